From an optimization exercise on the open Yosys and OpenROAD flow, aimed at a short achievable clock period and few clock cycles; shortcuts taken in it are not production practice.
RTL that was checked went through simulation tests only; none was proved equivalent to the original.
The runs stand in the order in which they began. Some may have run side by side, so a run need not build on the results above it, and the first need not be the original design.
Some runs may be left out. An edit can pass the tests and still lose a function that they never use.
Function not checked in run 3: the RTL went through the layout flow alone.
Power is estimated from default activity; no workload was simulated.

==> flow/design.v <==
module SumModule(input [31:0] num1, num2, output signed [31:0] result);
    assign result = num1 + num2;
endmodule
module Mux2to1(input sel, input [31:0] a, b, output[31:0] out);
	assign out = (sel == 0) ? a : b;
endmodule
module Mux3to1(input [1:0] sel, input[31:0] a, b, c, output [31:0] out);
	assign out= (sel == 2'b00) ? a:
		    (sel == 2'b01) ? b:
		    (sel == 2'b10) ? c:
			{32{1'b0}};
endmodule
module Mux4to1(input [1:0] sel, input[31:0] a, b, c, d, output [31:0] out);
	assign out= (sel == 2'b00) ? a:
		    (sel == 2'b01) ? b:
		    (sel == 2'b10) ? c:
		    (sel == 2'b11) ? d:
			{32{1'b0}};
endmodule
module DFlipFlop(input clk, en, sclr, d, output reg q);
    always @(posedge clk) begin
        if (sclr)
            q <= 1'b0;
        else if (en)
            q <= d;
    end
endmodule
module Register #(parameter N = 32) (
    input clk, en, sclr,
    input [N-1:0] d,
    output reg [N-1:0] q
);
    always @(posedge clk) begin
        if (sclr)
            q <= {N{1'b0}};
        else if (en)
            q <= d;
    end
endmodule
module RegisterFile(input clk, we, input [4:0] A1, A2, A3, input[31:0] WD3, output[31:0] RD1, RD2);
	reg[31:0] regFile [1:31];
	assign RD1 = (A1 == 5'd0) ? 32'b0 : (we && A3 == A1) ? WD3 : regFile[A1];
	assign RD2 = (A2 == 5'd0) ? 32'b0 : (we && A3 == A2) ? WD3 : regFile[A2];
	always@(posedge clk)begin 
		if(we == 1 && A3 != 5'b0)
			regFile[A3] <= WD3;
	end
endmodule
module ArithmeticLogicUnit (input signed [31:0] operandA, operandB, input [2:0] controlSignal, output reg [31:0] result, output zeroFlag);
    always @(operandA, operandB, controlSignal) begin
        case (controlSignal)
            3'b000:  result = operandA + operandB;
            3'b001:  result = operandA - operandB;
            3'b010:  result = operandA & operandB;
            3'b011:  result = operandA | operandB;
            3'b100:  result = operandA ^ operandB;
            3'b101:  result = operandA < operandB ? 1'b1 : 1'b0;
            3'b110:  result = $unsigned(operandA) < $unsigned(operandB) ? 1'b1 : 1'b0;
            default: result = {32{1'b0}};
        endcase
    end
    assign zeroFlag = ~|result;
endmodule
module ImmediateExtend(input [2:0] immSelect, input [31:7] instructionPart, output reg [31:0] extendedImmediate);
    always @(immSelect, instructionPart) begin 
        case(immSelect)
            3'b000: extendedImmediate = {{20{instructionPart[31]}}, instructionPart[31:20]};
            3'b001: extendedImmediate = {{20{instructionPart[31]}}, instructionPart[31:25], instructionPart[11:7]};
            3'b010: extendedImmediate = {{12{instructionPart[31]}}, instructionPart[31], instructionPart[19:12], instructionPart[20], instructionPart[30:21], 1'b0};
            3'b011: extendedImmediate = {{19{instructionPart[31]}}, instructionPart[31], instructionPart[7], instructionPart[30:25], instructionPart[11:8], 1'b0};
            3'b100: extendedImmediate = {instructionPart[31:12], {12{1'b0}}};
            default: extendedImmediate = {32{1'b0}};
        endcase
    end
endmodule
module ControlUnit(input [2:0] function3, input [6:0] function7, opcode, output reg memWrite, aluSrc, regWrite, jump, branch, jalr, output reg [1:0] resultSrc, output reg [2:0] aluControl, immSrc);
    wire [9:0] functionn;
    assign functionn = {function7, function3};
    always @(function3, function7, opcode) begin
        {memWrite, aluSrc, regWrite, jump, branch, jalr, resultSrc, aluControl, immSrc} = 14'b00000000000000;
        case (opcode)
            7'b0110011: begin
                regWrite = 1'b1;
                case (functionn)
                    10'b0000000000: aluControl = 3'b000;
                    10'b0100000000: aluControl = 3'b001;
                    10'b0000000111: aluControl = 3'b010;
                    10'b0000000110: aluControl = 3'b011;
                    10'b0000000010: aluControl = 3'b101;
                    10'b0000000011: aluControl = 3'b110;
                endcase
            end
            7'b0000011: {regWrite, resultSrc, aluSrc} = 4'b1011;
            7'b0010011: begin
                {aluSrc, regWrite} = 2'b11;
                case (function3)
                    3'b100: aluControl = 3'b100;
                    3'b110: aluControl = 3'b011;
                    3'b010: aluControl = 3'b101;
                    3'b011: aluControl = 3'b110;
                endcase
            end
            7'b1100111: {jalr, aluSrc, resultSrc, regWrite} = 5'b11101;
            7'b0100011: {immSrc, aluSrc, memWrite} = 5'b00111;
            7'b1101111: {resultSrc, immSrc, regWrite, jump} = 7'b1001011;
            7'b1100011: begin
                {branch, immSrc} = 4'b1011;
                case (function3)
                    3'b000: aluControl = 3'b001;
                    3'b001: aluControl = 3'b001;
                    3'b100: aluControl = 3'b101;
                    3'b101: aluControl = 3'b101;
                endcase
            end
            7'b0110111: {resultSrc, immSrc, regWrite} = 6'b111001;
        endcase
    end
endmodule
module ControlDecoder(input jalrFlag, jumpFlag, branchFlag, zeroFlag, aluResultFlag, input [2:0] funcCode, output [1:0] pcSource);
    assign pcSource = (jalrFlag) ? 2'b10 :
        ((jumpFlag) ||
        (branchFlag && funcCode == 3'b000 && zeroFlag) ||  
        (branchFlag && funcCode == 3'b001 && ~zeroFlag) ||  
        (branchFlag && funcCode == 3'b100 && aluResultFlag) ||  
        (branchFlag && funcCode == 3'b101 && ~aluResultFlag)) ? 2'b01 :  
        2'b00;
endmodule
module HazardUnit(
    input RegWriteM, RegWriteW,
    input [1:0] ResultSrcE, PCSrcE, ResultSrcM, ResultSrcW,
    input [4:0] Rs1D, Rs2D, Rs1E, Rs2E, RdE, RdM, RdW,
    output StallF, StallD, FlushD, FlushE,
    output [1:0] ForwardAE, ForwardBE
);
    wire loadStall;
    assign ForwardAE = ((Rs1E == RdM && RegWriteM) && Rs1E != 0) ? 2'b10 :
                      (((Rs1E == RdW && RegWriteW) && Rs1E != 0) || (Rs1E == RdW && ResultSrcW == 2'b11 && Rs1E != 0)) ? 2'b01 :
                      (Rs1E == RdM && ResultSrcM == 2'b11 && Rs1E != 0) ? 2'b11 :
                      2'b00;
    assign ForwardBE = ((Rs2E == RdM && RegWriteM) && Rs2E != 0) ? 2'b10 :
                      (((Rs2E == RdW && RegWriteW) && Rs2E != 0) || (Rs2E == RdW && ResultSrcW == 2'b11 && Rs2E != 0)) ? 2'b01 :
                      (Rs2E == RdM && ResultSrcM == 2'b11 && Rs2E != 0) ? 2'b11 :
                      2'b00;
    assign loadStall = ((Rs1D == RdE) || (Rs2D == RdE)) && ResultSrcE == 2'b01;
    assign StallF = loadStall;
    assign StallD = loadStall;
    assign FlushE = loadStall || (PCSrcE == 2'b01) || (PCSrcE == 2'b10);
    assign FlushD = (PCSrcE == 2'b01) || (PCSrcE == 2'b10);
endmodule
module IF_ID_Regs(
    input clk, sclr, en, 
    input [31:0] InstrF, PCF, PCPlus4F, 
    output [31:0] InstrD, PCD, PCPlus4D
);
    Register R1(clk, en, sclr, InstrF, InstrD);
    Register R2(clk, en, sclr, PCF, PCD);
    Register R3(clk, en, sclr, PCPlus4F, PCPlus4D);
endmodule
module ID_EX_Regs(
    input clk, sclr, RegWriteD, MemWriteD, ALUSrcD, JumpD, BranchD, JalrD, 
    input [1:0] ResultSrcD, 
    input [2:0] ALUControlD, func3D, 
    input [4:0] Rs1D, Rs2D, RdD, 
    input [31:0] PCD, ExtImmD, PCPlus4D, RD1D, RD2D, 
    output RegWriteE, MemWriteE, ALUSrcE, JumpE, BranchE, JalrE, 
    output [1:0] ResultSrcE, 
    output [2:0] ALUControlE, func3E, 
    output [4:0] Rs1E, Rs2E, RdE, 
    output [31:0] PCE, ExtImmE, PCPlus4E, RD1E, RD2E
);
    DFlipFlop D1(clk, 1'b1, sclr, RegWriteD, RegWriteE);
    DFlipFlop D2(clk, 1'b1, sclr, MemWriteD, MemWriteE);
    DFlipFlop D3(clk, 1'b1, sclr, JumpD, JumpE);
    DFlipFlop D4(clk, 1'b1, sclr, ALUSrcD, ALUSrcE);
    DFlipFlop D5(clk, 1'b1, sclr, BranchD, BranchE);
    DFlipFlop D6(clk, 1'b1, sclr, JalrD, JalrE);
    Register #(2) R4 (clk, 1'b1, sclr, ResultSrcD, ResultSrcE);
    Register #(3) R5 (clk, 1'b1, sclr, ALUControlD, ALUControlE);
    Register #(3) R6 (clk, 1'b1, sclr, func3D, func3E);
    Register #(5) R7 (clk, 1'b1, sclr, Rs1D, Rs1E);
    Register #(5) R8 (clk, 1'b1, sclr, Rs2D, Rs2E);
    Register #(5) R9 (clk, 1'b1, sclr, RdD, RdE);
    Register R10 (clk, 1'b1, sclr, PCD, PCE);
    Register R11(clk, 1'b1, sclr, ExtImmD, ExtImmE);
    Register R12(clk, 1'b1, sclr, PCPlus4D, PCPlus4E);
    Register R13(clk, 1'b1, sclr, RD1D, RD1E);
    Register R14(clk, 1'b1, sclr, RD2D, RD2E);
endmodule
module EX_Mem_Regs(
    input clk, rst, RegWriteE, MemWriteE, 
    input [1:0] ResultSrcE, 
    input [4:0] RdE, 
    input [31:0] ALUResultE, WriteDataE, ExtImmE, PCPlus4E, 
    output RegWriteM, MemWriteM, 
    output [1:0] ResultSrcM, 
    output [4:0] RdM, 
    output [31:0] ALUResultM, WriteDataM, ExtImmM, PCPlus4M
);
    DFlipFlop D7(clk, 1'b1, rst, RegWriteE, RegWriteM);
    DFlipFlop D8(clk, 1'b1, rst, MemWriteE, MemWriteM);
    Register #(2) R15 (clk, 1'b1, rst, ResultSrcE, ResultSrcM);
    Register #(5) R16 (clk, 1'b1, rst, RdE, RdM);
    Register R17 (clk, 1'b1, 1'b0, ALUResultE, ALUResultM);
    Register R18 (clk, 1'b1, 1'b0, WriteDataE, WriteDataM);
    Register R19 (clk, 1'b1, 1'b0, ExtImmE, ExtImmM);
    Register R20 (clk, 1'b1, 1'b0, PCPlus4E, PCPlus4M);
endmodule
module Mem_WB_Regs(
    input clk, rst, RegWriteM, 
    input [1:0] ResultSrcM, 
    input [4:0] RdM, 
    input [31:0] ALUResultM, ReadDataM, ExtImmM, PCPlus4M, 
    output RegWriteW, 
    output [1:0] ResultSrcW, 
    output [4:0] RdW, 
    output [31:0] ALUResultW, ReadDataW, ExtImmW, PCPlus4W
);
    DFlipFlop D9(clk, 1'b1, rst, RegWriteM, RegWriteW);
    Register #(2) R21 (clk, 1'b1, rst, ResultSrcM, ResultSrcW);
    Register #(5) R22 (clk, 1'b1, rst, RdM, RdW);
    Register R23 (clk, 1'b1, 1'b0, ALUResultM, ALUResultW);
    Register R24 (clk, 1'b1, 1'b0, ReadDataM, ReadDataW);
    Register R25 (clk, 1'b1, 1'b0, ExtImmM, ExtImmW);
    Register R26 (clk, 1'b1, 1'b0, PCPlus4M, PCPlus4W);
endmodule
module DataPath (
    input clk, rst, MemWriteD, ALUSrcD, RegWriteD, JumpD, BranchD, JalrD, StallF, StallD, FlushD, FlushE, 
    input [1:0] ResultSrcD, ForwardAE, ForwardBE, PCSrcE, 
    input [2:0] ALUControlD, ImmSrcD, 
    output BranchE, JumpE, JalrE, ZeroE, ALUResult0, RegWriteM, RegWriteW, 
    output [1:0] ResultSrcE,  
    output [2:0] func3D, func3E, 
    output [6:0] func7, op, 
    output [4:0] Rs1D, Rs2D, Rs1E, Rs2E, RdE, RdM, RdW, 
    output [1:0] ResultSrcM, ResultSrcW,
    output [31:0] imem_addr, input [31:0] imem_rdata,
    output [31:0] dmem_addr, output [31:0] dmem_wdata, output dmem_we, input [31:0] dmem_rdata
);
    wire [31:0] PCPlus4F, PCTargetE, ALUResultE, PCF_, PCF, InstrF, InstrD, ResultW, RD1D, RD2D, ExtImmD, SrcAE, ALUResultM, RD1E, RD2E,
        WriteDataE, ExtImmE, SrcBE, PCE, WriteDataM, ReadDataM, ALUResultW, ReadDataW, PCPlus4W, ExtImmW, PCD, PCPlus4D, PCPlus4E, ExtImmM, PCPlus4M;
    wire [4:0] RdD;
    wire [2:0] ALUControlE;
    wire [31:0] ResultM;
    wire MemWriteM, RegWriteE, MemWriteE, ALUSrcE;
    assign ALUResult0 = ALUResultE[0];
    assign Rs1D = InstrD[19:15];
    assign Rs2D = InstrD[24:20];
    assign RdD = InstrD[11:7];
    assign func3D = InstrD[14:12];
    assign func7 = InstrD[31:25];
    assign op = InstrD[6:0];
    Mux3to1 PCMux(PCSrcE, PCPlus4F, PCTargetE, ALUResultE, PCF_);
    Register PCReg(clk, ~StallF, rst, PCF_, PCF);
    assign imem_addr = PCF;
    assign InstrF = imem_rdata;
    SumModule PCAdd4(PCF, 4, PCPlus4F);
    IF_ID_Regs IF_ID_Reg(clk, FlushD | rst, ~StallD, InstrF, PCF, PCPlus4F, InstrD, PCD, PCPlus4D);
    RegisterFile RegFile(clk, RegWriteW, InstrD[19:15], InstrD[24:20], RdW, ResultW, RD1D, RD2D);
    ImmediateExtend Extend(ImmSrcD, InstrD[31:7], ExtImmD);
    ID_EX_Regs ID_EX_Reg(clk, FlushE | rst, RegWriteD, MemWriteD, ALUSrcD, JumpD, BranchD, JalrD, ResultSrcD, ALUControlD, 
        func3D, Rs1D, Rs2D, RdD, PCD, ExtImmD, PCPlus4D, RD1D, RD2D, RegWriteE, MemWriteE, ALUSrcE, JumpE, BranchE, JalrE, 
        ResultSrcE, ALUControlE, func3E, Rs1E, Rs2E, RdE, PCE, ExtImmE, PCPlus4E, RD1E, RD2E);
    Mux4to1 ForwardAMux(ForwardAE, RD1E, ResultW, ResultM, ExtImmE, SrcAE);
    Mux4to1 ForwardBMux(ForwardBE, RD2E, ResultW, ResultM, ExtImmE, WriteDataE);
    Mux2to1 ALUSrcBMux(ALUSrcE, WriteDataE, ExtImmE, SrcBE);
    SumModule PCImmAdd(PCE, ExtImmE, PCTargetE);
    ArithmeticLogicUnit ALU(SrcAE, SrcBE, ALUControlE, ALUResultE, ZeroE);
    EX_Mem_Regs EX_Mem_Reg(clk, rst, RegWriteE, MemWriteE, ResultSrcE, RdE, ALUResultE, WriteDataE, ExtImmE, 
        PCPlus4E, RegWriteM, MemWriteM, ResultSrcM, RdM, ALUResultM, WriteDataM, ExtImmM, PCPlus4M);
    assign dmem_addr = ALUResultM;
    assign dmem_wdata = WriteDataM;
    assign dmem_we = MemWriteM;
    assign ReadDataM = dmem_rdata;
    assign ResultM = ResultSrcM[1] ? (ResultSrcM[0] ? ExtImmM : PCPlus4M) : ALUResultM;
    Mem_WB_Regs Mem_WB_Reg(clk, rst, RegWriteM, ResultSrcM, RdM, ALUResultM, ReadDataM, ExtImmM, PCPlus4M, 
        RegWriteW, ResultSrcW, RdW, ALUResultW, ReadDataW, ExtImmW, PCPlus4W);
    Mux4to1 ResultSrcMux(ResultSrcW, ALUResultW, ReadDataW, PCPlus4W, ExtImmW, ResultW);
endmodule
module TopLevelPipe(input clk, rst,
	output [31:0] imem_addr, input [31:0] imem_rdata,
	output [31:0] dmem_addr, output [31:0] dmem_wdata, output dmem_we, input [31:0] dmem_rdata);
	wire MemWriteD, ALUSrcD, RegWriteD, JumpD, BranchD, JalrD, RegWriteM, RegWriteW, JalrE, JumpE, BranchE, ZeroE, ALUResult0, StallF, StallD, FlushD, FlushE;
	wire[1:0] ResultSrcD, ResultSrcE, PCSrcE, ForwardAE, ForwardBE, ResultSrcM, ResultSrcW;
	wire[2:0] func3D, func3E, ALUControlD, ImmSrcD;
	wire[4:0] Rs1D, Rs2D, Rs1E, Rs2E, RdE, RdM, RdW;
	wire[6:0] func7, op;
	ControlUnit	CTRL(func3D, func7, op, MemWriteD, ALUSrcD, RegWriteD, JumpD, BranchD, JalrD, ResultSrcD, ALUControlD, ImmSrcD);
	HazardUnit	HU(RegWriteM, RegWriteW, ResultSrcE, PCSrcE, ResultSrcM, ResultSrcW, Rs1D, Rs2D, Rs1E, Rs2E, RdE, RdM, RdW, StallF, StallD, FlushD, FlushE, ForwardAE, ForwardBE);
	ControlDecoder		DC(JalrE, JumpE, BranchE, ZeroE, ALUResult0, func3E, PCSrcE);
	DataPath	DP(clk, rst, MemWriteD, ALUSrcD, RegWriteD, JumpD, BranchD, JalrD, StallF, StallD, FlushD, FlushE, 
		ResultSrcD, ForwardAE, ForwardBE, PCSrcE, ALUControlD, ImmSrcD, BranchE, JumpE, JalrE, ZeroE, ALUResult0, RegWriteM, RegWriteW, 
		ResultSrcE, func3D, func3E, func7, op, Rs1D, Rs2D, Rs1E, Rs2E, RdE, RdM, RdW, ResultSrcM, ResultSrcW,
		imem_addr, imem_rdata, dmem_addr, dmem_wdata, dmem_we, dmem_rdata);
endmodule
==> flow/run.sh <==
#!/bin/bash
# synth_recipe.tcl (not shown) runs the flow's synth.tcl, then flattens the netlist and writes it again
# the make line also repeats each setting of config.mk as NAME=value (left out here)
make -C /OpenROAD-flow-scripts/flow DESIGN_CONFIG=/design/flow/config.mk WORK_HOME=/design/flow/orfs CLKGATE_MAP_FILE= SYNTH_SCRIPT=/design/flow/synth_recipe.tcl finish
==> flow/config.mk <==
export PLATFORM = sky130hd
export DESIGN_NAME = TopLevelPipe
export DESIGN_NICKNAME = TopLevelPipe
export VERILOG_FILES = /design/flow/design.v
export SDC_FILE = /design/flow/constraint.sdc
export NUM_CORES = 4
export LEC_CHECK = 0
export CAP_MARGIN = 20
export CORE_MARGIN = 2
export CORE_UTILIZATION = 40
export SLEW_MARGIN = 20
==> flow/constraint.sdc <==
create_clock -name core_clock -period 10.0 [get_ports {clk}]
set_input_delay 2.0000 -clock core_clock [delete_from_list [all_inputs] [get_ports {clk}]]
set_output_delay 2.0000 -clock core_clock [all_outputs]
set_load 0.01 [all_outputs]
==> parameters.txt, run 1 <==
Parameter                              Value

Outcome
  Result of the run ... finished clean

Pwr
  Worst IR Drop VDD ... 0.000170 V
  Power Dens Cells ... 187 nW/um^2
  Total power of the final layout ... 15.6 mW
  Leakage power ... 28.1 nW

Synthesis
  Average size of a mapped cell ... 14.1 sq um
  Number of instances in the synthesized netlist ... 5216
  Fraction of registers with async set or reset after synthesis ... 0%
  Post-synthesis sequential element count ... 1578
  Distinct cell type count of the synthesized netlist ... 89
  Main area contributors after synthesis ... sky130_fd_sc_hd__edfxtp_1 (40%), sky130_fd_sc_hd__mux4_2 (19%), sky130_fd_sc_hd__dfxtp_1 (16%), sky130_fd_sc_hd__mux2i_1 (2.8%), sky130_fd_sc_hd__ha_1 (2.5%)
  Dominant cell type by area after synthesis ... sky130_fd_sc_hd__edfxtp_1
  Share of synthesized area occupied by flip-flops and latches ... 56.4%
  YS warnings ... 9
  Count of flip-flops with a built-in enable after synthesis ... 992
  Post-synth design cell area ... 73600 sq um
  Top cell type's share of synthesized area ... 40.5%
  Most common flop cell mapped by yosys ... sky130_fd_sc_hd__edfxtp_1
  Syn_nets ... 5430

Route
  Final wirelength ... 241 mm
  First-pass iteration count of the detailed router ... 8
  Post-detailed-route wirelength per cell ... 30.5 um
  Initial DRC count ... 5089
  Vias per cell ... 6.07
  Antenna-violating nets left ... 0
  Number of remaining DRC errors ... 0
  Vias after detailed routing ... 48.0k

Worst setup path
  Data required time at the worst endpoint ... 10.66 ns
  Maximum fanout count along the critical path ... 32
  CP Launch Type ... flip-flop
  Arr. time, crit path ... 9.45 ns
  Critical path endpoint category ... flip-flop
  Worst setup path category ... reg2reg

STA
  Final number of max-transition violations ... 0
  Share of the clock period used by the worst path ... 87.8%
  Min cycle time layout ... 8.78 ns
  Normalized max-slew margin ... 21.9%
  Measured slew at the worst slew-check pin ... 1.17 ns
  Setup TNS ... 0 ns
  Final setup violation count ... 0
  Maximum operating frequency ... 114 MHz
  Worst clock skew on the final layout ... 0.0393 ns
  RSZ-0062 raised after global routing ... no
  Endpoints failing hold ... 0

Job
  Reported max-cap violation count ... 0

Finish
  Most frequent cells in the layout ... sky130_fd_sc_hd__edfxtp_1 (992), sky130_fd_sc_hd__mux4_2 (608), sky130_fd_sc_hd__dfxtp_1 (568)
  P&R area growth vs syn ... 13.4%
  Count of non-filler cells in the finished layout ... 7902
  Share of cells above drive strength 1 ... 20.7%
  Final net count ... 5512
  Most frequent standard cell in the layout excluding fill and tap cells ... sky130_fd_sc_hd__edfxtp_1
  Summed area of non-filler cells in the final layout ... 83500 sq um

Placed design
  Placed instance area ... 78100 sq um
  GP Congestion ... 0.969
  Detailed Place HPWL ... 156 mm
  Number of placed cells counting well taps ... 7597
  Number of input and output port buffers inserted ... 162

CTS
  Number of hold buffers added after CTS ... 0
  Maximum root-to-sink buffer count ... 3
  Total setup buffers inserted after CTS ... 0
  Clock tree from TritonCTS ... done
  Reg clk slew, reported paths ... 0.07 ns
  Cell at the root of the clock tree ... sky130_fd_sc_hd__clkbuf_16
  Source-to-sink clock delay at the later pin of the worst-skew pair ... 0.84 ns
  Sinks on the clock net ... 1578
  Cts repair resizes ... 0
  Num CTS Buffers ... 163
  H-Tree Depth ... 4

Die
  Floorplan die width ... 433 um
  Total Die Area ... 188000 sq um
  Number of rows created at floorplan ... 157
  Core region area ... 183000 sq um
  Top-Level Pins ... 163
  Die H ... 433 um
  Starting utilization of the core area ... 40.3%

Global routing
  Via count of the first global-routing pass ... 47.3k
  Total track usage ... 25.5%
  Number of antenna violations at the first check in global routing ... 8
  Wire length of the first global-routing pass ... 344 mm
  Overflow after GRT ... 0
  Pin count of the biggest net entering global routing ... 96

Hold path
  Tightest Hold Check Type ... reg2reg
-- logic make-up (layout without fill, tap and decap cells) --
| family | count (synthesis) | in the layout | synth area share [%] |
|---|---|---|---|
| xor+xnor | 104 | 104 | 1.24 |
| simple gates | 1116 | 1116 | 7.06 |
| buf+inv | 501 | 721 | 2.71 |
| other cells | 0 | 2 | 0 |
| flops | 1578 | 1578 | 56.4 |
| compound gates | 936 | 936 | 8.36 |
| mux | 833 | 833 | 21.7 |
| fa+ha+maj | 148 | 148 | 2.55 |
-- worst max-delay path: stages (launching register included) --
cell and delay, ns:
sky130_fd_sc_hd__dfxtp_1 0.63, sky130_fd_sc_hd__nand2_1 0.09, sky130_fd_sc_hd__a2111oi_0 0.67, sky130_fd_sc_hd__nand2_1 0.24, sky130_fd_sc_hd__nand2b_1 0.65, sky130_fd_sc_hd__o21ai_0 0.55
sky130_fd_sc_hd__mux2_2 0.45, sky130_fd_sc_hd__ha_1 0.58, sky130_fd_sc_hd__nand2_1 0.15, sky130_fd_sc_hd__nor4_1 0.51, sky130_fd_sc_hd__nor2b_1 0.13, sky130_fd_sc_hd__or4_1 0.42
sky130_fd_sc_hd__o21ba_2 0.27, sky130_fd_sc_hd__o31a_1 0.31, sky130_fd_sc_hd__a211oi_1 0.24, sky130_fd_sc_hd__buf_4 0.19, sky130_fd_sc_hd__nand4b_1 0.10, sky130_fd_sc_hd__nor4_1 0.26
sky130_fd_sc_hd__nand4b_1 0.27, sky130_fd_sc_hd__or4b_4 0.59, sky130_fd_sc_hd__and2_1 0.20, sky130_fd_sc_hd__nand4_1 0.32, sky130_fd_sc_hd__a21o_2 0.62, sky130_fd_sc_hd__a211oi_1 0.11
-- worst paths after layout --
kind / slack (ns) / start / cells after the start / endpoint
hold / removal: 0.33 / DP.ID_EX_Reg.R12.q[30] / 0 / DP.EX_Mem_Reg.R20.q[30]
hold reg to reg: 0.33 / DP.ID_EX_Reg.R12.q[30] / 0 / DP.EX_Mem_Reg.R20.q[30]
setup / recovery: 1.22 / DP.Mem_WB_Reg.R22.q[4] / 23 / DP.ID_EX_Reg.R14.q[16]
setup reg to reg: 1.22 / DP.Mem_WB_Reg.R22.q[4] / 23 / DP.ID_EX_Reg.R14.q[16]
-- layer usage --
layer	wire (um)	global-route usage (%)	up-vias
li1	-	-	20527
met5	36	0	-
met4	12500	12.2	6
met2	111000	40.0	2144
met3	17300	3.93	485
met1	99800	34.9	24838
-- power breakdown --
group / internal (mW) / total [mW] / switching [mW]
Sequential: 7.33 / 7.50 / 0.177
Clock: 3.43 / 6.10 / 2.68
Combinational: 0.689 / 2.01 / 1.32
-- layout make-up --
| class | count | area [sq um] |
|---|---|---|
| Fill cell | 16011 | 99400 |
| Sequential cell | 1578 | 41600 |
| Multi-Input combinational cell | 3137 | 30400 |
| Clock buffer | 203 | 4340 |
| Tap cell | 2464 | 3080 |
| Timing Repair Buffer | 288 | 2610 |
| Clock inverter | 100 | 982 |
| Inverter | 130 | 488 |
| Antenna cell | 2 | 5.00 |
-- through the flow --
stage	hold slack (ns)	utilization, %	worst slack [ns]
5_1_grt	0.332	45.6	0.628
3_3_place_gp	0.314	42.7	1.17
3_5_place_dp	0.314	42.7	1.42
2_1_floorplan	0.310	-	3.43
4_1_cts	0.327	45.6	1.41
6_report	0.327	45.6	1.22
-- synth_stat cells (all sizes together) (130+ instances only) --
cell type	number
a211oi	133
a21oi	332
clkbuf	276
dfxtp	586
edfxtp	992
ha	145
inv	130
mux2i	204
mux4	608
nand2	266
nor2	426
o21ai	140
-- sequential cells by signal (all words and copies together) (netlist names), 30 cells and up --
register             count
DP.EX_Mem_Reg.R19.q     32
DP.ID_EX_Reg.R11.q      32
DP.Mem_WB_Reg.R24.q     32
DP.RegFile.regFile     992
DP.IF_ID_Reg.R2.q       30
DP.ID_EX_Reg.R10.q      32
DP.Mem_WB_Reg.R26.q     32
DP.ID_EX_Reg.R14.q      32
DP.Mem_WB_Reg.R25.q     32
DP.IF_ID_Reg.R3.q       32
DP.ID_EX_Reg.R13.q      32
DP.Mem_WB_Reg.R23.q     32
DP.EX_Mem_Reg.R17.q     32
DP.EX_Mem_Reg.R20.q     32
DP.EX_Mem_Reg.R18.q     32
DP.ID_EX_Reg.R12.q      30
DP.IF_ID_Reg.R1.q       32
DP.PCReg.q              32
Testbench counts, summed over its fixed seeds: cycles 36,752.
==> run 2, diff against run 1 <==
==> flow/design.v (replaced) <==
module TopLevelPipe(input clk, rst,
	output [31:0] imem_addr, input [31:0] imem_rdata,
	output [31:0] dmem_addr, output [31:0] dmem_wdata, output dmem_we, input [31:0] dmem_rdata);
	reg  [31:0] pcF;
	assign imem_addr = pcF;
	wire [31:0] ins = imem_rdata;
	wire [6:0] op  = ins[6:0];
	wire [2:0] f3  = ins[14:12];
	wire [4:0] rs1 = ins[19:15];
	wire [4:0] rs2 = ins[24:20];
	wire [4:0] rd  = ins[11:7];
	wire isR    = op == 7'b0110011;
	wire isI    = op == 7'b0010011;
	wire isLW   = op == 7'b0000011;
	wire isSW   = op == 7'b0100011;
	wire isB    = op == 7'b1100011;
	wire isJAL  = op == 7'b1101111;
	wire isJALR = op == 7'b1100111;
	wire isLUI  = op == 7'b0110111;
	wire [31:0] immI = {{20{ins[31]}}, ins[31:20]};
	wire [31:0] immS = {{20{ins[31]}}, ins[31:25], ins[11:7]};
	wire [31:0] immB = {{19{ins[31]}}, ins[31], ins[7], ins[30:25], ins[11:8], 1'b0};
	wire [31:0] immJ = {{11{ins[31]}}, ins[31], ins[19:12], ins[20], ins[30:21], 1'b0};
	wire [31:0] immU = {ins[31:12], 12'b0};
	wire usesRs1 = isR | isI | isLW | isSW | isB | isJALR;
	wire usesRs2 = isR | isSW | isB;
	wire regWr   = (isR | isI | isLW | isJAL | isJALR | isLUI) & (rd != 5'd0);
	wire predT = isJAL | (isB & ins[31]);
	wire [31:0] pc4F = pcF + 32'd4;
	wire [31:0] tgtF = pcF + (isJAL ? immJ : immB);
	reg         vE, rwE, ldE, swE, brE, jalrE, predTE, passSelE;
	reg         fwdA, fwdB, fwdS;
	reg  [2:0]  f3E;
	reg  [4:0]  rdE;
	reg  [7:0]  aluE;        
	reg  [31:0] aE, bE, sE, passE, altE;
	reg         rwM, mwM, ldM;
	reg  [4:0]  rdM;
	reg  [31:0] resM, sdM;
	reg  [31:0] rf [1:31];
	wire [31:0] wbM = ldM ? dmem_rdata : resM;
	wire [31:0] rf1 = (rs1 == 5'd0) ? 32'd0 : (rwM && rdM == rs1) ? wbM : rf[rs1];
	wire [31:0] rf2 = (rs2 == 5'd0) ? 32'd0 : (rwM && rdM == rs2) ? wbM : rf[rs2];
	wire stall = ldE & ((usesRs1 & rs1 == rdE) | (usesRs2 & rs2 == rdE));
	wire [31:0] a  = fwdA ? resM : aE;
	wire [31:0] b  = fwdB ? resM : bE;
	wire [31:0] sd = fwdS ? resM : sE;
	wire [31:0] sum  = a + b;
	wire [31:0] diff = a - b;
	wire        lt   = {~a[31], a[30:0]} < {~b[31], b[30:0]};
	wire        ltu  = a < b;
	wire        eq   = a == b;
	wire [31:0] res = ({32{aluE[0]}} & sum) | ({32{aluE[1]}} & diff) | ({32{aluE[2]}} & (a & b)) |
	                  ({32{aluE[3]}} & (a | b)) | ({32{aluE[4]}} & (a ^ b)) |
	                  {31'd0, (aluE[5] & lt) | (aluE[6] & ltu)} | ({32{aluE[7]}} & passE);
	wire cond  = (f3E == 3'b000) ? eq : (f3E == 3'b001) ? ~eq : (f3E == 3'b100) ? lt : (f3E == 3'b101) ? ~lt : 1'b0;
	wire redirE = vE & ((brE & (cond ^ predTE)) | jalrE);
	wire [31:0] fixPC = jalrE ? sum : altE;
	wire [7:0] aluD;
	assign aluD[0] = ((isR | isI) & f3 == 3'b000 & ~(isR & ins[30])) | isLW | isSW;
	assign aluD[1] = isR & f3 == 3'b000 & ins[30];
	assign aluD[2] = (isR | isI) & f3 == 3'b111;
	assign aluD[3] = (isR | isI) & f3 == 3'b110;
	assign aluD[4] = (isR | isI) & f3 == 3'b100;
	assign aluD[5] = (isR | isI) & f3 == 3'b010;
	assign aluD[6] = (isR | isI) & f3 == 3'b011;
	assign aluD[7] = isJAL | isJALR | isLUI;
	wire go = ~rst & ~redirE & ~stall;    
	always @(posedge clk) begin
		if (rst)         pcF <= 32'd0;
		else if (redirE) pcF <= fixPC;
		else if (!stall) pcF <= predT ? tgtF : pc4F;
		vE    <= go;
		rwE   <= go & regWr;
		ldE   <= go & isLW & (rd != 5'd0);
		swE   <= go & isSW;
		brE   <= go & isB;
		jalrE <= go & isJALR;
		predTE <= predT;
		f3E   <= f3;
		rdE   <= rd;
		aluE  <= aluD;
		aE    <= rf1;
		bE    <= (isI | isLW | isJALR) ? immI : isSW ? immS : rf2;
		sE    <= rf2;
		passE <= isLUI ? immU : pc4F;
		altE  <= predT ? pc4F : tgtF;
		fwdA  <= rwE & vE & ~ldE & (rdE == rs1);
		fwdB  <= rwE & vE & ~ldE & (rdE == rs2) & ~(isI | isLW | isJALR | isSW);
		fwdS  <= rwE & vE & ~ldE & (rdE == rs2);
		rwM  <= ~rst & vE & rwE;
		mwM  <= ~rst & vE & swE;
		ldM  <= ldE;
		rdM  <= rdE;
		resM <= res;
		sdM  <= sd;
		if (rwM) rf[rdM] <= wbM;
	end
	assign dmem_addr  = resM;
	assign dmem_wdata = sdM;
	assign dmem_we    = mwM;
endmodule
==> run 2 against run 1 <==
Still clean on timing, DRC and antenna. Utilization up 0.16 points. Clock power is 13% lower. Synthesized cell count down 15%. Wire length shrank 10%. Critical path depth down 6. Sequential power fell by 19%. Sequential cell count fell by 296. Hold slack better by 0.053 ns. Register-to-register slack better by 2.8 ns. Largest cell class unchanged. Largest power group unchanged.
==> parameters.txt, run 2 <==
Parameter                              Value

Outcome
  Result of the run ... finished clean

STA
  Maximum operating frequency ... 157 MHz (+38%)
  Min cycle time layout ... 6.36 ns (-2.43 ns)
  Endpoints failing hold ... 0 (unchanged)
  Final setup violation count ... 0 (unchanged)
  Setup TNS ... 0 ns (unchanged)
  Measured slew at the worst slew-check pin ... 1.13 ns (-0.0372 ns)
  Share of the clock period used by the worst path ... 63.6% (-24 points)
  Worst clock skew on the final layout ... 0.0347 ns (-0.00464 ns)
  Normalized max-slew margin ... 24.4% (+2.5 points)
  Final number of max-transition violations ... 0 (unchanged)
  RSZ-0062 raised after global routing ... no
  Setup slack of the critical path after layout ... 3.64 ns (+2.43 ns)
  Worst slack on hold paths ... 0.379 ns (+0.0525 ns)

Route
  Number of remaining DRC errors ... 0 (unchanged)
  Vias after detailed routing ... 42.3k (-12%)
  Initial DRC count ... 5403 (+6.2%)
  Post-detailed-route wirelength per cell ... 32.3 um (+6.0%)
  Final wirelength ... 216 mm (-10%)
  Antenna-violating nets left ... 0 (unchanged)
  First-pass iteration count of the detailed router ... 6 (-2)
  Vias per cell ... 6.34 (+4.4%)

Global routing
  Pin count of the biggest net entering global routing ... 121 (+26%)
  Total track usage ... 26.3% (+0.80 points)
  Overflow after GRT ... 0 (unchanged)
  Via count of the first global-routing pass ... 41.5k (-12%)
  Wire length of the first global-routing pass ... 306 mm (-11%)
  Number of antenna violations at the first check in global routing ... 5 (-3)

Worst setup path
  Logic depth of the worst register-to-register path ... 14 (-39%)
  RR Startpoint ... fwdB
  Number of cells on the critical path ... 17 (-26%)
  Data required time at the worst endpoint ... 10.61 ns (-0.05 ns)
  CP Launch Type ... input pin
  End point of the critical path ... pcF[30]
  Reg-to-reg slack, setup ... 4.05 ns (+2.83 ns)
  CP Buf/Inv Count ... 1 (unchanged)
  Endpoint of the worst register-to-register path ... pcF[13]
  Critical path cell sequence ... clkdlybuf4s50_1 > nand4b_1 > nor2_1 > and2_1 > nor2_1 > a21o_1 > ha_1 > o21ai_0 > o21ai_0 > a221oi_1 > o21ai_0 > a31oi_1 > o21a_1 > o21ai_0 > xor2_1 > a2111oi_0 > a211oi_1
  Max stage delay cell, worst path ... sky130_fd_sc_hd__clkdlybuf4s50_1
  Worst setup path startpoint ... imem_rdata[2]
  Maximum fanout count along the critical path ... 15 (-53%)
  Worst setup path category ... in2reg
  Kind of cell with the highest combined delay on the critical path ... compound AO/OA/AOI/OAI gates
  Arr. time, crit path ... 6.97 ns (-2.48 ns)
  Critical path endpoint category ... flip-flop
  Top cell by count, worst path ... sky130_fd_sc_hd__o21ai_0
  Largest stage delay on the critical path ... 0.66 ns (about the same)

CTS
  Total setup buffers inserted after CTS ... 0 (unchanged)
  Maximum root-to-sink buffer count ... 3 (unchanged)
  Sinks on the clock net ... 1282 (-19%)
  Reg clk slew, reported paths ... 0.06 ns (about the same)
  H-Tree Depth ... 4 (unchanged)
  Cts repair resizes ... 0 (unchanged)
  Clock tree from TritonCTS ... done
  Source-to-sink clock delay at the later pin of the worst-skew pair ... 0.80 ns (-0.04 ns)
  Num CTS Buffers ... 136 (-17%)
  Number of hold buffers added after CTS ... 0 (unchanged)
  Cell at the root of the clock tree ... sky130_fd_sc_hd__clkbuf_16

Synthesis
  Main area contributors after synthesis ... sky130_fd_sc_hd__edfxtp_1 (47%), sky130_fd_sc_hd__mux4_2 (17%), sky130_fd_sc_hd__dfxtp_1 (9.1%), sky130_fd_sc_hd__mux2i_1 (4.4%), sky130_fd_sc_hd__ha_1 (2.5%)
  Fraction of registers with async set or reset after synthesis ... 0% (unchanged)
  Top cells by count, synth ... sky130_fd_sc_hd__edfxtp_1 (992), sky130_fd_sc_hd__mux4_2 (494), sky130_fd_sc_hd__nor2_1 (363), sky130_fd_sc_hd__dfxtp_1 (290), sky130_fd_sc_hd__mux2i_1 (281)
  Distinct cell type count of the synthesized netlist ... 75 (-16%)
  YS warnings ... 1 (-8)
  Average size of a mapped cell ... 14.4 sq um (+2.0%)
  Top-count cell post-synth ... sky130_fd_sc_hd__edfxtp_1
  Syn_nets ... 4622 (-15%)
  Number of instances in the synthesized netlist ... 4425 (-15%)
  Top cell type's share of synthesized area ... 46.8% (+6.3 points)
  Dominant cell type by area after synthesis ... sky130_fd_sc_hd__edfxtp_1
  Post-synth design cell area ... 63700 sq um (-14%)
  Count of flip-flops with a built-in enable after synthesis ... 992 (unchanged)
  Share of synthesized area occupied by flip-flops and latches ... 55.9% (-0.50 points)
  Post-synthesis sequential element count ... 1282 (-19%)
  Most common flop cell mapped by yosys ... sky130_fd_sc_hd__edfxtp_1

Finish
  Most frequent standard cell in the layout excluding fill and tap cells ... sky130_fd_sc_hd__edfxtp_1
  Final net count ... 4689 (-15%)
  Most flops, register ... rf
  Flip-flop count of the largest register, all copies and words added ... 992 (unchanged)
  Final-layout fill cell count ... 13.8k (-14%)
  Finished Core Util ... 45.8% (+0.16 points)
  Share of cells above drive strength 1 ... 20.9% (+0.15 points)
  Summed area of non-filler cells in the final layout ... 72500 sq um (-13%)
  Most frequent cells in the layout ... sky130_fd_sc_hd__edfxtp_1 (992), sky130_fd_sc_hd__mux4_2 (494), sky130_fd_sc_hd__nor2_1 (329)
  P&R area growth vs syn ... 13.8%
  Count of non-filler cells in the finished layout ... 6678 (-15%)

Die
  Total Die Area ... 162000 sq um (-13%)
  Die H ... 403 um (-6.9%)
  Floorplan die width ... 403 um (-6.9%)
  Starting utilization of the core area ... 40.3% (about the same)
  Core region area ... 158000 sq um (-13%)
  Number of rows created at floorplan ... 146 (-7.0%)
  Top-Level Pins ... 163 (unchanged)

Placed design
  GP Congestion ... 0.920 (-5.0%)
  Number of input and output port buffers inserted ... 162 (unchanged)
  Placed instance area ... 67800 sq um (-13%)
  Worst slack at placement ... 2.95 ns (+1.53 ns)
  Number of placed cells counting well taps ... 6425 (-15%)
  Detailed Place HPWL ... 133 mm (-15%)

Hold path
  Tightest Hold Check Type ... reg2reg
  Critical hold path startpoint ... ldE

Job
  Reported max-cap violation count ... 0 (unchanged)

Pwr
  Worst IR Drop VDD ... 0.000188 V (+10%)
  Leakage power ... 25.1 nW (-11%)
  Total power of the final layout ... 13.3 mW (-15%)
  Power Dens Cells ... 184 nW/um^2 (-1.9%)
run 2: layer usage:
layer,routed length (um),part of all wire (%),global-route usage [%],vias to the layer above
li1,-,-,-,17739
met1,84500,39,35.5,21857
met2,98800,46,40.6,2315
met3,21800,10,5.63,424
met4,11000,5.1,12.6,0
met5,0,0,0,-
run 2: cell type report:
class                           count  area [sq um]  share of cell area, %
Sequential cell                  1282         35600                   49.1
Multi-Input combinational cell   2701         26700                   36.9
Clock buffer                      186          3860                   5.32
Tap cell                         2072          2590                   3.58
Timing Repair Buffer              258          2430                   3.35
Clock inverter                     62           810                   1.12
Inverter                          113           424                  0.585
Antenna cell                        4          10.0                 0.0138
run 2: report_power, final:
part / total [mW] / switching (mW) / leakage [nW] / internal (mW)
logic: 1.90 / 1.22 / 11.0 / 0.685
clock network: 5.29 / 2.22 / 2.27 / 3.07
registers: 6.10 / 0.114 / 11.8 / 5.99
total: 13.3 / 3.55 / 25.1 / 9.74
run 2: cell families after synthesis:
| kind of cell | after synthesis | share of synthesized area, % |
|---|---|---|
| xor+xnor | 107 | 1.47 |
| flops | 1282 | 55.9 |
| mux | 849 | 23.2 |
| fa+ha+maj | 131 | 2.61 |
| simple gates | 764 | 5.40 |
| buf+inv | 442 | 2.64 |
| compound gates | 850 | 8.78 |
run 2: worst min-delay path by stage:
stage          end  cells past startpoint  slack [ns]
2_1_floorplan  ldM                      0        0.36
5_1_grt        ldM                      0        0.39
3_5_place_dp   ldM                      0        0.38
6_report       ldM                      0        0.38
4_1_cts        ldM                      0        0.38
3_3_place_gp   ldM                      0        0.38
Testbench counts for the RTL of run 2, summed over its fixed seeds: cycles 31,335.
==> run 3, diff against run 2 <==
--- a/flow/design.v
+++ b/flow/design.v
@@ -25,15 +25,31 @@
 	wire usesRs1 = isR | isI | isLW | isSW | isB | isJALR;
 	wire usesRs2 = isR | isSW | isB;
 	wire regWr   = (isR | isI | isLW | isJAL | isJALR | isLUI) & (rd != 5'd0);
-	wire predT = isJAL | (isB & ins[31]);
+	localparam BHB = 6, JTB = 4;
+	reg  [1:0]  bht [0:(1<<BHB)-1];      
+	reg  [(1<<JTB)-1:0] jtv;
+	reg  [29:0] jtt [0:(1<<JTB)-1];
+	wire [BHB-1:0] bhiF = pcF[BHB+1:2];
+	wire [JTB-1:0] jtiF = pcF[JTB+1:2];
+	wire bdis  = bht[bhiF][1];
+	wire predT = isJAL | (isB & (ins[31] ^ bdis));
 	wire [31:0] pc4F = pcF + 32'd4;
 	wire [31:0] tgtF = pcF + (isJAL ? immJ : immB);
+	wire jhit = jtv[jtiF];
+	wire [31:0] jpred = jhit ? {jtt[jtiF], 2'b00} : pc4F;
 	reg         vE, rwE, ldE, swE, brE, jalrE, predTE, passSelE;
 	reg         fwdA, fwdB, fwdS;
 	reg  [2:0]  f3E;
 	reg  [4:0]  rdE;
 	reg  [7:0]  aluE;        
-	reg  [31:0] aE, bE, sE, passE, altE;
+	reg  [31:0] aE, bE, sE, passE, altE, jpredE;
+	reg  [BHB-1:0] bhiE;
+	reg  [JTB-1:0] jtiE;
+	reg         statE;
+	reg         bupM, boutM, jupM;
+	reg  [BHB-1:0] bhiM;
+	reg  [JTB-1:0] jtiM;
+	reg  [29:0] jtgtM;
 	reg         rwM, mwM, ldM;
 	reg  [4:0]  rdM;
 	reg  [31:0] resM, sdM;
@@ -54,7 +70,10 @@
 	                  ({32{aluE[3]}} & (a | b)) | ({32{aluE[4]}} & (a ^ b)) |
 	                  {31'd0, (aluE[5] & lt) | (aluE[6] & ltu)} | ({32{aluE[7]}} & passE);
 	wire cond  = (f3E == 3'b000) ? eq : (f3E == 3'b001) ? ~eq : (f3E == 3'b100) ? lt : (f3E == 3'b101) ? ~lt : 1'b0;
-	wire redirE = vE & ((brE & (cond ^ predTE)) | jalrE);
+	wire [31:0] jx = a ^ bE ^ jpredE;
+	wire [31:0] jg = (a & bE) | ((a ^ bE) & ~jpredE);
+	wire jok = (jx == {jg[30:0], 1'b0});
+	wire redirE = vE & ((brE & (cond ^ predTE)) | (jalrE & ~jok));
 	wire [31:0] fixPC = jalrE ? sum : altE;
 	wire [7:0] aluD;
 	assign aluD[0] = ((isR | isI) & f3 == 3'b000 & ~(isR & ins[30])) | isLW | isSW;
@@ -69,7 +88,7 @@
 	always @(posedge clk) begin
 		if (rst)         pcF <= 32'd0;
 		else if (redirE) pcF <= fixPC;
-		else if (!stall) pcF <= predT ? tgtF : pc4F;
+		else if (!stall) pcF <= predT ? tgtF : isJALR ? jpred : pc4F;
 		vE    <= go;
 		rwE   <= go & regWr;
 		ldE   <= go & isLW & (rd != 5'd0);
@@ -85,6 +104,10 @@
 		sE    <= rf2;
 		passE <= isLUI ? immU : pc4F;
 		altE  <= predT ? pc4F : tgtF;
+		jpredE <= jpred;
+		bhiE  <= bhiF;
+		jtiE  <= jtiF;
+		statE <= ins[31];
 		fwdA  <= rwE & vE & ~ldE & (rdE == rs1);
 		fwdB  <= rwE & vE & ~ldE & (rdE == rs2) & ~(isI | isLW | isJALR | isSW);
 		fwdS  <= rwE & vE & ~ldE & (rdE == rs2);
@@ -94,6 +117,21 @@
 		rdM  <= rdE;
 		resM <= res;
 		sdM  <= sd;
+		bupM  <= ~rst & vE & brE;
+		boutM <= cond ^ statE;           
+		bhiM  <= bhiE;
+		jupM  <= ~rst & vE & jalrE;
+		jtiM  <= jtiE;
+		jtgtM <= sum[31:2];
+		if (rst) begin : rs
+			integer i;
+			for (i = 0; i < (1<<BHB); i = i + 1) bht[i] <= 2'd0;
+			jtv <= 0;
+		end else begin
+			if (bupM) bht[bhiM] <= boutM ? (bht[bhiM] == 2'd3 ? 2'd3 : bht[bhiM] + 2'd1)
+			                             : (bht[bhiM] == 2'd0 ? 2'd0 : bht[bhiM] - 2'd1);
+			if (jupM) begin jtv[jtiM] <= 1'b1; jtt[jtiM] <= jtgtM; end
+		end
 		if (rwM) rf[rdM] <= wbM;
 	end
 	assign dmem_addr  = resM;
--- a/flow/config.mk
+++ b/flow/config.mk
@@ -5,7 +5,9 @@
 export SDC_FILE = /design/flow/constraint.sdc
 export NUM_CORES = 4
 export LEC_CHECK = 0
+export ABC_CLOCK_PERIOD_IN_PS = 2500
 export CAP_MARGIN = 20
 export CORE_MARGIN = 2
 export CORE_UTILIZATION = 40
+export SETUP_SLACK_MARGIN = 5
 export SLEW_MARGIN = 20
==> run 3 against run 2 <==
Global-route usage down 1.1 points. Synthesized cell count up 37%. Final cell count up 40%. Sequential cell count up 708. Critical path depth down 3. Wire length up 40%. Clock-buffer cell count up 80. Critical path type is now reg2reg.
==> parameters.txt, run 3 <==
Parameter                              Value

Outcome
  Result of the run ... finished clean

Synthesis
  Post-synthesis sequential element count ... 1990 (+55%)
  Dominant cell type by area after synthesis ... sky130_fd_sc_hd__edfxtp_1
  Top cells by count, synth ... sky130_fd_sc_hd__edfxtp_1 (1600), sky130_fd_sc_hd__mux4_2 (686), sky130_fd_sc_hd__dfxtp_1 (390), sky130_fd_sc_hd__nor2_1 (364), sky130_fd_sc_hd__mux2i_1 (325)
  YS warnings ... 1 (unchanged)
  Average size of a mapped cell ... 15.4 sq um (+7.0%)
  Distinct cell type count of the synthesized netlist ... 87 (+16%)
  Count of flip-flops with a built-in enable after synthesis ... 1600 (+61%)
  Fraction of registers with async set or reset after synthesis ... 0% (unchanged)
  Share of synthesized area occupied by flip-flops and latches ... 60.0% (+4.1 points)
  Most common flop cell mapped by yosys ... sky130_fd_sc_hd__edfxtp_1
  Main area contributors after synthesis ... sky130_fd_sc_hd__edfxtp_1 (52%), sky130_fd_sc_hd__mux4_2 (17%), sky130_fd_sc_hd__dfxtp_1 (8.4%), sky130_fd_sc_hd__mux2i_1 (3.5%), sky130_fd_sc_hd__ha_1 (1.8%)
  Top cell type's share of synthesized area ... 51.6% (+4.8 points)
  Post-synth design cell area ... 93100 sq um (+46%)
  Top-count cell post-synth ... sky130_fd_sc_hd__edfxtp_1
  Number of instances in the synthesized netlist ... 6046 (+37%)
  Syn_nets ... 6279 (+36%)

STA
  Final number of max-transition violations ... 0 (unchanged)
  Maximum operating frequency ... 200 MHz (+27%)
  Setup TNS ... 0 ns (unchanged)
  RSZ-0062 raised after global routing ... yes
  Worst clock skew on the final layout ... 0.0479 ns (+0.0133 ns)
  Endpoints failing hold ... 0 (unchanged)
  Min cycle time layout ... 4.99 ns (-1.36 ns)
  Final setup violation count ... 0 (unchanged)
  Setup slack of the critical path after layout ... 5.01 ns (+1.36 ns)
  Normalized max-slew margin ... 21.3% (-3.1 points)
  Measured slew at the worst slew-check pin ... 1.17 ns (+0.0390 ns)
  Share of the clock period used by the worst path ... 49.9% (-14 points)
  Worst slack on hold paths ... 0.327 ns (-0.0527 ns)

Global routing
  Overflow after GRT ... 0 (unchanged)
  Number of antenna violations at the first check in global routing ... 14 (+9)
  Wire length of the first global-routing pass ... 429 mm (+40%)
  Total track usage ... 25.2% (-1.1 points)
  Via count of the first global-routing pass ... 58.3k (+40%)
  Pin count of the biggest net entering global routing ... 133 (+9.9%)

Placed design
  Worst slack at placement ... 3.16 ns (+0.205 ns)
  Number of input and output port buffers inserted ... 162 (unchanged)
  Detailed Place HPWL ... 189 mm (+42%)
  GP Congestion ... 0.948 (+3.0%)

Worst setup path
  Kind of cell with the highest combined delay on the critical path ... compound AO/OA/AOI/OAI gates
  Worst setup path startpoint ... fwdA
  Critical path endpoint category ... flip-flop
  Largest stage delay on the critical path ... 0.52 ns (-0.14 ns)
  CP Launch Type ... flip-flop
  Max stage delay cell, worst path ... sky130_fd_sc_hd__a211oi_1
  Worst setup path category ... reg2reg
  CP Buf/Inv Count ... 3 (+2)
  RR Startpoint ... fwdA
  Data required time at the worst endpoint ... 10.72 ns (+0.11 ns)
  Endpoint of the worst register-to-register path ... pcF[25]
  Maximum fanout count along the critical path ... 9 (-6)
  Critical path cell sequence ... buf_6 > buf_4 > mux2i_1 > ha_1 > inv_1 > o31ai_1 > a221oi_1 > a211oi_1 > o21ai_0 > a21boi_1 > mux2i_1 > a21oi_1 > a21oi_1 > a211oi_1
  Logic depth of the worst register-to-register path ... 14 (unchanged)
  Arr. time, crit path ... 5.72 ns (-1.25 ns)
  Number of cells on the critical path ... 14 (-3)
  Reg-to-reg slack, setup ... 5.01 ns (+0.96 ns)

Die
  Total Die Area ... 237000 sq um (+46%)
  Die H ... 486 um (+21%)
  Floorplan die width ... 486 um (+21%)
  Number of rows created at floorplan ... 177 (+21%)
  Starting utilization of the core area ... 40.1% (-0.12 points)
  Core region area ... 232000 sq um (+47%)
  Top-Level Pins ... 163 (unchanged)

Pwr
  Worst IR Drop VDD ... 0.000209 V (+11%)
  Leakage power ... 35.7 nW (+43%)
  Power Dens Cells ... 191 nW/um^2 (+3.8%)

CTS
  Clock tree from TritonCTS ... done
  Reg clk slew, reported paths ... 0.06 ns (about the same)
  H-Tree Depth ... 4 (unchanged)
  Maximum root-to-sink buffer count ... 3 (unchanged)
  Sinks on the clock net ... 1990 (+55%)
  Num CTS Buffers ... 205 (+51%)
  Source-to-sink clock delay at the later pin of the worst-skew pair ... 0.89 ns (+0.09 ns)
  Cell at the root of the clock tree ... sky130_fd_sc_hd__clkbuf_16

Finish
  Most frequent cells in the layout ... sky130_fd_sc_hd__edfxtp_1 (1600), sky130_fd_sc_hd__mux4_2 (686), sky130_fd_sc_hd__dfxtp_1 (378)
  Most flops, register ... rf
  Flip-flop count of the largest register, all copies and words added ... 992 (unchanged)
  Finished Core Util ... 45.7% (-0.057 points)
  Share of cells above drive strength 1 ... 23.8% (+2.9 points)
  P&R area growth vs syn ... 14.0%
  Final net count ... 6356 (+36%)
  Final-layout fill cell count ... 19.9k (+45%)
  Most frequent standard cell in the layout excluding fill and tap cells ... sky130_fd_sc_hd__edfxtp_1
  Biggest regs ... rf (992), jtt (480), bht (128)

Route
  Initial DRC count ... 6677 (+24%)
  Number of remaining DRC errors ... 0 (unchanged)
  Final wirelength ... 303 mm (+40%)
  Vias after detailed routing ... 57.8k (+36%)
  Antenna-violating nets left ... 0 (unchanged)
  Vias per cell ... 6.18 (-2.5%)
  First-pass iteration count of the detailed router ... 8 (+2)
  Post-detailed-route wirelength per cell ... 32.4 um (+0.27%)

Hold path
  Tightest Hold Check Type ... reg2reg
  Critical hold path startpoint ... bhiE[3]
  Worst hold stages ... 0 (unchanged)
  Endpoint, Worst Hold ... bhiM[3]

Job
  Reported max-cap violation count ... 0 (unchanged)
[run 3: cell types whose count changed in the layout (fill, tap and decap cells not counted), moves of 26 or more]
cell | before | now
sky130_fd_sc_hd__buf_4 | 93 | 139
sky130_fd_sc_hd__clkbuf_16 | 141 | 208
sky130_fd_sc_hd__dfxtp_1 | 286 | 378
sky130_fd_sc_hd__edfxtp_1 | 992 | 1600
sky130_fd_sc_hd__fa_1 | 3 | 33
sky130_fd_sc_hd__inv_1 | 112 | 150
sky130_fd_sc_hd__mux2_2 | 73 | 129
sky130_fd_sc_hd__mux2i_1 | 279 | 305
sky130_fd_sc_hd__mux4_2 | 494 | 686
sky130_fd_sc_hd__nand2_1 | 150 | 216
sky130_fd_sc_hd__nor3_1 | 72 | 180
sky130_fd_sc_hd__o21ai_0 | 115 | 182
sky130_fd_sc_hd__xor2_1 | 46 | 72
[run 3: how the worst max path moves through the flow]
stage and endpoint:
2_1_floorplan pcF[28], 3_3_place_gp pcF[28], 3_5_place_dp pcF[28], 4_1_cts pcF[28], 5_1_grt pcF[28], 6_report pcF[25]
[run 3: kinds of logic after synthesis]
group           count (synthesis)  synth area share, %
simple gates                 1041                 5.21
xor+xnor                      144                 1.36
buf+inv                       603                 2.50
mux                          1143                 21.7
compound gates                956                 6.68
flops                        1990                 60.0
fa+ha+maj                     169                 2.54
[run 3: layout make-up]
class / instances / area [sq um] / area share [%]
antenna: 7 / 17.5 / 0.0165
clock buffer: 266 / 5560 / 5.24
clock inverter: 118 / 1340 / 1.27
inverter: 158 / 599 / 0.565
multi-input combinational: 3454 / 35900 / 33.9
sequential: 1990 / 55900 / 52.7
tap: 3043 / 3810 / 3.59
timing repair buffer: 314 / 2920 / 2.75
[run 3: worst register-to-register path: stages, from the launching register on]
cell	delay (ns)
sky130_fd_sc_hd__dfxtp_4	0.39
sky130_fd_sc_hd__buf_6	0.21
sky130_fd_sc_hd__buf_4	0.26
sky130_fd_sc_hd__mux2i_1	0.44
sky130_fd_sc_hd__ha_1	0.47
sky130_fd_sc_hd__inv_1	0.26
sky130_fd_sc_hd__o31ai_1	0.40
sky130_fd_sc_hd__a221oi_1	0.17
sky130_fd_sc_hd__a211oi_1	0.52
sky130_fd_sc_hd__o21ai_0	0.32
sky130_fd_sc_hd__a21boi_1	0.50
sky130_fd_sc_hd__mux2i_1	0.48
sky130_fd_sc_hd__a21oi_1	0.20
sky130_fd_sc_hd__a21oi_1	0.16
sky130_fd_sc_hd__a211oi_1	0.08
[run 3: repair_timing]
action / 4_1_cts / 5_1_grt
setup endpoints to repair: 108 / 61
gates cloned: 1 / 1
pin swaps: 15 / 12
resized for setup: 69 / 65
hold buffers: 0 / 0
buffers inserted: 15 / 10
[run 3: where the power goes]
part	leakage [nW]	internal [mW]	switching, mW
clock	3.37	4.51	3.34
sequential	18.4	9.46	0.385
combinational	13.9	0.926	1.59
total	35.7	14.9	5.31
[run 3: through the flow]
stage,power (mW),area [sq um],std cells
after floorplan,11.4,93300,6046
after global placement,12.4,98300,8932
after detailed placement,12.5,98300,8932
after CTS,20.3,106000,9332
after global routing,20.8,106000,9343
final,20.2,106000,9350
[run 3: per-layer routing]
layer | track usage, % | vias up | part of all wire (%)
met3 | 3.79 | 585 | 7.7
met1 | 33.0 | 30210 | 39
met5 | 0 | - | 0.0026
met2 | 41.8 | 2785 | 49
met4 | 11.0 | 2 | 4.7
li1 | - | 24193 | -
==> run 4, diff against run 3 <==
--- a/flow/design.v
+++ b/flow/design.v
@@ -1,8 +1,9 @@
 module TopLevelPipe(input clk, rst,
 	output [31:0] imem_addr, input [31:0] imem_rdata,
 	output [31:0] dmem_addr, output [31:0] dmem_wdata, output dmem_we, input [31:0] dmem_rdata);
-	reg  [31:0] pcF;
-	assign imem_addr = pcF;
+	reg  [31:0] pcF;         
+	reg  [31:0] pcO;         
+	assign imem_addr = pcO;
 	wire [31:0] ins = imem_rdata;
 	wire [6:0] op  = ins[6:0];
 	wire [2:0] f3  = ins[14:12];
@@ -32,12 +33,19 @@
 	wire [BHB-1:0] bhiF = pcF[BHB+1:2];
 	wire [JTB-1:0] jtiF = pcF[JTB+1:2];
 	wire bdis  = bht[bhiF][1];
-	wire predT = isJAL | (isB & (ins[31] ^ bdis));
+	wire stat  = ins[31] | (f3 == 3'b001);
+	wire predT = isJAL | (isB & (stat ^ bdis));
 	wire [31:0] pc4F = pcF + 32'd4;
-	wire [31:0] tgtF = pcF + (isJAL ? immJ : immB);
+	wire [13:0] loB = {1'b0, pcF[12:0]} + {1'b0, immB[12:0]};
+	wire [21:0] loJ = {1'b0, pcF[20:0]} + {1'b0, immJ[20:0]};
+	wire [18:0] hiB = pcF[31:13], hiBp = hiB + 19'd1, hiBm = hiB - 19'd1;
+	wire [10:0] hiJ = pcF[31:21], hiJp = hiJ + 11'd1, hiJm = hiJ - 11'd1;
+	wire [31:0] tgtB = {ins[31] ? (loB[13] ? hiB : hiBm) : (loB[13] ? hiBp : hiB), loB[12:0]};
+	wire [31:0] tgtJ = {ins[31] ? (loJ[21] ? hiJ : hiJm) : (loJ[21] ? hiJp : hiJ), loJ[20:0]};
+	wire [31:0] tgtF = isJAL ? tgtJ : tgtB;
 	wire jhit = jtv[jtiF];
 	wire [31:0] jpred = jhit ? {jtt[jtiF], 2'b00} : pc4F;
-	reg         vE, rwE, ldE, swE, brE, jalrE, predTE, passSelE;
+	reg         vE, rwE, ldE, swE, brE, jalrE, predTE;
 	reg         fwdA, fwdB, fwdS;
 	reg  [2:0]  f3E;
 	reg  [4:0]  rdE;
@@ -46,18 +54,21 @@
 	reg  [BHB-1:0] bhiE;
 	reg  [JTB-1:0] jtiE;
 	reg         statE;
+	reg         redirR;      
+	reg  [31:0] fixR;
+	reg         rwM, mwM, ldM;
+	reg  [4:0]  rdM;
+	reg  [31:0] resM, sdM, daM;
 	reg         bupM, boutM, jupM;
 	reg  [BHB-1:0] bhiM;
 	reg  [JTB-1:0] jtiM;
 	reg  [29:0] jtgtM;
-	reg         rwM, mwM, ldM;
-	reg  [4:0]  rdM;
-	reg  [31:0] resM, sdM;
 	reg  [31:0] rf [1:31];
 	wire [31:0] wbM = ldM ? dmem_rdata : resM;
 	wire [31:0] rf1 = (rs1 == 5'd0) ? 32'd0 : (rwM && rdM == rs1) ? wbM : rf[rs1];
 	wire [31:0] rf2 = (rs2 == 5'd0) ? 32'd0 : (rwM && rdM == rs2) ? wbM : rf[rs2];
 	wire stall = ldE & ((usesRs1 & rs1 == rdE) | (usesRs2 & rs2 == rdE));
+	wire vEk = vE & ~redirR;             
 	wire [31:0] a  = fwdA ? resM : aE;
 	wire [31:0] b  = fwdB ? resM : bE;
 	wire [31:0] sd = fwdS ? resM : sE;
@@ -73,7 +84,7 @@
 	wire [31:0] jx = a ^ bE ^ jpredE;
 	wire [31:0] jg = (a & bE) | ((a ^ bE) & ~jpredE);
 	wire jok = (jx == {jg[30:0], 1'b0});
-	wire redirE = vE & ((brE & (cond ^ predTE)) | (jalrE & ~jok));
+	wire redirE = vEk & ((brE & (cond ^ predTE)) | (jalrE & ~jok));
 	wire [31:0] fixPC = jalrE ? sum : altE;
 	wire [7:0] aluD;
 	assign aluD[0] = ((isR | isI) & f3 == 3'b000 & ~(isR & ins[30])) | isLW | isSW;
@@ -84,11 +95,16 @@
 	assign aluD[5] = (isR | isI) & f3 == 3'b010;
 	assign aluD[6] = (isR | isI) & f3 == 3'b011;
 	assign aluD[7] = isJAL | isJALR | isLUI;
-	wire go = ~rst & ~redirE & ~stall;    
+	wire go = ~rst & ~redirR & ~stall;    
+	wire [31:0] nextF = predT ? tgtF : isJALR ? jpred : pc4F;
+	wire [31:0] nextO = predT ? tgtF : isJALR ? jpred : pcO + 32'd4;
 	always @(posedge clk) begin
 		if (rst)         pcF <= 32'd0;
-		else if (redirE) pcF <= fixPC;
-		else if (!stall) pcF <= predT ? tgtF : isJALR ? jpred : pc4F;
+		else if (redirR) pcF <= fixR;
+		else if (!stall) pcF <= nextF;
+		if (rst)         pcO <= 32'd0;
+		else if (redirR) pcO <= fixR;
+		else if (!stall) pcO <= nextO;
 		vE    <= go;
 		rwE   <= go & regWr;
 		ldE   <= go & isLW & (rd != 5'd0);
@@ -107,20 +123,23 @@
 		jpredE <= jpred;
 		bhiE  <= bhiF;
 		jtiE  <= jtiF;
-		statE <= ins[31];
+		statE <= stat;
 		fwdA  <= rwE & vE & ~ldE & (rdE == rs1);
 		fwdB  <= rwE & vE & ~ldE & (rdE == rs2) & ~(isI | isLW | isJALR | isSW);
 		fwdS  <= rwE & vE & ~ldE & (rdE == rs2);
-		rwM  <= ~rst & vE & rwE;
-		mwM  <= ~rst & vE & swE;
+		redirR <= ~rst & redirE;
+		fixR   <= fixPC;
+		rwM  <= ~rst & vEk & rwE;
+		mwM  <= ~rst & vEk & swE;
 		ldM  <= ldE;
 		rdM  <= rdE;
 		resM <= res;
+		daM  <= sum;                     
 		sdM  <= sd;
-		bupM  <= ~rst & vE & brE;
+		bupM  <= ~rst & vEk & brE;
 		boutM <= cond ^ statE;           
 		bhiM  <= bhiE;
-		jupM  <= ~rst & vE & jalrE;
+		jupM  <= ~rst & vEk & jalrE;
 		jtiM  <= jtiE;
 		jtgtM <= sum[31:2];
 		if (rst) begin : rs
@@ -134,7 +153,7 @@
 		end
 		if (rwM) rf[rdM] <= wbM;
 	end
-	assign dmem_addr  = resM;
+	assign dmem_addr  = daM;
 	assign dmem_wdata = sdM;
 	assign dmem_we    = mwM;
 endmodule
==> flow/flow/run.sh (new file) <==
#!/bin/bash
set -euo pipefail
bash standard.sh SETUP_SLACK_MARGIN=7 finish > standard_make.log 2>&1
==> flow/standard.sh (new file) <==
#!/bin/bash
# synth_recipe.tcl (not shown) runs the flow's synth.tcl, then flattens the netlist and writes it again
# the make line also repeats each setting of config.mk as NAME=value (left out here)
make -C /OpenROAD-flow-scripts/flow DESIGN_CONFIG=/design/flow/config.mk WORK_HOME=/design/flow/orfs CLKGATE_MAP_FILE= SYNTH_SCRIPT=/design/flow/synth_recipe.tcl "${@:-finish}"
--- a/flow/config.mk
+++ b/flow/config.mk
@@ -9,5 +9,4 @@
 export CAP_MARGIN = 20
 export CORE_MARGIN = 2
 export CORE_UTILIZATION = 40
-export SETUP_SLACK_MARGIN = 5
 export SLEW_MARGIN = 20
removed: flow/run.sh
==> run 4 against run 3 <==
Power up 16%. Sequential cell count up 66. Hold slack worse by 0.0011 ns. Largest power group unchanged. Still clean on timing, DRC and antenna. Largest cell class unchanged. Design area up 22%. Synthesized cell count up 11%. Non-clock buffer count up 737.
==> parameters.txt, run 4 <==
Parameter                              Value

Global routing
  Overflow after GRT ... 0 (unchanged)
  Pin count of the biggest net entering global routing ... 77 (-42%)
  Wire length of the first global-routing pass ... 532 mm (+24%)
  Number of antenna violations at the first check in global routing ... 14 (unchanged)
  Total track usage ... 30.8% (+5.6 points)
  Via count of the first global-routing pass ... 67.2k (+15%)

Finish
  Most flops, register ... rf
  Most frequent cells in the layout ... sky130_fd_sc_hd__edfxtp_1 (1600), sky130_fd_sc_hd__mux4_2 (593), sky130_fd_sc_hd__buf_4 (401)
  Share of cells above drive strength 1 ... 42.3% (+19 points)
  P&R area growth vs syn ... 33.3%
  Summed area of non-filler cells in the final layout ... 129000 sq um (+22%)
  Flip-flop count of the largest register, all copies and words added ... 992 (unchanged)
  Count of non-filler cells in the finished layout ... 10.8k (+16%)
  Final-layout fill cell count ... 18.8k (-5.4%)
  Most frequent standard cell in the layout excluding fill and tap cells ... sky130_fd_sc_hd__edfxtp_1
  Final net count ... 7707 (+21%)
  Biggest regs ... rf (992), jtt (480), bht (128)

Pwr
  Leakage power ... 46.0 nW (+29%)
  Worst IR Drop VDD ... 0.000175 V (-16%)
  Total power of the final layout ... 23.4 mW (+16%)
  Power Dens Cells ... 181 nW/um^2 (-4.9%)

Worst setup path
  Endpoint of the worst register-to-register path ... fixR[31]
  Data required time at the worst endpoint ... 10.78 ns (+0.06 ns)
  Critical path endpoint category ... flip-flop
  Worst setup path startpoint ... imem_rdata[8]
  Maximum fanout count along the critical path ... 3 (-6)
  Logic depth of the worst register-to-register path ... 18 (+4)
  Arr. time, crit path ... 4.83 ns (-0.89 ns)
  Reg-to-reg slack, setup ... 6.09 ns (+1.08 ns)
  CP Launch Type ... input pin
  RR Startpoint ... fwdA
  End point of the critical path ... pcO[29]
  Worst setup path category ... in2reg

Synthesis
  Main area contributors after synthesis ... sky130_fd_sc_hd__edfxtp_1 (50%), sky130_fd_sc_hd__mux4_2 (14%), sky130_fd_sc_hd__dfxtp_1 (9.4%), sky130_fd_sc_hd__mux2i_1 (4.2%), sky130_fd_sc_hd__mux2_2 (2.0%)
  Average size of a mapped cell ... 14.5 sq um (-5.8%)
  Post-synthesis sequential element count ... 2056 (+3.3%)
  Share of synthesized area occupied by flip-flops and latches ... 59.0% (-1.0 points)
  Distinct cell type count of the synthesized netlist ... 87 (unchanged)
  Count of flip-flops with a built-in enable after synthesis ... 1600 (unchanged)
  YS warnings ... 1 (unchanged)
  Top cell type's share of synthesized area ... 49.6% (-2.1 points)
  Post-synth design cell area ... 96900 sq um (+4.1%)
  Number of instances in the synthesized netlist ... 6685 (+11%)
  Top cells by count, synth ... sky130_fd_sc_hd__edfxtp_1 (1600), sky130_fd_sc_hd__mux4_2 (593), sky130_fd_sc_hd__dfxtp_1 (456), sky130_fd_sc_hd__mux2i_1 (403), sky130_fd_sc_hd__nor2_1 (386)
  Top-count cell post-synth ... sky130_fd_sc_hd__edfxtp_1
  Fraction of registers with async set or reset after synthesis ... 0% (unchanged)
  Most common flop cell mapped by yosys ... sky130_fd_sc_hd__edfxtp_1
  Syn_nets ... 6920 (+10%)
  Dominant cell type by area after synthesis ... sky130_fd_sc_hd__edfxtp_1

Route
  Final wirelength ... 393 mm (+30%)
  Vias per cell ... 6.46 (+4.6%)
  Antenna-violating nets left ... 0 (unchanged)
  Number of remaining DRC errors ... 0 (unchanged)
  First-pass iteration count of the detailed router ... 7 (-1)
  Initial DRC count ... 9696 (+45%)
  Vias after detailed routing ... 70.1k (+21%)
  Post-detailed-route wirelength per cell ... 36.2 um (+12%)

Die
  Total Die Area ... 246000 sq um (+4.1%)
  Die H ... 496 um (+2.0%)
  Core region area ... 241000 sq um (+3.8%)
  Starting utilization of the core area ... 40.3% (+0.12 points)
  Number of rows created at floorplan ... 180 (+1.7%)
  Top-Level Pins ... 163 (unchanged)
  Floorplan die width ... 496 um (+2.0%)

STA
  Min cycle time layout ... 4.05 ns (-0.942 ns)
  Final number of max-transition violations ... 0 (unchanged)
  Final setup violation count ... 0 (unchanged)
  Maximum operating frequency ... 247 MHz (+23%)
  Share of the clock period used by the worst path ... 40.5% (-9.4 points)
  Setup TNS ... 0 ns (unchanged)
  Worst clock skew on the final layout ... 0.0523 ns (+0.00436 ns)
  Endpoints failing hold ... 0 (unchanged)
  Normalized max-slew margin ... 20.0% (-1.4 points)
  Measured slew at the worst slew-check pin ... 1.19 ns (+0.0194 ns)
  RSZ-0062 raised after global routing ... yes

CTS
  Source-to-sink clock delay at the later pin of the worst-skew pair ... 0.90 ns (about the same)
  Maximum root-to-sink buffer count ... 3 (unchanged)
  Num CTS Buffers ... 213 (+3.9%)
  Reg clk slew, reported paths ... 0.07 ns (about the same)
  Number of hold buffers added after CTS ... 0 (unchanged)
  Cell at the root of the clock tree ... sky130_fd_sc_hd__clkbuf_16
  H-Tree Depth ... 4 (unchanged)
  Clock tree from TritonCTS ... done
  Sinks on the clock net ... 2056 (+3.3%)

Outcome
  Result of the run ... finished clean

Hold path
  Tightest Hold Check Type ... reg2reg
  Critical hold path startpoint ... jtiE[2]

Placed design
  Number of placed cells counting well taps ... 9670 (+8.3%)
  Placed instance area ... 104000 sq um (+6.3%)
  GP Congestion ... 0.914 (-3.5%)
  Number of input and output port buffers inserted ... 162 (unchanged)
  Detailed Place HPWL ... 198 mm (+4.8%)

Job
  Reported max-cap violation count ... 0 (unchanged)
-- run 4: cell types whose count changed in the layout (fill, tap and decap cells not counted), sizes merged, moves of 66 or more --
cell / previous run / this run
buf: 162 / 959
a211oi: 142 / 63
clkdlybuf4s50: 144 / 32
dfxtp: 390 / 456
mux2i: 325 / 403
a221oi: 20 / 107
mux4: 686 / 593
a21oi: 249 / 366
-- run 4: cell type report --
| class | instances | area, sq um | area share [%] |
|---|---|---|---|
| tap | 3185 | 3990 | 3.08 |
| timing repair buffer | 1051 | 15000 | 11.6 |
| multi-input combinational | 3931 | 44500 | 34.4 |
| inverter | 218 | 873 | 0.676 |
| sequential | 2056 | 57500 | 44.5 |
| timing repair inverter | 1 | 8.76 | 0.00678 |
| antenna | 5 | 12.5 | 0.00968 |
| clock inverter | 89 | 1260 | 0.972 |
| clock buffer | 313 | 6100 | 4.72 |
-- run 4: worst min path at each step --
stage	to	slack, ns	cells after the start
2_1_floorplan	bhiM[3]	0.31	0
3_3_place_gp	bhiM[3]	0.31	0
3_5_place_dp	bhiM[5]	0.31	0
4_1_cts	bhiM[5]	0.33	0
5_1_grt	bhiM[4]	0.33	0
6_report	jtiM[2]	0.33	0
-- run 4: cell families (layout without fill, tap and decap cells) --
logic type / Yosys count / in the layout / synth area share, %
DFF: 2056 / 2056 / 59.0
other: 0 / 5 / 0
buffers and inverters: 715 / 1672 / 3.00
and+or+nand+nor: 1182 / 1195 / 5.66
muxes: 1171 / 1171 / 20.0
adders and majority gates: 171 / 175 / 2.47
xor gates and xnor gates: 200 / 200 / 1.81
AOI/OAI and AO/OA: 1190 / 1190 / 8.09
-- run 4: timing repair --
item,in CTS,in global routing
setup buffers,452,146
endpoints found under the hold margin,0,0
gates cloned,157,17
endpoints found under the setup margin,1243,790
resized for setup,1830,443
pin swaps,265,261
-- run 4: per-layer routing --
| layer | vias to the layer above | wire length, um | track usage [%] |
|---|---|---|---|
| li1 | 27897 | - | - |
| met1 | 36002 | 142000 | 39.5 |
| met2 | 4930 | 177000 | 47.7 |
| met3 | 1276 | 43400 | 7.16 |
| met4 | 8 | 29300 | 18.7 |
| met5 | - | 48 | 0 |
-- run 4: power breakdown --
part	leakage (nW)	switching [mW]	internal [mW]
registers	18.9	0.274	9.83
logic	23.5	2.76	2.15
clock network	3.59	3.49	4.91
total	46.0	6.53	16.9
-- run 4: per-stage QoR --
stage	hold slack, ns	setup WS (ns)	util (%)
after floorplan	0.310	5.36	-
after global placement	0.311	3.89	43.4
after detailed placement	0.312	3.88	43.4
after CTS	0.326	6.10	52.1
after global routing	0.334	5.89	53.7
final	0.325	5.95	53.7
-- run 4: critical path, cell delays in order --
cell and delay [ns]:
sky130_fd_sc_hd__buf_12 0.09, sky130_fd_sc_hd__ha_4 0.12, sky130_fd_sc_hd__inv_2 0.03, sky130_fd_sc_hd__fa_2 0.34, sky130_fd_sc_hd__nand2b_4 0.16, sky130_fd_sc_hd__o2bb2ai_4 0.14
sky130_fd_sc_hd__o21ai_4 0.16, sky130_fd_sc_hd__a211oi_4 0.08, sky130_fd_sc_hd__buf_6 0.13, sky130_fd_sc_hd__buf_12 0.12, sky130_fd_sc_hd__buf_16 0.12, sky130_fd_sc_hd__or4b_4 0.47
sky130_fd_sc_hd__o211ai_1 0.14, sky130_fd_sc_hd__o31ai_2 0.14, sky130_fd_sc_hd__xor2_1 0.27, sky130_fd_sc_hd__nand3_1 0.14, sky130_fd_sc_hd__nor3b_2 0.17
Testbench counts for the RTL of run 4, summed over its fixed seeds: cycles 30,793.
==> run 5, diff against run 4 <==
==> flow/design.v (replaced) <==
module TopLevelPipe(input clk, rst,
	output [31:0] imem_addr, input [31:0] imem_rdata,
	output [31:0] dmem_addr, output [31:0] dmem_wdata, output dmem_we, input [31:0] dmem_rdata);
	reg  [31:0] pcF;         
	reg  [31:0] pcO;         
	assign imem_addr = pcO;
	wire [31:0] ins = imem_rdata;
	wire [6:0] op  = ins[6:0];
	wire [2:0] f3  = ins[14:12];
	wire [4:0] rs1 = ins[19:15];
	wire [4:0] rs2 = ins[24:20];
	wire [4:0] rd  = ins[11:7];
	wire isR    = op == 7'b0110011;
	wire isI    = op == 7'b0010011;
	wire isLW   = op == 7'b0000011;
	wire isSW   = op == 7'b0100011;
	wire isB    = op == 7'b1100011;
	wire isJAL  = op == 7'b1101111;
	wire isJALR = op == 7'b1100111;
	wire isLUI  = op == 7'b0110111;
	wire [31:0] immI = {{20{ins[31]}}, ins[31:20]};
	wire [31:0] immS = {{20{ins[31]}}, ins[31:25], ins[11:7]};
	wire [31:0] immB = {{19{ins[31]}}, ins[31], ins[7], ins[30:25], ins[11:8], 1'b0};
	wire [31:0] immJ = {{11{ins[31]}}, ins[31], ins[19:12], ins[20], ins[30:21], 1'b0};
	wire [31:0] immU = {ins[31:12], 12'b0};
	wire [31:0] immT = isJAL ? immJ : immB;
	wire usesRs1 = isR | isI | isLW | isSW | isB | isJALR;
	wire usesRs2 = isR | isSW | isB;
	wire useImm  = isI | isLW | isJALR | isSW;
	wire regWr   = (isR | isI | isLW | isJAL | isJALR | isLUI) & (rd != 5'd0);
	localparam BHI = 5, BTI = 5, BHN = 1 << BHI, BTN = 1 << BTI;
	reg  [1:0]  bht [0:BHN-1];      
	reg  [BTN-1:0] btv;
	reg  [29:0] btt [0:BTN-1];
	wire [BTN-1:0] bts = 1 << pcF[BTI+1:2];
	reg         bdis, bhit, bh1, bh0;
	reg  [29:0] btr;
	always @* begin : tables
		integer i;
		bdis = 1'b0; bhit = 1'b0; bh1 = 1'b0; bh0 = 1'b0; btr = 30'd0;
		for (i = 0; i < BTN; i = i + 1) begin
			bdis = bdis | (bts[i] & bht[i][1]);
			bhit = bhit | (bts[i] & btv[i]);
			bh1  = bh1 | (bts[i] & btv[i] & ~bht[i][1]);    
			bh0  = bh0 | (bts[i] & btv[i] & bht[i][1]);     
			btr  = btr | ({30{bts[i]}} & btt[i]);
		end
	end
	wire [31:0] btgt = {btr, 2'b00};
	wire stat  = ins[31] | (f3 == 3'b001);
	wire predT = isJAL | (isB & (stat ^ bdis));
	wire [31:0] pc4F = pcF + 32'd4;
	wire [31:0] jpred = bhit ? btgt : pc4F;
	reg         vE, rwE, ldE, swE, brE, brqE, jalE, jalrE, predTE, bUsedE;
	reg  [2:0]  f3E;
	reg  [4:0]  rdE;
	reg  [7:0]  aluE;        
	reg  [31:0] aE, bE, sE, passE, pcE, immE, jpredE;
	reg  [BHI-1:0] bhiE, bhiM;
	reg  [BTI-1:0] btiE, btiM;
	reg         statE;
	reg         redirR;      
	reg         fixSelR;     
	reg  [31:0] fixAR, fixBR;
	reg         fdRedirR;    
	reg  [31:0] tpcR, timmR;  
	reg         rwM, mwM, ldM;
	reg  [4:0]  rdM;
	reg  [31:0] resM, sdM, daM;
	reg         bupM, boutM, tupM;
	reg  [29:0] ttgtM;
	reg  [31:0] rf [1:31];
	wire [31:0] wbM = ldM ? dmem_rdata : resM;
	wire [31:0] s1 = 1 << rs1, s2 = 1 << rs2;
	reg  [31:0] rd1, rd2;
	always @* begin : rfread
		integer i;
		rd1 = 32'd0; rd2 = 32'd0;
		for (i = 1; i < 32; i = i + 1) begin
			rd1 = rd1 | ({32{s1[i]}} & rf[i]);
			rd2 = rd2 | ({32{s2[i]}} & rf[i]);
		end
	end
	wire [31:0] rf1 = (rwM && rdM == rs1) ? wbM : rd1;    
	wire [31:0] rf2 = (rwM && rdM == rs2) ? wbM : rd2;
	wire stall = ldE & ((usesRs1 & rs1 == rdE) | (usesRs2 & rs2 == rdE));
	wire fwdE = rwE & ~ldE;
	wire fwdA = fwdE & (rdE == rs1);
	wire fwdB = fwdE & (rdE == rs2) & ~useImm;
	wire fwdS = fwdE & (rdE == rs2);
	wire vEk = vE & ~redirR;             
	wire [31:0] a  = aE;
	wire [31:0] b  = bE;
	wire [31:0] sum  = a + b;
	wire [31:0] diff = a - b;
	wire        lt   = {~a[31], a[30:0]} < {~b[31], b[30:0]};
	wire        ltu  = a < b;
	wire        eq   = a == b;
	wire [31:0] res = ({32{aluE[0]}} & sum) | ({32{aluE[1]}} & diff) | ({32{aluE[2]}} & (a & b)) |
	                  ({32{aluE[3]}} & (a | b)) | ({32{aluE[4]}} & (a ^ b)) |
	                  {31'd0, (aluE[5] & lt) | (aluE[6] & ltu)} | ({32{aluE[7]}} & passE);
	wire cond  = (f3E == 3'b000) ? eq : (f3E == 3'b001) ? ~eq : (f3E == 3'b100) ? lt : (f3E == 3'b101) ? ~lt : 1'b0;
	wire [31:0] tgtE = pcE + immE;
	wire [31:0] pc4E = pcE + 32'd4;
	wire [31:0] jx = a ^ b ^ jpredE;
	wire [31:0] jg = (a & b) | ((a ^ b) & ~jpredE);
	wire jok = (jx == {jg[30:0], 1'b0});
	wire [31:0] tx = pcE ^ immE ^ jpredE;
	wire [31:0] tg = (pcE & immE) | ((pcE ^ immE) & ~jpredE);
	wire tok = (tx == {tg[30:0], 1'b0});
	wire condq = f3E[0] ? ~eq : eq;      
	wire redirQ = vEk & ((brqE & (condq ^ predTE)) | (jalrE & ~jok));
	wire [31:0] fixQ = jalrE ? sum : condq ? tgtE : pc4E;
	wire redirE = vEk & ((brE & ~brqE & (cond ^ predTE)) | ((jalE | (brE & cond)) & bUsedE & ~tok));
	wire [31:0] fixA = tgtE;                  
	wire [7:0] aluD;
	assign aluD[0] = ((isR | isI) & f3 == 3'b000 & ~(isR & ins[30])) | isLW | isSW;
	assign aluD[1] = isR & f3 == 3'b000 & ins[30];
	assign aluD[2] = (isR | isI) & f3 == 3'b111;
	assign aluD[3] = (isR | isI) & f3 == 3'b110;
	assign aluD[4] = (isR | isI) & f3 == 3'b100;
	assign aluD[5] = (isR | isI) & f3 == 3'b010;
	assign aluD[6] = (isR | isI) & f3 == 3'b011;
	assign aluD[7] = isJAL | isJALR | isLUI;
	wire go = ~rst & ~redirR & ~redirQ & ~fdRedirR & ~stall;    
	wire useB = ((isJAL | isJALR) & bhit) | (isB & (stat ? bh1 : bh0));    
	wire [31:0] tgtR = tpcR + timmR;
	wire selB = go & useB;
	wire [31:0] fixR = fixSelR ? fixBR : fixAR;
	wire [31:0] nextF = selB ? btgt : rst ? 32'd0 : redirR ? fixR : redirQ ? fixQ : fdRedirR ? tgtR : stall ? pcO : pc4F;
	wire [31:0] nextO = selB ? btgt : rst ? 32'd0 : redirR ? fixR : redirQ ? fixQ : fdRedirR ? tgtR : stall ? pcF : pcO + 32'd4;
	always @(posedge clk) begin
		pcF <= nextF;
		pcO <= nextO;
		fdRedirR <= go & predT & ~bhit;
		tpcR     <= pcF;
		timmR    <= immT;
		vE    <= go;
		rwE   <= go & regWr;
		ldE   <= go & isLW & (rd != 5'd0);
		swE   <= go & isSW;
		brE   <= go & isB;
		brqE  <= go & isB & ~f3[2];
		jalE  <= go & isJAL;
		jalrE <= go & isJALR;
		predTE <= predT;
		bUsedE <= predT & bhit;
		f3E   <= f3;
		rdE   <= rd;
		aluE  <= aluD;
		aE    <= fwdA ? res : rf1;
		bE    <= fwdB ? res : useImm ? (isSW ? immS : immI) : rf2;
		sE    <= fwdS ? res : rf2;
		passE <= isLUI ? immU : pc4F;
		pcE   <= pcF;
		immE  <= immT;
		jpredE <= jpred;
		bhiE  <= pcF[BHI+1:2];
		btiE  <= pcF[BTI+1:2];
		statE <= stat;
		redirR <= ~rst & redirE;
		fixSelR <= brE & ~cond;
		fixAR  <= fixA;
		fixBR  <= pc4E;
		rwM  <= ~rst & vEk & rwE;
		mwM  <= ~rst & vEk & swE;
		ldM  <= ldE;
		rdM  <= rdE;
		resM <= res;
		daM  <= sum;                     
		sdM  <= sE;
		bupM  <= ~rst & vEk & brE;
		boutM <= cond ^ statE;           
		bhiM  <= bhiE;
		tupM  <= ~rst & vEk & (jalE | jalrE | (brE & cond));
		btiM  <= btiE;
		ttgtM <= jalrE ? sum[31:2] : tgtE[31:2];
		if (rst) begin : rs
			integer i;
			for (i = 0; i < BHN; i = i + 1) bht[i] <= 2'd0;
			btv <= 0;
		end else begin
			if (bupM) bht[bhiM] <= boutM ? (bht[bhiM] == 2'd3 ? 2'd3 : bht[bhiM] + 2'd1)
			                             : (bht[bhiM] == 2'd0 ? 2'd0 : bht[bhiM] - 2'd1);
			if (tupM) begin btv[btiM] <= 1'b1; btt[btiM] <= ttgtM; end
		end
		if (rwM) rf[rdM] <= wbM;
	end
	assign dmem_addr  = daM;
	assign dmem_wdata = sdM;
	assign dmem_we    = mwM;
endmodule
--- a/flow/config.mk
+++ b/flow/config.mk
@@ -8,5 +8,5 @@
 export ABC_CLOCK_PERIOD_IN_PS = 2500
 export CAP_MARGIN = 20
 export CORE_MARGIN = 2
-export CORE_UTILIZATION = 40
+export CORE_UTILIZATION = 33
 export SLEW_MARGIN = 20
==> run 5 against run 4 <==
Sequential cell count up 503. Design area up 13%. Still clean. Critical path depth fell by 2. Global-route usage grew 2.8 points. Worst setup slack improved by 0.086 ns. Non-clock buffer count rose by 322. Largest cell class unchanged. Clock power rose by 29%. Area after synthesis rose by 12%.
==> parameters.txt, run 5 <==
Parameter                              Value

Placed design
  Detailed Place HPWL ... 304 mm (+54%)
  Worst slack at placement ... 3.07 ns (-0.809 ns)
  Placed instance area ... 118000 sq um (+13%)
  GP Congestion ... 1.01 (+10%)
  Number of input and output port buffers inserted ... 162 (unchanged)
  Number of placed cells counting well taps ... 12.6k (+30%)

Job
  Reported max-cap violation count ... 0 (unchanged)

STA
  Normalized max-slew margin ... 14.8% (-5.2 points)
  Final setup violation count ... 0 (unchanged)
  Worst clock skew on the final layout ... 0.0660 ns (+0.0137 ns)
  Measured slew at the worst slew-check pin ... 1.28 ns (+0.0862 ns)
  Setup slack of the critical path after layout ... 6.03 ns (+0.0859 ns)
  Share of the clock period used by the worst path ... 39.7% (-0.86 points)
  Setup TNS ... 0 ns (unchanged)
  Worst slack on hold paths ... 0.328 ns (+0.00225 ns)
  Maximum operating frequency ... 252 MHz (+2.2%)
  Min cycle time layout ... 3.97 ns (-0.0859 ns)
  Endpoints failing hold ... 0 (unchanged)
  Final number of max-transition violations ... 0 (unchanged)
  RSZ-0062 raised after global routing ... yes

Die
  Floorplan die width ... 578 um (+17%)
  Top-Level Pins ... 163 (unchanged)
  Core region area ... 328000 sq um (+36%)
  Total Die Area ... 334000 sq um (+36%)
  Die H ... 578 um (+17%)
  Starting utilization of the core area ... 33.2% (-7.1 points)
  Number of rows created at floorplan ... 210 (+17%)

Global routing
  Met1 global-route usage ... 39.9% (+0.44 points)
  Routing layer with the top usage in global route ... met2
  Pin count of the biggest net entering global routing ... 72 (-6.5%)
  Met3 routing resource usage after global routing ... 16.8% (+9.6 points)
  Met2 track demand over resource ... 47.0% (-0.68 points)
  Total track usage ... 33.6% (+2.8 points)
  Number of antenna violations at the first check in global routing ... 51 (+37)
  Overflow after GRT ... 0 (unchanged)
  Via count of the first global-routing pass ... 87.8k (+31%)
  Wire length of the first global-routing pass ... 766 mm (+44%)

CTS
  Sinks on the clock net ... 2559 (+24%)
  H-Tree Depth ... 5 (+1)
  Num CTS Buffers ... 280 (+31%)
  Clock tree from TritonCTS ... done
  Source-to-sink clock delay at the later pin of the worst-skew pair ... 0.98 ns (+0.08 ns)
  Reg clk slew, reported paths ... 0.06 ns (about the same)
  Cell at the root of the clock tree ... sky130_fd_sc_hd__clkbuf_16
  Number of hold buffers added after CTS ... 0 (unchanged)
  Maximum root-to-sink buffer count ... 4 (+1)

Synthesis
  Distinct cell type count of the synthesized netlist ... 90 (+3.4%)
  Main area contributors after synthesis ... sky130_fd_sc_hd__edfxtp_1 (56%), sky130_fd_sc_hd__dfxtp_1 (10%), sky130_fd_sc_hd__a22oi_1 (6.5%), sky130_fd_sc_hd__a221oi_1 (2.1%), sky130_fd_sc_hd__nor2_1 (2.0%)
  Top-count cell post-synth ... sky130_fd_sc_hd__edfxtp_1
  Share of synthesized area occupied by flip-flops and latches ... 65.6% (+6.7 points)
  Syn_nets ... 8592 (+24%)
  Fraction of registers with async set or reset after synthesis ... 0% (unchanged)
  Most common flop cell mapped by yosys ... sky130_fd_sc_hd__edfxtp_1
  Count of flip-flops with a built-in enable after synthesis ... 2016 (+26%)
  Top cells by count, synth ... sky130_fd_sc_hd__edfxtp_1 (2016), sky130_fd_sc_hd__a22oi_1 (949), sky130_fd_sc_hd__nor2_1 (593), sky130_fd_sc_hd__dfxtp_1 (543), sky130_fd_sc_hd__nand2_1 (522)
  Post-synthesis sequential element count ... 2559 (+24%)
  Number of instances in the synthesized netlist ... 8322 (+24%)
  Average size of a mapped cell ... 13.1 sq um (-9.8%)
  Post-synth design cell area ... 109000 sq um (+12%)
  YS warnings ... 1 (unchanged)
  Top cell type's share of synthesized area ... 55.6% (+6.1 points)
  Dominant cell type by area after synthesis ... sky130_fd_sc_hd__edfxtp_1

Worst setup path
  Critical path cell sequence ... buf_6 > fa_1 > xnor2_2 > nor4_4 > nand3_2 > nor4_2 > buf_4 > o22ai_4 > a21o_4 > or4_4 > nor2_4 > buf_12 > clkbuf_16 > o2bb2ai_4 > a21o_1
  Max stage delay cell, worst path ... sky130_fd_sc_hd__fa_1
  Critical path endpoint category ... flip-flop
  Maximum fanout count along the critical path ... 7 (+4)
  Data required time at the worst endpoint ... 10.89 ns (+0.11 ns)
  Endpoint of the worst register-to-register path ... pcO[31]
  Kind of cell with the highest combined delay on the critical path ... simple AND/OR/NAND/NOR gates
  Largest stage delay on the critical path ... 0.52 ns (+0.05 ns)
  Worst setup path category ... reg2reg
  Arr. time, crit path ... 4.86 ns (+0.03 ns)
  Logic depth of the worst register-to-register path ... 15 (-3)
  Reg-to-reg slack, setup ... 6.03 ns (-0.06 ns)
  RR Startpoint ... bE[5]
  CP Buf/Inv Count ... 4 (-1)
  CP Launch Type ... flip-flop

Route
  Final wirelength ... 591 mm (+50%)
  Antenna-violating nets left ... 0 (unchanged)
  Number of remaining DRC errors ... 0 (unchanged)
  Initial DRC count ... 22.0k (+130%)
  Post-detailed-route wirelength per cell ... 42.0 um (+16%)
  First-pass iteration count of the detailed router ... 31 (+24)
  Vias per cell ... 6.80 (+5.2%)
  Vias after detailed routing ... 95.7k (+36%)

Finish
  Summed area of non-filler cells in the final layout ... 146000 sq um (+13%)
  Most frequent cells in the layout ... sky130_fd_sc_hd__edfxtp_1 (2016), sky130_fd_sc_hd__a22oi_1 (822), sky130_fd_sc_hd__buf_4 (621)
  Most frequent standard cell in the layout excluding fill and tap cells ... sky130_fd_sc_hd__edfxtp_1
  Flip-flop count of the largest register, all copies and words added ... 992 (unchanged)
  Most flops, register ... rf
  P&R area growth vs syn ... 34.5%
  Finished Core Util ... 44.7% (-9.0 points)
  Final net count ... 9717 (+26%)
  Share of cells above drive strength 1 ... 32.0% (-10 points)
  Count of non-filler cells in the finished layout ... 14.1k (+30%)
  Biggest regs ... rf (992), btt (960), bht (64)

Pwr
  Total power of the final layout ... 27.3 mW (+17%)
  Worst IR Drop VDD ... 0.000136 V (-22%)
  Switching pwr ... 7.63 mW (+17%)
  Cell-internal power ... 19.7 mW (+16%)
  Leakage power ... 52.0 nW (+13%)
  Fraction of power consumed by combinational cells ... 15.9% (-5.1 points)
  Net switching fraction of the power ... 27.9% (+0.083 points)
  Seq pwr share ... 44.4% (+1.2 points)
  Power Dens Cells ... 187 nW/um^2 (+3.0%)
  Share of total power in the clock network ... 39.7% (+3.8 points)

Outcome
  Result of the run ... finished clean

Hold path
  Worst hold stages ... 0 (unchanged)
  Critical hold path startpoint ... sE[28]
  Endpoint, Worst Hold ... sdM[28]
  Tightest Hold Check Type ... reg2reg
==> run 5: cell count changes in the layout (fill, tap and decap cells not counted), moves of 90 or more <==
cell,previous run,this run
sky130_fd_sc_hd__a22oi_1,47,822
sky130_fd_sc_hd__mux4_2,593,16
sky130_fd_sc_hd__edfxtp_1,1600,2016
sky130_fd_sc_hd__mux2i_1,322,79
sky130_fd_sc_hd__a22o_1,6,236
sky130_fd_sc_hd__buf_4,401,621
sky130_fd_sc_hd__nand3_1,42,224
sky130_fd_sc_hd__nand2_1,257,433
sky130_fd_sc_hd__nand4_1,27,191
sky130_fd_sc_hd__nor2_1,302,421
sky130_fd_sc_hd__a22oi_2,13,127
sky130_fd_sc_hd__a221oi_1,21,111
==> run 5: worst reg2reg max path, delay by kind of cell (launching register included) <==
family,cells,cell delay [ns]
AOI/OAI and AO/OA,4,0.60
and+or+nand+nor,5,1.48
adders and majority gates,1,0.52
DFF,1,0.40
buffers and inverters,4,0.70
xor gates and xnor gates,1,0.20
==> run 5: per-layer routing <==
| metal | wire (um) | part of all wire (%) | vias to the layer above |
|---|---|---|---|
| met1 | 195000 | 33 | 46722 |
| li1 | - | - | 35176 |
| met2 | 235000 | 40 | 10420 |
| met3 | 102000 | 17 | 3312 |
| met4 | 57500 | 9.7 | 45 |
| met5 | 867 | 0.15 | - |
==> run 5: worst max path at each step <==
stage / startpoint / slack [ns] / end / depth (start not counted)
6_report: bE[5] / 6.03 / pcO[31] / 15
5_1_grt: bE[5] / 6.04 / pcO[31] / 15
4_1_cts: pcF[2] / 6.25 / pcO[28] / 14
3_5_place_dp: imem_rdata[19] / 3.07 / pcO[28] / 10
3_3_place_gp: imem_rdata[19] / 3.05 / pcO[28] / 10
2_1_floorplan: imem_rdata[3] / 5.79 / pcF[28] / 9
==> run 5: cell families (layout without fill, tap and decap cells) <==
family / count (synthesis) / in the layout / share of synthesized area, %
AOI/OAI and AO/OA: 2404 / 2404 / 16.3
xor gates and xnor gates: 247 / 247 / 1.99
adders and majority gates: 206 / 206 / 2.81
buffers and inverters: 750 / 2096 / 2.62
DFF: 2559 / 2559 / 65.6
muxes: 185 / 185 / 1.98
other: 0 / 52 / 0
and+or+nand+nor: 1971 / 1973 / 8.64
==> run 5: cell type report <==
class	instances	area, sq um
fill	28540	181000
sequential	2559	71800
multi-input combinational	5015	41800
timing repair buffer	1373	16900
clock buffer	365	7690
tap	4346	5440
clock inverter	140	1700
inverter	217	840
antenna	52	130
timing repair inverter	1	7.51
==> run 5: power groups by stage <==
stage | clock [mW] | combinational, mW | sequential, mW
3_5_place_dp | 0 | 2.73 | 12.3
3_3_place_gp | 0 | 2.73 | 12.3
2_1_floorplan | 0 | 1.46 | 12.1
5_1_grt | 11.2 | 4.43 | 12.1
4_1_cts | 10.7 | 3.73 | 12.1
6_report | 10.8 | 4.35 | 12.1
==> run 5: timing repair <==
item / in CTS / in global routing
setup endpoints to repair: 1493 / 949
setup buffers: 634 / 223
resized for setup: 2041 / 579
cloned: 62 / 24
pin swaps: 391 / 318
Testbench counts for the RTL of run 5, summed over its fixed seeds: cycles 31,023.
==> run 6, diff against run 5 <==
--- a/flow/config.mk
+++ b/flow/config.mk
@@ -8,5 +8,6 @@
 export ABC_CLOCK_PERIOD_IN_PS = 2500
 export CAP_MARGIN = 20
 export CORE_MARGIN = 2
-export CORE_UTILIZATION = 33
+export CORE_UTILIZATION = 40
+export PLACE_DENSITY = 0.45
 export SLEW_MARGIN = 20
==> run 6 against run 5 <==
Final cell count shrank 5.6%. Clock power about the same. Synthesized cell count unchanged. Largest power group unchanged. First-iteration DRC count fell by 30%. Non-clock buffer count is 4 higher. Area after synthesis did not move. Largest cell class unchanged. Still clean. Clock-buffer cell count increased by 19. Sequential share of layout area up 0.21 points. Worst setup slack got worse by 0.23 ns.
==> parameters.txt, run 6 <==
Parameter                              Value

Route
  Antenna-violating nets left ... 0 (unchanged)
  Vias after detailed routing ... 90.6k (-5.3%)
  First-pass iteration count of the detailed router ... 12 (-61%)
  Initial DRC count ... 15.3k (-30%)
  Vias per cell ... 6.82 (+0.29%)
  Number of remaining DRC errors ... 0 (unchanged)
  Post-detailed-route wirelength per cell ... 45.3 um (+7.9%)
  Final wirelength ... 601 mm (+1.8%)

Global routing
  Met3 routing resource usage after global routing ... 12.7% (-4.1 points)
  Routing layer with the top usage in global route ... met2
  Wire length of the first global-routing pass ... 785 mm (+2.4%)
  Pin count of the biggest net entering global routing ... 80 (+11%)
  Overflow after GRT ... 0 (unchanged)
  Total track usage ... 42.0% (+8.4 points)
  Via count of the first global-routing pass ... 85.6k (-2.6%)
  Number of antenna violations at the first check in global routing ... 44 (-14%)
  Met2 track demand over resource ... 63.4% (+16 points)
  Met1 global-route usage ... 52.6% (+13 points)

Worst setup path
  Reg-to-reg slack, setup ... 6.01 ns (-0.02 ns)
  CP Launch Type ... input pin
  Data required time at the worst endpoint ... 10.83 ns (-0.06 ns)
  Worst setup path category ... in2reg
  RR Startpoint ... aE[5]
  Maximum fanout count along the critical path ... 4 (-3)
  Arr. time, crit path ... 5.02 ns (+0.16 ns)
  Endpoint of the worst register-to-register path ... ldE
  Logic depth of the worst register-to-register path ... 14 (-1)
  Critical path endpoint category ... flip-flop

Synthesis
  Top cell type's share of synthesized area ... 55.6% (unchanged)
  Number of instances in the synthesized netlist ... 8322 (unchanged)
  Most common flop cell mapped by yosys ... sky130_fd_sc_hd__edfxtp_1
  Average size of a mapped cell ... 13.1 sq um (unchanged)
  Fraction of registers with async set or reset after synthesis ... 0% (unchanged)
  Top cells by count, synth ... sky130_fd_sc_hd__edfxtp_1 (2016), sky130_fd_sc_hd__a22oi_1 (949), sky130_fd_sc_hd__nor2_1 (593), sky130_fd_sc_hd__dfxtp_1 (543), sky130_fd_sc_hd__nand2_1 (522)
  Syn_nets ... 8592 (unchanged)
  Share of synthesized area occupied by flip-flops and latches ... 65.6% (unchanged)
  Top-count cell post-synth ... sky130_fd_sc_hd__edfxtp_1
  YS warnings ... 1 (unchanged)
  Dominant cell type by area after synthesis ... sky130_fd_sc_hd__edfxtp_1
  Main area contributors after synthesis ... sky130_fd_sc_hd__edfxtp_1 (56%), sky130_fd_sc_hd__dfxtp_1 (10%), sky130_fd_sc_hd__a22oi_1 (6.5%), sky130_fd_sc_hd__a221oi_1 (2.1%), sky130_fd_sc_hd__nor2_1 (2.0%)
  Post-synth design cell area ... 109000 sq um (unchanged)
  Post-synthesis sequential element count ... 2559 (unchanged)
  Count of flip-flops with a built-in enable after synthesis ... 2016 (unchanged)
  Distinct cell type count of the synthesized netlist ... 90 (unchanged)

Die
  Starting utilization of the core area ... 40.2% (+7.0 points)
  Number of rows created at floorplan ... 191 (-9.0%)
  Top-Level Pins ... 163 (unchanged)
  Die H ... 526 um (-9.1%)
  Floorplan die width ... 526 um (-9.1%)
  Total Die Area ... 276000 sq um (-17%)
  Core region area ... 271000 sq um (-17%)

STA
  Endpoints failing hold ... 0 (unchanged)
  Normalized max-slew margin ... 22.2% (+7.4 points)
  RSZ-0062 raised after global routing ... yes
  Share of the clock period used by the worst path ... 42.0% (+2.3 points)
  Maximum operating frequency ... 238 MHz (-5.4%)
  Worst clock skew on the final layout ... 0.0840 ns (+0.0180 ns)
  Setup TNS ... 0 ns (unchanged)
  Final number of max-transition violations ... 0 (unchanged)
  Min cycle time layout ... 4.20 ns (+0.229 ns)
  Measured slew at the worst slew-check pin ... 1.17 ns (-0.111 ns)
  Final setup violation count ... 0 (unchanged)

Outcome
  Result of the run ... finished clean

Finish
  Final net count ... 9729 (+0.12%)
  Most frequent standard cell in the layout excluding fill and tap cells ... sky130_fd_sc_hd__edfxtp_1
  Count of non-filler cells in the finished layout ... 13.3k (-5.6%)
  Biggest regs ... rf (992), btt (960), bht (64)
  P&R area growth vs syn ... 33.8%
  Share of cells above drive strength 1 ... 32.5% (+0.55 points)
  Most flops, register ... rf
  Most frequent cells in the layout ... sky130_fd_sc_hd__edfxtp_1 (2016), sky130_fd_sc_hd__a22oi_1 (779), sky130_fd_sc_hd__buf_4 (593)
  Flip-flop count of the largest register, all copies and words added ... 992 (unchanged)

Pwr
  Leakage power ... 52.1 nW (about the same)
  Power Dens Cells ... 186 nW/um^2 (-0.50%)
  Worst IR Drop VDD ... 0.000144 V (+6.3%)

CTS
  H-Tree Depth ... 5 (unchanged)
  Cell at the root of the clock tree ... sky130_fd_sc_hd__clkbuf_16
  Reg clk slew, reported paths ... 0.06 ns (about the same)
  Num CTS Buffers ... 288 (+2.9%)
  Sinks on the clock net ... 2559 (unchanged)
  Maximum root-to-sink buffer count ... 4 (unchanged)
  Source-to-sink clock delay at the later pin of the worst-skew pair ... 0.95 ns (-0.03 ns)
  Clock tree from TritonCTS ... done
  Number of hold buffers added after CTS ... 0 (unchanged)

Placed design
  Number of placed cells counting well taps ... 11.8k (-6.0%)
  Detailed Place HPWL ... 341 mm (+12%)
  GP Congestion ... 0.980 (-2.6%)
  Number of input and output port buffers inserted ... 162 (unchanged)

Hold path
  Worst hold stages ... 0 (unchanged)
  Critical hold path startpoint ... sE[0]
  Endpoint, Worst Hold ... sdM[0]
  Tightest Hold Check Type ... reg2reg

Job
  Reported max-cap violation count ... 0 (unchanged)
run 6: cell counts after synthesis:
No cell type changed its count.
run 6: how the worst max path moves through the flow:
stage                         startpoint      end  slack, ns  cells after the start
after detailed placement  imem_rdata[14]   pcO[6]       3.45                     12
after CTS                 imem_rdata[31]  pcF[28]       6.01                     12
after global routing      imem_rdata[31]  pcF[28]       5.87                     12
after global placement    imem_rdata[14]   pcF[6]       3.46                     12
after floorplan            imem_rdata[3]  pcF[28]       5.79                      9
final                     imem_rdata[31]  pcF[28]       5.80                     12
run 6: metrics by stage:
step	setup slack, ns	hold slack (ns)	total power, mW	area (sq um)	util [%]
5_1_grt	5.87	0.330	27.6	146000	53.8
3_3_place_gp	3.46	0.311	15.1	117000	43.4
6_report	5.80	0.325	27.0	146000	53.8
2_1_floorplan	5.79	0.310	13.6	112000	-
3_5_place_dp	3.45	0.312	15.1	117000	43.4
4_1_cts	6.01	0.326	26.5	141000	52.1
run 6: metal layers:
layer,share of wire (%),vias up,routed length [um]
met5,0.060,-,359
met4,8.3,48,49900
met3,12,2255,71600
met2,43,7296,259000
met1,37,45819,220000
li1,-,35147,-
run 6: cell families (layout without fill, tap and decap cells):
| family | after synthesis | count (layout) | synth area share, % |
|---|---|---|---|
| AOI/OAI and AO/OA | 2404 | 2404 | 16.3 |
| xor gates and xnor gates | 247 | 247 | 1.99 |
| adders and majority gates | 206 | 206 | 2.81 |
| buffers and inverters | 750 | 2114 | 2.62 |
| DFF | 2559 | 2559 | 65.6 |
| muxes | 185 | 185 | 1.98 |
| other | 0 | 21 | 0 |
| and+or+nand+nor | 1971 | 1972 | 8.64 |
run 6: cell type report:
cell class | count | area [sq um]
repair buffers | 1377 | 17000
well taps | 3570 | 4470
repair inverters | 2 | 15.0
fillers | 22490 | 125000
inverters | 217 | 857
clock buffers | 384 | 8010
clock inverters | 134 | 1120
diodes | 21 | 52.6
multi-input cells | 5014 | 42400
flip-flops and latches | 2559 | 71700
run 6: repair_timing:
action / in CTS / in global routing
buffers inserted: 660 / 210
gates cloned: 52 / 9
gates resized for setup: 2216 / 515
endpoints found under the setup margin: 1635 / 871
pin swaps: 505 / 342
run 6: critical path: stages:
cell and delay [ns]:
sky130_fd_sc_hd__buf_6 0.10, sky130_fd_sc_hd__buf_12 0.13, sky130_fd_sc_hd__a21oi_4 0.32, sky130_fd_sc_hd__o311ai_2 0.17, sky130_fd_sc_hd__a211oi_2 0.19, sky130_fd_sc_hd__nand4_1 0.43, sky130_fd_sc_hd__a32oi_4 0.43, sky130_fd_sc_hd__o41ai_4 0.14
sky130_fd_sc_hd__buf_12 0.19, sky130_fd_sc_hd__or2_4 0.25, sky130_fd_sc_hd__or4_4 0.50, sky130_fd_sc_hd__o21ai_1 0.15
run 6: power by group:
group          switching [mW]  internal (mW)  leakage (nW)
sequential              0.339           11.7          23.7
combinational            2.66           1.81          23.9
clock                    4.56           5.96          4.47
total                    7.55           19.5          52.1
==> run 7, diff against run 6 <==
--- a/flow/design.v
+++ b/flow/design.v
@@ -109,10 +109,11 @@
 	wire [31:0] tg = (pcE & immE) | ((pcE ^ immE) & ~jpredE);
 	wire tok = (tx == {tg[30:0], 1'b0});
 	wire condq = f3E[0] ? ~eq : eq;      
-	wire redirQ = vEk & ((brqE & (condq ^ predTE)) | (jalrE & ~jok));
-	wire [31:0] fixQ = jalrE ? sum : condq ? tgtE : pc4E;
-	wire redirE = vEk & ((brE & ~brqE & (cond ^ predTE)) | ((jalE | (brE & cond)) & bUsedE & ~tok));
-	wire [31:0] fixA = tgtE;                  
+	wire redirQ = vEk & brqE & (condq ^ predTE);
+	wire [31:0] fixQ = condq ? tgtE : pc4E;
+	wire redirE = vEk & ((brE & ~brqE & (cond ^ predTE)) | ((jalE | (brE & cond)) & bUsedE & ~tok) |
+	                     (jalrE & ~jok));
+	wire [31:0] fixA = jalrE ? sum : tgtE;    
 	wire [7:0] aluD;
 	assign aluD[0] = ((isR | isI) & f3 == 3'b000 & ~(isR & ins[30])) | isLW | isSW;
 	assign aluD[1] = isR & f3 == 3'b000 & ins[30];
--- a/flow/config.mk
+++ b/flow/config.mk
@@ -9,5 +9,5 @@
 export CAP_MARGIN = 20
 export CORE_MARGIN = 2
 export CORE_UTILIZATION = 40
-export PLACE_DENSITY = 0.45
+export PLACE_DENSITY = 0.5
 export SLEW_MARGIN = 20
==> run 7 against run 6 <==
Non-clock buffer count increased by 61. Register-to-register slack improved by 0.31 ns. Wire length increased by 1.3%. Final cell count increased by 1.3%. Hold slack got worse by 0.00072 ns. Design area increased by 1.2%. Combinational power decreased by 2%. Critical endpoint is now aE[3]. Largest cell class unchanged.
==> parameters.txt, run 7 <==
Parameter                              Value

Outcome
  Result of the run ... finished clean

Route
  Number of remaining DRC errors ... 0 (unchanged)
  Antenna-violating nets left ... 0 (unchanged)
  Initial DRC count ... 20.2k (+32%)
  Post-detailed-route wirelength per cell ... 45.3 um (about the same)
  Vias after detailed routing ... 95.4k (+5.3%)
  Vias per cell ... 7.09 (+4.0%)
  Final wirelength ... 610 mm (+1.3%)
  First-pass iteration count of the detailed router ... 22 (+10)

Global routing
  Number of antenna violations at the first check in global routing ... 53 (+20%)
  Overflow after GRT ... 0 (unchanged)
  Via count of the first global-routing pass ... 88.0k (+2.8%)
  Total track usage ... 42.3% (+0.29 points)
  Pin count of the biggest net entering global routing ... 56 (-30%)
  Wire length of the first global-routing pass ... 790 mm (+0.69%)

Die
  Starting utilization of the core area ... 40.1% (-0.058 points)
  Total Die Area ... 275000 sq um (-0.41%)
  Floorplan die width ... 524 um (-0.20%)
  Die H ... 524 um (-0.20%)
  Core region area ... 270000 sq um (-0.26%)
  Top-Level Pins ... 163 (unchanged)
  Number of rows created at floorplan ... 191 (unchanged)

Worst setup path
  Data required time at the worst endpoint ... 10.82 ns (about the same)
  Critical path endpoint category ... flip-flop
  CP Launch Type ... input pin
  Arr. time, crit path ... 4.64 ns (-0.38 ns)
  Worst setup path category ... in2reg
  Maximum fanout count along the critical path ... 10 (+6)
  Reg-to-reg slack, setup ... 6.32 ns (+0.31 ns)

STA
  Maximum operating frequency ... 262 MHz (+9.9%)
  Setup slack of the critical path after layout ... 6.18 ns (+0.378 ns)
  Share of the clock period used by the worst path ... 38.2% (-3.8 points)
  Min cycle time layout ... 3.82 ns (-0.378 ns)
  RSZ-0062 raised after global routing ... yes
  Normalized max-slew margin ... 16.5% (-5.7 points)
  Final number of max-transition violations ... 0 (unchanged)
  Final setup violation count ... 0 (unchanged)
  Worst clock skew on the final layout ... 0.0877 ns (+0.00364 ns)
  Endpoints failing hold ... 0 (unchanged)
  Worst slack on hold paths ... 0.325 ns (-0.000716 ns)
  Measured slew at the worst slew-check pin ... 1.25 ns (+0.0850 ns)
  Setup TNS ... 0 ns (unchanged)

Placed design
  Number of input and output port buffers inserted ... 162 (unchanged)
  GP Congestion ... 1.02 (+3.9%)
  Detailed Place HPWL ... 319 mm (-6.6%)
  Worst slack at placement ... 3.52 ns (+0.0704 ns)

Synthesis
  Number of instances in the synthesized netlist ... 8410 (+1.1%)
  Post-synth design cell area ... 108000 sq um (-0.41%)
  Dominant cell type by area after synthesis ... sky130_fd_sc_hd__edfxtp_1
  Count of flip-flops with a built-in enable after synthesis ... 2016 (unchanged)
  Distinct cell type count of the synthesized netlist ... 94 (+4.4%)
  Average size of a mapped cell ... 12.9 sq um (-1.5%)
  Syn_nets ... 8680 (+1.0%)
  YS warnings ... 1 (unchanged)
  Fraction of registers with async set or reset after synthesis ... 0% (unchanged)
  Most common flop cell mapped by yosys ... sky130_fd_sc_hd__edfxtp_1
  Post-synthesis sequential element count ... 2530 (-1.1%)
  Top cells by count, synth ... sky130_fd_sc_hd__edfxtp_1 (2016), sky130_fd_sc_hd__a22oi_1 (1148), sky130_fd_sc_hd__nand2_1 (713), sky130_fd_sc_hd__nor2_1 (581), sky130_fd_sc_hd__dfxtp_1 (514)
  Main area contributors after synthesis ... sky130_fd_sc_hd__edfxtp_1 (56%), sky130_fd_sc_hd__dfxtp_1 (9.5%), sky130_fd_sc_hd__a22oi_1 (8.0%), sky130_fd_sc_hd__nand2_1 (2.5%), sky130_fd_sc_hd__nor2_1 (2.0%)
  Top cell type's share of synthesized area ... 55.9% (+0.23 points)
  Top-count cell post-synth ... sky130_fd_sc_hd__edfxtp_1
  Share of synthesized area occupied by flip-flops and latches ... 65.4% (-0.27 points)

Finish
  Most flops, register ... rf
  Finished Core Util ... 54.6% (+0.80 points)
  Most frequent cells in the layout ... sky130_fd_sc_hd__edfxtp_1 (2016), sky130_fd_sc_hd__a22oi_1 (871), sky130_fd_sc_hd__nand2_1 (672)
  Final net count ... 9880 (+1.6%)
  Final-layout fill cell count ... 21.9k (-2.7%)
  Area of the multi-input gates ... 43300 sq um (+2.3%)
  Combined flip-flop and latch cell area ... 71200 sq um (-0.73%)
  Share of cells above drive strength 1 ... 34.3% (+1.8 points)
  P&R area growth vs syn ... 36.0%
  Biggest regs ... rf (992), btt (960), bht (64)
  Most frequent standard cell in the layout excluding fill and tap cells ... sky130_fd_sc_hd__edfxtp_1
  Flip-flop count of the largest register, all copies and words added ... 992 (unchanged)

CTS
  Reg clk slew, reported paths ... 0.06 ns (about the same)
  Maximum root-to-sink buffer count ... 4 (unchanged)
  H-Tree Depth ... 5 (unchanged)
  Cell at the root of the clock tree ... sky130_fd_sc_hd__clkbuf_16
  Source-to-sink clock delay at the later pin of the worst-skew pair ... 0.98 ns (+0.03 ns)
  Num CTS Buffers ... 282 (-2.1%)
  Sinks on the clock net ... 2530 (-1.1%)
  Clock tree from TritonCTS ... done

Job
  Reported max-cap violation count ... 0 (unchanged)

Hold path
  Tightest Hold Check Type ... reg2reg

Pwr
  Leakage power ... 53.0 nW (+1.9%)
  Power Dens Cells ... 182 nW/um^2 (-1.8%)
  Worst IR Drop VDD ... 0.000162 V (+12%)
  Total power of the final layout ... 26.9 mW (-0.58%)
[run 7: cell families (layout without fill, tap and decap cells)]
kind of cell             count (synthesis)  count (layout)  share of synthesized area [%]
XOR/XNOR                               244             244                           1.99
buffers and inverters                  736            2148                           2.60
multiplexers                           156             156                           1.73
flip-flops                            2530            2530                           65.4
AO/OA/AOI/OAI                         2363            2363                           16.0
AND/OR/NAND/NOR                       2175            2186                           9.49
other                                    0              49                              0
adder cells (fa/ha/maj)                206             206                           2.82
[run 7: final cells by class]
cell class / instances / share of cell area [%]
Clock buffer: 349 / 5.15
Inverter: 203 / 0.552
Antenna cell: 49 / 0.0832
Timing Repair Buffer: 1438 / 12.4
Multi-Input combinational cell: 5155 / 29.4
Tap cell: 3570 / 3.03
Sequential cell: 2530 / 48.3
Clock inverter: 158 / 1.11
[run 7: through the flow]
| step | instance area [sq um] | instances |
|---|---|---|
| global route | 147000 | 13411 |
| CTS | 142000 | 13162 |
| detailed placement | 116000 | 11898 |
| floorplan | 111000 | 8410 |
| global placement | 116000 | 11890 |
| finish | 147000 | 13452 |
[run 7: path summary, 6_finish.rpt]
check / startpoint / to / depth (start not counted)
setup / recovery: imem_rdata[15] / aE[3] / 14
hold / removal: sE[19] / sdM[19] / 0
setup reg to reg: aE[12] / pcF[22] / 16
hold reg to reg: sE[19] / sdM[19] / 0
[run 7: critical path, stage by stage]
cell and delay, ns:
sky130_fd_sc_hd__buf_12 0.12, sky130_fd_sc_hd__buf_12 0.14, sky130_fd_sc_hd__or3b_4 0.32, sky130_fd_sc_hd__buf_6 0.12
sky130_fd_sc_hd__nor2_4 0.03, sky130_fd_sc_hd__buf_12 0.13, sky130_fd_sc_hd__buf_12 0.16, sky130_fd_sc_hd__a22oi_1 0.32
sky130_fd_sc_hd__nand2_1 0.18, sky130_fd_sc_hd__nor4_2 0.29, sky130_fd_sc_hd__and3_1 0.26, sky130_fd_sc_hd__nand3_4 0.22
sky130_fd_sc_hd__o211ai_1 0.20, sky130_fd_sc_hd__o21ai_1 0.09
[run 7: power breakdown]
group          total (mW)  internal, mW  switching, mW
Combinational        4.37          1.69           2.68
Sequential           11.9          11.6          0.270
Clock                10.7          6.10           4.56
Total                26.9          19.4           7.50
[run 7: timing repair]
| item | in CTS | in global routing |
|---|---|---|
| cloned | 97 | 14 |
| endpoints found under the setup margin | 1468 | 1055 |
| pin swaps | 558 | 509 |
| buffers inserted | 660 | 227 |
| hold buffers | 0 | 0 |
| resized for setup | 2385 | 661 |
[run 7: layer usage]
metal  part of all wire (%)  up-vias  global-route usage, %  routed length (um)
li1                       -    35493                      -                   -
met1                     34    47169                   50.9              209000
met2                     41     9432                   60.9              251000
met3                     14     3233                   16.8               87500
met4                     10       56                   31.5               61400
met5                   0.15        -                  0.970                 888
Testbench counts for the RTL of run 7, summed over its fixed seeds: cycles 31,134.

## re-timing with driven ports
The results above use ideal ports. As a check the final layouts listed here were re-extracted and re-timed, cells and wires unchanged.
Step 1 sets driving cells, clkbuf_16 on the clock port and buf_2 on the other inputs (assumed; they add their load-dependent delay and slew).
Step 2 also shifts input and output timing later by t, the mid clock arrival at the registers, as if the neighbouring blocks saw the same clock.
Three values: ideal, step 1, step 2; two values: the first two.
| run | t (ns) | setup WS [ns] | worst register clock-pin slew, ns |
|---|---|---|---|
| run 1 | 0.905 | 1.216 / 1.216 / 1.216 | 0.07 / 0.07 |
| run 2 | 0.860 | 3.644 / 3.689 / 2.829 | 0.07 / 0.07 |
| run 3 | 0.950 | 5.005 / 5.005 / 4.127 | 0.07 / 0.07 |
| run 4 | 0.981 | 5.947 / 5.780 / 4.799 | 0.07 / 0.07 |
| run 5 | 1.065 | 6.033 / 6.033 / 4.995 | 0.07 / 0.07 |
| run 6 | 1.013 | 5.804 / 5.794 / 4.781 | 0.07 / 0.07 |
| run 7 | 1.056 | 6.182 / 6.137 / 5.081 | 0.08 / 0.08 |
After both steps setup and hold are still met in every run listed. For run 4, which loses most, drivers alone change the setup slack by -0.167 ns; drivers and shift together by -1.148 ns.
